From an optimization exercise on the open Yosys and OpenROAD flow, aimed at small area; shortcuts taken in it are not production practice.
Function was checked by simulation only, so behaviour that the tests miss may differ from the original.
The runs stand in the order in which they began. Some may have run side by side, so a run need not build on the results above it, and the first need not be the original design.
Not every run is shown, and edits may drop behaviour that the tests do not exercise.
The flow treats the clock pin as an ideal source, which a real chip does not have.
Power is estimated from default activity; no workload was simulated.

==> design.v <==
`timescale 1ns / 1ps
module Top(
    input CLK,RST,BTNC,BTNU,BTNL,BTNR,BTND,
    input [15:0] SW,
    output [15:0] LED,
    output [7:0] SSEG_CA,
    output [7:0] SSEG_AN
    );
    localparam [4:0] S_IDLE = 5'd0,  S_SHOW = 5'd9,  S_GUESS = 5'd10,
                     S_WRONG = 5'd11, S_RIGHT = 5'd12, S_SLA = 5'd13,
                     S_SLB = 5'd14, S_NEXT = 5'd20, S_WINL = 5'd21,
                     S_WIND = 5'd22, S_LOSEL = 5'd23, S_LOSED = 5'd24,
                     S_DEAD = 5'd31;
    localparam [1:0] CL_FLASH = 2'd0, CL_GUESS = 2'd1, CL_WIN = 2'd2,
                     CL_LOSE = 2'd3;
    reg [20:0] C;
    wire tick = C[1] & C[0];
    wire fl   = C[4];
    wire sl   = C[6];
    wire slow = C[7];
    wire [2:0] pt = C[4:2];
    always @(posedge CLK)
        if (RST) C <= 21'd1;
        else     C <= C + 21'd1;
    reg [4:0] st;
    reg [1:0] ig, id;           
    reg [2:0] sp;               
    reg       ans, act;         
    reg [1:0] cl;               
    reg [3:0] sh;               
    reg [3:0] val;
    reg [3:0] u7, u6, u5;       
    reg [2:0] r0;               
    reg [2:0] r1;
    reg [3:0] r2, r3;
    reg l15, l0, lmid, lodd, leven;
    reg [2:0] pp;               
    reg       dir;
    wire [3:0] rd0 = {r0[2], r0[1], 1'b1, r0[0]};
    wire [3:0] rd1 = {r1, 1'b1};
    reg [3:0] nv;
    integer j;
    always @(*) begin
        nv = val;
        for (j = 0; j < 16; j = j + 1)
            if (SW[j]) nv = j[3:0];
    end
    reg [3:0] rsel;
    always @(*)
        case (id)
            2'd0: rsel = rd0;
            2'd1: rsel = rd1;
            2'd2: rsel = r2;
            default: rsel = r3;
        endcase
    wire [2:0] sp_next = sp - 3'd1;
    always @(posedge CLK) begin
        if (RST) begin
            st <= S_IDLE;
            cl <= CL_FLASH;
            sh <= 4'd8;
            ig <= 2'd0;
            id <= 2'd0;
            act <= 1'b0;
            val <= 4'd0;
            {l15, l0, lmid, lodd, leven} <= 5'b00000;
        end
        else if (tick) begin
            case (st)
            S_IDLE: begin
                cl <= CL_FLASH;
                sh <= 4'd8;
                ig <= 2'd0;
                id <= 2'd0;
                if (BTNC) begin
                    st <= 5'd1;
                    r0 <= {C[2], C[4], C[3]};
                    r1 <= {C[6], C[7], C[19]};
                    r2 <= {C[5], C[9], C[13], C[20]};
                    r3 <= {C[8], C[11], C[16], C[12]};
                end
            end
            5'd1, 5'd2, 5'd3, 5'd4, 5'd5, 5'd6, 5'd7, 5'd8: begin
                cl <= CL_FLASH;
                sh <= {1'b0, st[2:0] - 3'd1};
                if (fl != st[0]) st <= st + 5'd1;
            end
            S_SHOW: begin
                if (fl) begin
                    cl <= CL_FLASH;
                    sh <= BTNR ? 4'd4 : 4'd8;
                end
                else begin
                    cl <= CL_GUESS;
                    ans <= BTNR;
                    ig <= 2'd0;
                    id <= 2'd3;
                    act <= 1'b0;
                    st <= S_GUESS;
                end
            end
            S_GUESS: begin
                if (BTND && slow) begin
                    val <= nv;
                    case (ig)
                        2'd0: u7 <= nv;
                        2'd1: u6 <= nv;
                        2'd2: u5 <= nv;
                        default: ;
                    endcase
                    sp <= {1'b1, ~ig};
                    act <= 1'b1;
                    if (nv > rsel) begin
                        {l15, l0, lmid, lodd, leven} <= 5'b10000;
                        st <= S_WRONG;
                    end
                    else if (nv < rsel) begin
                        {l15, l0, lmid, lodd, leven} <= 5'b01000;
                        st <= S_WRONG;
                    end
                    else begin
                        {l15, l0, lmid, lodd, leven} <= 5'b11111;
                        st <= S_RIGHT;
                    end
                end
            end
            S_WRONG: begin
                if (!slow && !BTND) begin
                    if (ig == 2'd3) st <= S_LOSEL;
                    else begin
                        ig <= ig + 2'd1;
                        act <= 1'b0;
                        st <= S_GUESS;
                    end
                end
            end
            S_RIGHT: begin
                if (!sl) st <= S_SLA;
            end
            S_SLA, S_SLB: begin
                if (sl == (st == S_SLA)) begin
                    {l15, l0, lmid, lodd, leven} <= 5'b00000;
                    sp <= sp_next;
                    if (sp_next == {1'b0, id}) st <= S_NEXT;
                    else st <= (st == S_SLA) ? S_SLB : S_SLA;
                end
            end
            S_NEXT: begin
                if (!sl) begin
                    act <= 1'b0;
                    ig <= 2'd0;
                    id <= id - 2'd1;
                    if (id == 2'd0) begin
                        ans <= 1'b1;
                        st <= S_WINL;
                    end
                    else st <= S_GUESS;
                end
            end
            S_WINL: begin
                if (slow) begin
                    {l15, l0, lmid, lodd, leven} <= 5'b01011;
                    cl <= CL_FLASH;
                    sh <= 4'd4;
                    st <= BTNC ? 5'd1 : S_WIND;
                end
                else if (BTNC) st <= S_IDLE;
            end
            S_WIND: begin
                if (!slow) begin
                    {l15, l0, lmid, lodd, leven} <= 5'b00000;
                    cl <= CL_WIN;
                    st <= BTNC ? S_DEAD : S_WINL;
                end
                else if (BTNC) st <= S_IDLE;
            end
            S_LOSEL: begin
                if (slow) cl <= CL_LOSE;
                if (BTNC) st <= S_IDLE;
                else if (slow) st <= S_LOSED;
            end
            S_LOSED: begin
                if (!slow) begin
                    cl <= CL_FLASH;
                    sh <= 4'd4;
                end
                if (BTNC) st <= S_IDLE;
                else if (!slow) st <= S_LOSEL;
            end
            default: begin
                {l15, l0, lmid, lodd, leven} <= 5'b00010;
            end
            endcase
        end
    end
    always @(posedge CLK)
        if (RST) begin
            pp  <= 3'd7;
            dir <= 1'b1;
        end
        else if (C[7:0] == 8'h81 && st != S_DEAD) begin
            pp  <= dir ? pp + 3'd1 : pp - 3'd1;
            dir <= (id == 2'd0);
        end
    assign LED = {l15, {7{lmid}}, {4{lodd, leven}}} | {15'd0, l0};
    wire [3:0] t = {1'b0, pt} + sh;
    reg [1:0] ri;
    reg [3:0] rv;
    always @(*) begin
        ri = (cl == CL_FLASH) ? t[1:0] : pt[1:0];
        case (ri)
            2'd0: rv = rd0;
            2'd1: rv = rd1;
            2'd2: rv = r2;
            default: rv = r3;
        endcase
    end
    reg en;
    reg [3:0] dg;
    always @(*) begin
        en = 1'b0;
        dg = 4'h0;
        case (cl)
        CL_FLASH: begin
            if (t[3:2] == 2'b01) begin en = 1'b1; dg = rv; end
        end
        CL_GUESS: begin
            if (act && pt == sp) begin en = 1'b1; dg = val; end
            else if (!pt[2]) begin
                if (ans || pt[1:0] > id) begin en = 1'b1; dg = rv; end
            end
            else if (~pt[1:0] < ig) begin
                en = 1'b1;
                case (pt[1:0])
                    2'd3: dg = u7;
                    2'd2: dg = u6;
                    default: dg = u5;
                endcase
            end
        end
        CL_WIN: begin
            if (pt == 3'd6) begin en = 1'b1; dg = {1'b0, pp}; end
            else if (pt[2:1] == 2'b10) en = 1'b1;
        end
        default: begin
            en = 1'b1;
            if (!pt[2]) dg = rv;
            else if (pt == 3'd7) dg = 4'hF;
        end
        endcase
    end
    reg [6:0] seg;
    always @(*)
        case (dg)
            4'h0: seg = 7'b0111111;
            4'h1: seg = 7'b0000110;
            4'h2: seg = 7'b1011011;
            4'h3: seg = 7'b1001111;
            4'h4: seg = 7'b1100110;
            4'h5: seg = 7'b1101101;
            4'h6: seg = 7'b1111101;
            4'h7: seg = 7'b0000111;
            4'h8: seg = 7'b1111111;
            4'h9: seg = 7'b1100111;
            4'hA: seg = 7'b1110111;
            4'hB: seg = 7'b1111100;
            4'hC: seg = 7'b0111001;
            4'hD: seg = 7'b1011110;
            4'hE: seg = 7'b1111001;
            default: seg = 7'b1110001;
        endcase
    assign SSEG_CA = {1'b1, ~seg};
    assign SSEG_AN = ~({7'd0, en} << pt);
endmodule
==> run.sh <==
#!/bin/bash
# synth_recipe.tcl (not shown) runs the flow's synth.tcl, then flattens the netlist and writes it again
# the make line also repeats each setting of config.mk as NAME=value (left out here)
make -C /OpenROAD-flow-scripts/flow DESIGN_CONFIG=/design/flow/config.mk WORK_HOME=/design/flow/orfs CLKGATE_MAP_FILE= SYNTH_SCRIPT=/design/flow/synth_recipe.tcl finish
==> config.mk <==
export PLATFORM = sky130hd
export DESIGN_NAME = Top
export DESIGN_NICKNAME = Top
export VERILOG_FILES = /design/flow/design.v
export SDC_FILE = /design/flow/constraint.sdc
export NUM_CORES = 4
export LEC_CHECK = 0
export CAP_MARGIN = 20
export CORE_MARGIN = 2
export CORE_UTILIZATION = 40
export SLEW_MARGIN = 20
==> constraint.sdc <==
create_clock -name core_clock -period 8.0 [get_ports {CLK}]
set_input_delay 1.6000 -clock core_clock [delete_from_list [all_inputs] [get_ports {CLK}]]
set_output_delay 1.6000 -clock core_clock [all_outputs]
set_load 0.01 [all_outputs]
==> results.sh, run 1 <==
export IMPL_finalSetupViolCount=0
export IMPL_grt_max_degree=58
export IMPL_routed_via_density=5.87
export IMPL_crit_fanout=21
export IMPL_routedWlPerCell_um=18.0
export IMPL_cap_violations=0
export IMPL_fp_dieH_um=124
export IMPL_worst_slew_pin_transition_ns=0.910
export IMPL_synth_edff_count=30
export IMPL_rsz0062_at_grt="false"
export IMPL_power_frac_comb=0.133
export IMPL_cp_required_ns=6.40
export IMPL_synth_seq_area_share=0.329
export IMPL_grt_pass1_wl_mm=25.9
export IMPL_die_x_um=124
export IMPL_ys_ff_latch=80
export IMPL_root_buffer="clkbuf_16"
export IMPL_power_density_nw_per_um2=157
export IMPL_holdCritPathClass="reg2reg"
export IMPL_p_total_uw=1030
export IMPL_critPathArrivalTime_ns=5.03
export IMPL_grt_pass1_vias=5109
export IMPL_nets=762
export IMPL_hpwlAfterDp_mm=11.6
export IMPL_dieArea_um2=15400
export IMPL_yosys_warnings=1
export IMPL_finalSetupTns_ns=0
export IMPL_dp_slack_ns=1.70
export IMPL_yosysMostFrequentCell="nor2_1"
export IMPL_antenna_found_initial=0
export IMPL_synth_commonest_cells="nor2_1, nand2_1, dfxtp_1"
export IMPL_routabilityCongestion=0.892
export IMPL_switching_share=0.272
export IMPL_slew_headroom=0.389
export IMPL_drt_first_pass_iters=5
export IMPL_overflow=0
export IMPL_place_inst=874
export IMPL_synth_area_leaders="dfxtp_1, edfxtp_1, ha_1"
export IMPL_yosys_area_top_type_share=0.173
export IMPL_clock_path_buffers=2
export IMPL_fp_coreArea_um2=14000
export IMPL_n_antenna_cell=0
export IMPL_max_freq_mhz=151
export IMPL_critPathLaunchType="flop"
export IMPL_cp_end_kind="output pin"
export IMPL_drtIter0Drc=335
export IMPL_drc=0
export IMPL_fin_cells=890
export IMPL_status="no timing/DRC/antenna violations"
export IMPL_path_clk_slew_ns=0.07
export IMPL_fin_worst_skew_ns=0.00990
export IMPL_cts_buffers=9
export IMPL_slowest_delay_ns=0.87
export IMPL_cp_cell_sequence="inv_1 > fa_1 > or3_1 > a211o_1 > nand3_1 > a221oi_1 > nor3b_1 > inv_1 > ha_1 > mux2_2 > o21ai_0 > clkdlybuf4s50_1"
export IMPL_fin_ws_ns=1.37
export IMPL_synthFlopType="dfxtp_1"
export IMPL_cts_setup_buffers=0
export IMPL_placement_io_buffers=51
export IMPL_start_util=0.413
export IMPL_cts_resized_gates=0
export IMPL_worstSkewPairLatency_ns=0.36
export IMPL_finalHoldViolations=0
export IMPL_finalWirelength_mm=16.0
export IMPL_cts_tree="yes"
export IMPL_num_vias=5226
export IMPL_hold_buffers=0
export IMPL_report_final_slew_viol_count=0
export IMPL_power_frac_clock=0.446
export IMPL_intPower_uw=750
export IMPL_pwr_share_seq=0.421
export IMPL_cpMaxStageDelayCell="dfxtp_1"
export IMPL_worstSetupPathType="reg2out"
export IMPL_ys_types=79
export IMPL_ir_drop_v=0.0000865
export IMPL_power_switching_uw=280
export IMPL_grt_use_total=0.218
export IMPL_syn_inst=695
export IMPL_rows=43
export IMPL_p_leak_uw=0.00232
export IMPL_crit_top_cell="inv_1"
export IMPL_syn_cell_area_um2=5780
export IMPL_drive_above_1_share=0.0521
export IMPL_fin_crit_ns=6.63
export IMPL_synthesis_nets=752
export IMPL_n_fill_cell=1374
export IMPL_num_io_pins=55
export IMPL_avgSynthCellArea_um2=8.31
export IMPL_htree_levels=3
export IMPL_syn_to_final_growth_pct=13.9
export IMPL_async_flop_share=0
export IMPL_fin_crit_sh=0.829
export IMPL_yosys_area_top_type="dfxtp_1"
export IMPL_clock_sinks=80
export IMPL_ant_nets=0
[flip-flops by register name, indices dropped and copies added, names as in the netlist, 4 cells and up]
| register | count |
|---|---|
| val | 4 |
| u6 | 4 |
| r3 | 4 |
| u7 | 4 |
| C | 21 |
| u5 | 4 |
| st | 5 |
| r2 | 4 |
| sh | 4 |
[power groups by stage]
stage | logic, µW | registers (µW) | clock network (µW)
floorplan | 91.8 | 438 | 0
global placement | 131 | 442 | 0
detailed placement | 134 | 442 | 0
CTS | 135 | 433 | 465
global route | 151 | 434 | 479
finish | 137 | 433 | 460
[metrics by stage]
stage | instance area [µm²] | hold slack [ns] | util
global placement | 6240 | 0.409 | 0.446
finish | 6580 | 0.424 | 0.470
global route | 6580 | 0.446 | 0.470
CTS | 6560 | 0.431 | 0.469
floorplan | 5780 | 0.400 | -
detailed placement | 6240 | 0.417 | 0.446
[metal layers]
layer / GRT usage / share of wire / vias to the layer above / wire length [µm]
met4: 0.0976 / 0.031 / 0 / 490
met2: 0.356 / 0.45 / 205 / 7260
met3: 0.0375 / 0.063 / 33 / 1010
li1: - / - / 2531 / -
met1: 0.282 / 0.45 / 2457 / 7250
met5: 0 / 0 / - / 0
[final cells by class]
class,instances,area (µm²),share of cell area
Clock inverter,6,76.3,0.0116
Clock buffer,10,250,0.0381
Tap cell,180,225,0.0342
Sequential cell,80,1900,0.289
Inverter,32,120,0.0183
Timing Repair Buffer,54,531,0.0807
Multi-Input combinational cell,528,3470,0.528
[kinds of logic (layout without fill, tap and decap cells)]
family,count (synthesis),count (layout),share of synthesized area
adder cells (fa/ha/maj),34,34,0.0763
multiplexers,13,13,0.0227
AND/OR/NAND/NOR,268,268,0.238
AO/OA/AOI/OAI,180,180,0.212
flip-flops,80,80,0.329
XOR/XNOR,32,32,0.0485
buffers and inverters,87,102,0.0724
other,1,1,0.000649
[critical path, delay by kind of cell (launching register included)]
kind / cells / cell delay [ns]
buffers and inverters: 3 / 1.01
adder cells (fa/ha/maj): 2 / 0.86
AO/OA/AOI/OAI: 3 / 0.60
multiplexers: 1 / 0.27
flip-flops: 1 / 0.87
AND/OR/NAND/NOR: 3 / 1.05
[path summary, 6_finish.rpt]
path	slack, ns	end	startpoint	cells after the start
setup / recovery	1.37	SSEG_CA[1]	C[3]	12
hold / removal	0.42	C[0]	C[0]	1
setup reg to reg	4.84	lmid	id[0]	12
hold reg to reg	0.42	C[0]	C[0]	1
[layout by cell type (no fill, tap or decap), types with 5 or more instances in the layout]
| cell type | instances |
|---|---|
| xor2_1 | 17 |
| and2_1 | 6 |
| dfxtp_1 | 50 |
| and3_1 | 5 |
| or2_2 | 7 |
| o21ai_0 | 38 |
| mux2i_1 | 12 |
| a21oi_1 | 45 |
| clkbuf_16 | 10 |
| xnor2_1 | 15 |
| o211ai_1 | 7 |
| or3_1 | 10 |
| nand2_1 | 62 |
| edfxtp_1 | 30 |
| nand4_1 | 12 |
| and3b_1 | 6 |
| a211o_1 | 5 |
| a31oi_1 | 7 |
| nand3_1 | 26 |
| a22oi_1 | 5 |
| nor3_1 | 17 |
| a21o_1 | 7 |
| nor2_1 | 65 |
| inv_1 | 32 |
| nor4_1 | 5 |
| a211oi_1 | 5 |
| nor2b_1 | 13 |
| nand2b_1 | 9 |
| ha_1 | 32 |
| o31ai_1 | 5 |
| nor3b_1 | 7 |
| clkdlybuf4s50_1 | 50 |
==> run 2, diff against run 1 <==
==> design.v (replaced) <==
`timescale 1ns / 1ps
module Top(
    input CLK,RST,BTNC,BTNU,BTNL,BTNR,BTND,
    input [15:0] SW,
    output [15:0] LED,
    output [7:0] SSEG_CA,
    output [7:0] SSEG_AN
    );
    localparam [4:0] S_IDLE = 5'd0,  S_F1 = 5'd8, S_SHOW = 5'd16,
                     S_GUESS = 5'd1, S_WRONG = 5'd2, S_RIGHT = 5'd3,
                     S_SLA = 5'd4, S_SLB = 5'd5, S_NEXT = 5'd6,
                     S_WINL = 5'd17, S_WIND = 5'd18, S_LOSEL = 5'd19,
                     S_LOSED = 5'd20, S_DEAD = 5'd21;
    localparam [1:0] CL_FLASH = 2'd0, CL_GUESS = 2'd1, CL_WIN = 2'd2,
                     CL_LOSE = 2'd3;
    reg [20:0] C;
    wire [21:0] cy;
    assign cy[0] = 1'b1;
    genvar k;
    generate for (k = 0; k < 21; k = k + 1) begin : g_cy
        assign cy[k+1] = cy[k] & C[k];
    end endgenerate
    always @(posedge CLK)
        if (RST) C <= 21'd1;
        else     C <= C ^ cy[20:0];
    wire tick = cy[2];
    wire fl   = C[4];
    wire sl   = C[6];
    wire slow = C[7];
    wire [2:0] pt = C[4:2];
    reg [4:0] st;
    reg [1:0] ig, id;           
    reg [2:0] sp;               
    reg       ans, act;         
    reg [1:0] cl;               
    reg [3:0] sh;               
    reg [3:0] val;
    reg [3:0] u7, u6, u5;       
    reg [2:0] r0, r1;           
    reg [3:0] r2, r3;
    reg lo, lh, ll;             
    reg [2:0] pp;               
    reg       dir;
    wire [3:0] rd0 = {r0[2], r0[1], 1'b1, r0[0]};
    wire [3:0] rd1 = {r1, 1'b1};
    reg [3:0] nv;
    integer j;
    always @(*) begin
        nv = val;
        for (j = 0; j < 16; j = j + 1)
            if (SW[j]) nv = j[3:0];
    end
    reg [3:0] rsel;
    always @(*)
        case (id)
            2'd0: rsel = rd0;
            2'd1: rsel = rd1;
            2'd2: rsel = r2;
            default: rsel = r3;
        endcase
    wire [2:0] sp_next = sp - 3'd1;
    wire eq = (nv == rsel);
    wire gt = (nv[3] & ~rsel[3]) |
              (~(nv[3] ^ rsel[3]) & nv[2] & ~rsel[2]) |
              (~(nv[3] ^ rsel[3]) & ~(nv[2] ^ rsel[2]) & nv[1] & ~rsel[1]) |
              (~(nv[3] ^ rsel[3]) & ~(nv[2] ^ rsel[2]) & ~(nv[1] ^ rsel[1]) & nv[0] & ~rsel[0]);
    always @(posedge CLK) begin
        if (RST) begin
            st <= S_IDLE;
            cl <= CL_FLASH;
            sh[3] <= 1'b1;
            val <= 4'd0;
            {lo, lh, ll} <= 3'b000;
        end
        else if (tick) begin
            case (st)
            S_IDLE: begin
                cl <= CL_FLASH;
                sh <= 4'd8;
                ig <= 2'd0;
                id <= 2'd0;
                if (BTNC) begin
                    st <= S_F1;
                    r0 <= {C[2], C[4], C[3]};
                    r1 <= {C[6], C[7], C[19]};
                    r2 <= {C[5], C[9], C[13], C[20]};
                    r3 <= {C[8], C[11], C[16], C[12]};
                end
            end
            5'd8, 5'd9, 5'd10, 5'd11, 5'd12, 5'd13, 5'd14, 5'd15: begin
                cl <= CL_FLASH;
                sh <= {1'b0, st[2:0]};
                if (fl == st[0]) st <= st + 5'd1;
            end
            S_SHOW: begin
                if (fl) begin
                    cl <= CL_FLASH;
                    sh <= {~BTNR, BTNR, 2'b00};
                end
                else begin
                    cl <= CL_GUESS;
                    ans <= BTNR;
                    ig <= 2'd0;
                    id <= 2'd3;
                    act <= 1'b0;
                    st <= S_GUESS;
                end
            end
            S_GUESS: begin
                if (BTND && slow) begin
                    val <= nv;
                    case (ig)
                        2'd0: u7 <= nv;
                        2'd1: u6 <= nv;
                        2'd2: u5 <= nv;
                        default: ;
                    endcase
                    sp <= {1'b1, ~ig};
                    act <= 1'b1;
                    if (gt) begin
                        {lo, lh, ll} <= 3'b010;
                        st <= S_WRONG;
                    end
                    else if (!eq) begin
                        {lo, lh, ll} <= 3'b001;
                        st <= S_WRONG;
                    end
                    else begin
                        {lo, lh, ll} <= 3'b111;
                        st <= S_RIGHT;
                    end
                end
            end
            S_WRONG: begin
                if (!slow && !BTND) begin
                    if (ig == 2'd3) st <= S_LOSEL;
                    else begin
                        ig <= ig + 2'd1;
                        act <= 1'b0;
                        st <= S_GUESS;
                    end
                end
            end
            S_RIGHT: begin
                if (!sl) st <= S_SLA;
            end
            S_SLA, S_SLB: begin
                if (sl == (st == S_SLA)) begin
                    {lo, lh, ll} <= 3'b000;
                    sp <= sp_next;
                    if (sp_next == {1'b0, id}) st <= S_NEXT;
                    else st <= (st == S_SLA) ? S_SLB : S_SLA;
                end
            end
            S_NEXT: begin
                if (!sl) begin
                    act <= 1'b0;
                    ig <= 2'd0;
                    id <= id - 2'd1;
                    if (id == 2'd0) begin
                        ans <= 1'b1;
                        st <= S_WINL;
                    end
                    else st <= S_GUESS;
                end
            end
            S_WINL: begin
                if (slow) begin
                    {lo, lh, ll} <= 3'b101;
                    cl <= CL_FLASH;
                    sh <= 4'd4;
                    st <= BTNC ? S_F1 : S_WIND;
                end
                else if (BTNC) st <= S_IDLE;
            end
            S_WIND: begin
                if (!slow) begin
                    {lo, lh, ll} <= 3'b000;
                    cl <= CL_WIN;
                    st <= BTNC ? S_DEAD : S_WINL;
                end
                else if (BTNC) st <= S_IDLE;
            end
            S_LOSEL: begin
                if (slow) cl <= CL_LOSE;
                if (BTNC) st <= S_IDLE;
                else if (slow) st <= S_LOSED;
            end
            S_LOSED: begin
                if (!slow) begin
                    cl <= CL_FLASH;
                    sh <= 4'd4;
                end
                if (BTNC) st <= S_IDLE;
                else if (!slow) st <= S_LOSEL;
            end
            default: begin    
                {lo, lh, ll} <= 3'b100;
            end
            endcase
        end
    end
    always @(posedge CLK)
        if (RST) begin
            pp  <= 3'd7;
            dir <= 1'b1;
        end
        else if (C[7:0] == 8'h81 && st != S_DEAD) begin
            pp  <= dir ? pp + 3'd1 : pp - 3'd1;
            dir <= (id == 2'd0);
        end
    assign LED = {lh, {7{lo & lh}}, {4{lo, lo & ll}}} | {15'd0, ll};
    wire fcl = (cl == 2'd0), gcl = (cl == 2'd1), wcl = (cl == 2'd2), lcl = (cl == 2'd3);
    wire c0 = pt[0] & sh[0];
    wire t0 = pt[0] ^ sh[0];
    wire t1 = pt[1] ^ sh[1] ^ c0;
    wire c1 = (pt[1] & sh[1]) | (c0 & (pt[1] ^ sh[1]));
    wire fen = ~sh[3] & (pt[2] ^ sh[2] ^ c1) & ~(pt[2] & sh[2] & c1);
    wire [1:0] ri = fcl ? {t1, t0} : pt[1:0];
    reg [3:0] rv;
    always @(*)
        case (ri)
            2'd0: rv = rd0;
            2'd1: rv = rd1;
            2'd2: rv = r2;
            default: rv = r3;
        endcase
    wire mv = gcl & act & ~|(pt ^ sp);
    wire gt_id = (pt[1] & ~id[1]) | (~(pt[1] ^ id[1]) & pt[0] & ~id[0]);
    wire lt_ig = (ig[1] & pt[1]) | (~(ig[1] ^ ~pt[1]) & ig[0] & pt[0]);
    wire s_r  = (fcl & fen) | (~mv & ~pt[2] & ((gcl & (ans | gt_id)) | lcl));
    wire s_v  = mv;
    wire s_u  = ~mv & gcl & pt[2] & lt_ig;
    wire s_p  = wcl & pt[2] & pt[1] & ~pt[0];
    wire s_f  = lcl & pt[2] & pt[1] & pt[0];
    wire en = s_r | s_v | s_u | (wcl & pt[2] & ~(pt[1] & pt[0])) | (lcl);
    reg [3:0] uv;
    always @(*)
        case (pt[1:0])
            2'd3: uv = u7;
            2'd2: uv = u6;
            default: uv = u5;
        endcase
    wire [3:0] dg = ({4{s_r}} & rv) | ({4{s_v}} & val) | ({4{s_u}} & uv) | ({4{s_p}} & {1'b0, pp}) | {4{s_f}};
    reg [6:0] seg;
    always @(*)
        case (dg)
            4'h0: seg = 7'b0111111;
            4'h1: seg = 7'b0000110;
            4'h2: seg = 7'b1011011;
            4'h3: seg = 7'b1001111;
            4'h4: seg = 7'b1100110;
            4'h5: seg = 7'b1101101;
            4'h6: seg = 7'b1111101;
            4'h7: seg = 7'b0000111;
            4'h8: seg = 7'b1111111;
            4'h9: seg = 7'b1100111;
            4'hA: seg = 7'b1110111;
            4'hB: seg = 7'b1111100;
            4'hC: seg = 7'b0111001;
            4'hD: seg = 7'b1011110;
            4'hE: seg = 7'b1111001;
            default: seg = 7'b1110001;
        endcase
    assign SSEG_CA = {1'b1, ~seg};
    wire [7:0] dec = {pt == 7, pt == 6, pt == 5, pt == 4, pt == 3, pt == 2, pt == 1, pt == 0};
    assign SSEG_AN = ~({8{en}} & dec);
endmodule
--- a/config.mk
+++ b/config.mk
@@ -8,4 +8,5 @@
 export CAP_MARGIN = 20
 export CORE_MARGIN = 2
 export CORE_UTILIZATION = 40
+export CTS_BUF_LIST = sky130_fd_sc_hd__clkbuf_8
 export SLEW_MARGIN = 20
==> run 2 against run 1 <==
Net effect: highest routed layer unchanged; critical endpoint is now SSEG_CA[0]; largest cell class unchanged; power is 19% lower; sequential cell count is 2 lower; sequential share of layout area is 3.8 points higher; die area is 8.4% lower; via count is 21% lower.
==> results.sh, run 2 <==
export IMPL_min_delay_start="C[0]"
export IMPL_dieArea_um2=14100
export IMPL_fin_cells=756
export IMPL_nets=648
export IMPL_finalSetupTns_ns=0
export IMPL_antenna_found_initial=0
export IMPL_path_clk_slew_ns=0.08
export IMPL_yosys_area_top_type="edfxtp_1"
export IMPL_cts_setup_buffers=0
export IMPL_root_buffer="clkbuf_8"
export IMPL_overflow=0
export IMPL_use_met2=0.286
export IMPL_placement_io_buffers=51
export IMPL_n_fill_cell=1194
export IMPL_fp_coreArea_um2=12800
export IMPL_p_leak_uw=0.00227
export IMPL_cts_tree="yes"
export IMPL_cp_end_kind="output pin"
export IMPL_finalWirelength_mm=12.7
export IMPL_cap_violations=0
export IMPL_worstSetupPathType="reg2out"
export IMPL_drt_first_pass_iters=5
export IMPL_clock_sinks=78
export IMPL_clock_path_buffers=2
export IMPL_finalSetupViolCount=0
export IMPL_critPathLaunchType="flop"
export IMPL_grt_pass1_wl_mm=20.3
export IMPL_ir_drop_v=0.0000583
export IMPL_routabilityCongestion=0.913
export IMPL_rsz0062_at_grt="false"
export IMPL_final_cell_mix="clkdlybuf4s50_1, ha_1, dfxtp_1, nor2_1, edfxtp_1"
export IMPL_busiest_layer="met2"
export IMPL_worstRegToRegCells=20
export IMPL_async_flop_share=0
export IMPL_yosys_warnings=1
export IMPL_fp_dieH_um=119
export IMPL_fin_ws_ns=1.79
export IMPL_fin_worst_skew_ns=0.0117
export IMPL_synth_commonest_cells="ha_1, dfxtp_1, nor2_1"
export IMPL_worst_r2r_setup_slack_ns=3.69
export IMPL_grt_util_met1=0.248
export IMPL_hold_slack_ns=0.426
export IMPL_routed_via_density=5.43
export IMPL_rows=41
export IMPL_syn_inst=556
export IMPL_synthFlopType="dfxtp_1"
export IMPL_ant_nets=0
export IMPL_r2r_end="C[20]"
export IMPL_htree_levels=3
export IMPL_num_io_pins=55
export IMPL_slew_headroom=0.426
export IMPL_top_register="C"
export IMPL_synth_edff_count=38
export IMPL_yosysMostFrequentCell="ha_1"
export IMPL_die_x_um=119
export IMPL_n_antenna_cell=0
export IMPL_multi_input_area_um2=2940
export IMPL_critPathArrivalTime_ns=4.61
export IMPL_synth_area_leaders="edfxtp_1, dfxtp_1, ha_1"
export IMPL_regArea_um2=1940
export IMPL_yosys_area_top_type_share=0.216
export IMPL_hold_end="C[0]"
export IMPL_status="no timing/DRC/antenna violations"
export IMPL_dp_slack_ns=2.19
export IMPL_final_common_cell="clkdlybuf4s50_1"
export IMPL_hold_buffers=0
export IMPL_drive_above_1_share=0.0719
export IMPL_place_inst=740
export IMPL_avgSynthCellArea_um2=9.49
export IMPL_cp_required_ns=6.40
export IMPL_hpwlAfterDp_mm=9.58
export IMPL_grt_max_degree=48
export IMPL_fin_crit_ns=6.21
export IMPL_syn_cell_area_um2=5280
export IMPL_finalHoldViolations=0
export IMPL_largest_reg_flops=21
export IMPL_top_regs="C x21, st x5"
export IMPL_grtUsageMet3=0.0455
export IMPL_synth_seq_area_share=0.368
export IMPL_power_density_nw_per_um2=141
export IMPL_ys_ff_latch=78
export IMPL_num_vias=4107
export IMPL_grt_use_total=0.182
export IMPL_synthesis_nets=625
export IMPL_grt_pass1_vias=3866
export IMPL_fin_crit_sh=0.776
export IMPL_holdCritPathClass="reg2reg"
export IMPL_final_core_util=0.465
export IMPL_drtIter0Drc=296
export IMPL_report_final_slew_viol_count=0
export IMPL_worstSkewPairLatency_ns=0.37
export IMPL_syn_to_final_growth_pct=12.6
export IMPL_holdPathStages=1
export IMPL_reg2reg_from="C[2]"
export IMPL_cts_buffers=9
export IMPL_crit_fanout=20
export IMPL_drc=0
export IMPL_max_freq_mhz=161
export IMPL_start_util=0.413
export IMPL_ys_types=81
export IMPL_worst_slew_pin_transition_ns=0.860
export IMPL_cts_resized_gates=0
export IMPL_routedWlPerCell_um=16.8
==> run 2: layout make-up <==
class | count | area share
clock inverters | 7 | 0.0110
inverters | 34 | 0.0223
repair buffers | 52 | 0.0872
multi-input cells | 404 | 0.496
flip-flops and latches | 78 | 0.327
well taps | 172 | 0.0362
clock buffers | 9 | 0.0209
==> run 2: worst max-delay path: stages (launching register included) <==
cell             delay [ns]
dfxtp_1                0.84
ha_1                   0.28
fa_1                   0.42
mux2i_2                0.36
mux4_2                 0.60
a221oi_2               0.68
nand2b_2               0.28
o22ai_1                0.08
a31oi_1                0.14
clkdlybuf4s50_1        0.55
==> run 2: layer usage <==
| layer | part of all wire | vias up |
|---|---|---|
| met5 | 0 | - |
| met3 | 0.048 | 11 |
| met4 | 0.013 | 0 |
| li1 | - | 2068 |
| met1 | 0.46 | 1930 |
| met2 | 0.48 | 98 |
==> run 2: how the worst max path moves through the flow <==
stage,from,endpoint,slack (ns),cells after the start
2_1_floorplan,sh[0],SSEG_CA[0],3.64,9
3_3_place_gp,C[2],SSEG_CA[0],2.27,9
3_5_place_dp,C[2],SSEG_CA[0],2.19,9
4_1_cts,C[2],SSEG_CA[0],1.76,9
5_1_grt,C[2],SSEG_CA[0],1.51,9
6_report,C[2],SSEG_CA[0],1.79,9
==> run 2: power breakdown <==
group | total (µW) | leakage, µW | switching (µW) | internal, µW
sequential | 438 | 0.000679 | 14.6 | 424
combinational | 107 | 0.00148 | 58.9 | 48.3
clock | 292 | 0.000102 | 150 | 142
total | 838 | 0.00227 | 223 | 614
==> run 2: cells by family after synthesis <==
logic type,count (synthesis),synth area share
and+or+nand+nor,197,0.210
AOI/OAI and AO/OA,124,0.164
DFF,78,0.368
buffers and inverters,74,0.0740
adders and majority gates,46,0.112
muxes,23,0.0498
xor gates and xnor gates,13,0.0216
other,1,0.000711
==> run 2: metrics by stage <==
step                      total power, µW  area, µm²
after detailed placement              554       5750
final                                 838       5940
after floorplan                       518       5280
after CTS                             848       5940
after global routing                  877       5940
after global placement                552       5750
==> run 3, diff against run 2 <==
==> flow/run.sh (new file) <==
#!/bin/bash
# Own layout flow: the standard ORFS layout (standard.sh) with
#  - synthesis: the standard script, but abc runs an area-oriented script
#    (flow/area.abc) and Yosys does not extract half/full adder cells;
#  - port buffers: sky130_fd_sc_hd__buf_1 on every input and output;
set -euo pipefail
HERE=$(pwd)

# synthesis script: synth_recipe.tcl with the abc command given our script
{
  head -n 1 synth_recipe.tcl
  echo "proc abc {args} {"
  echo "  set i [lsearch \$args -script]"
  echo "  set args [lreplace \$args [expr {\$i + 1}] [expr {\$i + 1}] $HERE/flow/area.abc]"
  echo "  yosys abc {*}\$args"
  echo "}"
  tail -n +2 synth_recipe.tcl
} > own_synth.tcl
sed -e "s#SYNTH_SCRIPT=[^ ]*#SYNTH_SCRIPT=$HERE/own_synth.tcl#" standard.sh > own_standard.sh

export ADDER_MAP_FILE=
export BUFFER_PORTS_ARGS="-buffer_cell sky130_fd_sc_hd__buf_1"
export CTS_ARGS="-sink_clustering_enable -repair_clock_nets -dont_use_dummy_load -buf_list sky130_fd_sc_hd__clkbuf_8"

bash own_standard.sh 2>&1 | tee flow_make.log | tail -n 40
==> flow/area.abc (new file) <==
strash
&get -n
&deepsyn -T 30
&put
dch -f
amap
mfs2
strash
dch -f
amap
topo
dnsize
==> standard.sh (new file) <==
#!/bin/bash
# synth_recipe.tcl (not shown) runs the flow's synth.tcl, then flattens the netlist and writes it again
# the make line also repeats each setting of config.mk as NAME=value (left out here)
make -C /OpenROAD-flow-scripts/flow DESIGN_CONFIG=/design/flow/config.mk WORK_HOME=/design/flow/orfs CLKGATE_MAP_FILE= SYNTH_SCRIPT=/design/flow/synth_recipe.tcl "${@:-finish}"
--- a/config.mk
+++ b/config.mk
@@ -5,6 +5,7 @@
 export SDC_FILE = /design/flow/constraint.sdc
 export NUM_CORES = 4
 export LEC_CHECK = 0
+export ABC_AREA = 1
 export CAP_MARGIN = 20
 export CORE_MARGIN = 2
 export CORE_UTILIZATION = 40
removed: run.sh
==> run 3 against run 2 <==
Net effect: global-route usage is 1.1 points higher; power shrank 6.4%; routed wire length decreased by 16%; critical endpoint is now SSEG_CA[6]; highest routed layer unchanged.
==> results.sh, run 3 <==
export IMPL_yosys_area_top_type="edfxtp_1"
export IMPL_critPathLaunchType="flop"
export IMPL_nets=586
export IMPL_finalSetupViolCount=0
export IMPL_cap_violations=0
export IMPL_grt_max_degree=31
export IMPL_synth_commonest_cells="nor2_1, clkinv_1, dfxtp_1"
export IMPL_grt_use_total=0.193
export IMPL_hold_slack_ns=0.438
export IMPL_power_density_nw_per_um2=171
export IMPL_grt_pass1_vias=3525
export IMPL_worstSetupPathType="reg2out"
export IMPL_fp_coreArea_um2=10200
export IMPL_final_cell_mix="nor2_1, clkinv_1, buf_1"
export IMPL_cts_tree="yes"
export IMPL_largest_reg_flops=21
export IMPL_async_flop_share=0
export IMPL_syn_inst=514
export IMPL_drc=0
export IMPL_dieArea_um2=11300
export IMPL_slew_headroom=0.336
export IMPL_synthFlopType="dfxtp_1"
export IMPL_ir_drop_v=0.0000828
export IMPL_htree_levels=3
export IMPL_n_antenna_cell=0
export IMPL_syn_to_final_growth_pct=9.52
export IMPL_drtIter0Drc=322
export IMPL_overflow=0
export IMPL_cts_buffers=9
export IMPL_intPower_uw=565
export IMPL_path_clk_slew_ns=0.07
export IMPL_top_register="C"
export IMPL_cp_end_kind="output pin"
export IMPL_synth_xor_area_share=0
export IMPL_synthAdderAreaFrac=0
export IMPL_synth_seq_area_share=0.465
export IMPL_fin_area_um2=4580
export IMPL_switching_share=0.279
export IMPL_fin_crit_sh=0.857
export IMPL_report_final_slew_viol_count=0
export IMPL_crit_fanout=15
export IMPL_power_frac_clock=0.284
export IMPL_synth_edff_count=38
export IMPL_holdCritPathClass="reg2reg"
export IMPL_drive_above_1_share=0.0214
export IMPL_final_common_cell="nor2_1"
export IMPL_die_x_um=106
export IMPL_hpwlAfterDp_mm=8.31
export IMPL_routabilityCongestion=0.973
export IMPL_status="no timing/DRC/antenna violations"
export IMPL_grt_pass1_wl_mm=17.0
export IMPL_use_met2=0.300
export IMPL_synth_simple_gate_area_frac=0.229
export IMPL_place_inst=688
export IMPL_routed_via_density=5.60
export IMPL_finalSetupTns_ns=0
export IMPL_p_leak_uw=0.00146
export IMPL_drt_first_pass_iters=5
export IMPL_ant_nets=0
export IMPL_cts_resized_gates=0
export IMPL_finalHoldViolations=0
export IMPL_fin_crit_ns=6.86
export IMPL_power_frac_comb=0.154
export IMPL_clock_path_buffers=2
export IMPL_final_core_util=0.447
export IMPL_busiest_layer="met2"
export IMPL_top_regs="C x21, st x5"
export IMPL_root_buffer="clkbuf_8"
export IMPL_ys_types=43
export IMPL_pwr_share_seq=0.562
export IMPL_rsz0062_at_grt="false"
export IMPL_clock_sinks=78
export IMPL_yosysMostFrequentCell="nor2_1"
export IMPL_dpl_cell_area_um2=4450
export IMPL_routedWlPerCell_um=15.3
export IMPL_fin_cells=697
export IMPL_placement_io_buffers=51
export IMPL_synth_area_leaders="edfxtp_1, dfxtp_1, nor2_1"
export IMPL_avgSynthCellArea_um2=8.13
export IMPL_worst_slew_pin_transition_ns=0.983
export IMPL_max_freq_mhz=146
export IMPL_yosys_warnings=1
export IMPL_synth_top_family_by_area="simple AND/OR/NAND/NOR gates"
export IMPL_ys_ff_latch=78
export IMPL_worstSkewPairLatency_ns=0.35
export IMPL_cp_required_ns=6.40
export IMPL_grt_util_met1=0.264
export IMPL_hold_buffers=0
export IMPL_finalWirelength_mm=10.7
export IMPL_fp_dieH_um=106
export IMPL_fin_worst_skew_ns=0.0257
export IMPL_start_util=0.408
export IMPL_critPathArrivalTime_ns=5.26
export IMPL_synthesis_nets=537
export IMPL_yosys_area_top_type_share=0.273
export IMPL_power_switching_uw=219
export IMPL_syn_cell_area_um2=4180
export IMPL_synth_compound_area_frac=0.216
export IMPL_antenna_found_initial=0
export IMPL_synthMuxAreaShare=0
export IMPL_grtUsageMet3=0.0331
export IMPL_cts_setup_buffers=0
export IMPL_rows=37
export IMPL_num_vias=3900
export IMPL_num_io_pins=55
-- run 3: cell types whose count changed in the layout (fill, tap and decap cells not counted), moves of 23 or more --
cell / previous run / this run
buf_1: 0 / 51
clkdlybuf4s50_1: 51 / 0
clkinv_1: 1 / 70
ha_1: 44 / 0
inv_1: 32 / 0
nor2_1: 40 / 102
nor2b_1: 26 / 3
nor3_1: 8 / 34
-- run 3: routing by layer --
metal,share of wire,routed length (µm)
met1,0.48,5110
met2,0.45,4770
met3,0.059,632
met4,0.015,159
met5,0,0
-- run 3: path summary, 6_finish.rpt --
kind	startpoint	to	slack [ns]	cells past startpoint
worst max-delay path	C[3]	SSEG_CA[6]	1.14	19
worst min-delay path	C[0]	C[0]	0.44	1
worst max register to register	C[2]	C[20]	4.28	15
worst min register to register	C[0]	C[0]	0.44	1
-- run 3: power by group through the flow --
stage / combinational, µW / sequential, µW / clock, µW
global placement: 117 / 449 / 0
detailed placement: 118 / 449 / 0
CTS: 118 / 440 / 231
global route: 134 / 442 / 244
floorplan: 83.6 / 444 / 0
finish: 121 / 441 / 223
-- run 3: cell families after synthesis --
kind of cell,count (synthesis)
DFF,78
buffers and inverters,85
AOI/OAI and AO/OA,136
and+or+nand+nor,214
other,1
-- run 3: cell type report --
type	count	area [µm²]
sequential	78	1940
timing repair buffer	53	206
fill	1017	5650
tap	136	170
clock buffer	9	124
multi-input combinational	351	1870
inverter	70	263
-- run 3: metrics by stage --
step	total power [µW]	setup WS, ns
global route	820	0.666
global placement	565	1.75
finish	784	1.14
CTS	789	1.18
detailed placement	566	1.59
floorplan	528	2.54
-- run 3: worst max-delay path, cell delays in order (launching register included) --
cell,delay (ns)
dfxtp_1,0.65
clkinv_1,0.42
o22ai_1,0.22
a2111oi_0,0.11
nand3_1,0.25
clkinv_1,0.14
or4_1,0.47
o21ai_0,0.25
clkinv_1,0.18
o311ai_0,0.64
clkinv_1,0.23
nor2_1,0.20
o22ai_1,0.13
clkinv_1,0.12
a21oi_1,0.07
o22a_1,0.18
nor2_1,0.15
clkinv_1,0.11
a32o_1,0.27
buf_1,0.12
==> run 4, diff against run 3 <==
--- a/flow/run.sh
+++ b/flow/run.sh
@@ -3,6 +3,11 @@
 #  - synthesis: the standard script, but abc runs an area-oriented script
 #    (flow/area.abc) and Yosys does not extract half/full adder cells;
 #  - port buffers: sky130_fd_sc_hd__buf_1 on every input and output;
+#  - CTS: clkbuf_8 buffers and no dummy loads, then each clock buffer
+#    shrunk to the smallest size that keeps the flip-flop clock-pin slew
+#    under 105 ps (flow/downsize_clk.tcl, run after CTS).
+# Every tool's output goes to the ORFS logs under orfs/logs; make's own
+# output goes to flow_make.log here.
 set -euo pipefail
 HERE=$(pwd)
 
@@ -20,6 +25,7 @@
 
 export ADDER_MAP_FILE=
 export BUFFER_PORTS_ARGS="-buffer_cell sky130_fd_sc_hd__buf_1"
+export POST_CTS_TCL=$HERE/flow/downsize_clk.tcl
 export CTS_ARGS="-sink_clustering_enable -repair_clock_nets -dont_use_dummy_load -buf_list sky130_fd_sc_hd__clkbuf_8"
 
 bash own_standard.sh 2>&1 | tee flow_make.log | tail -n 40
==> flow/downsize_clk.tcl (new file) <==
# POST_CTS hook: downsize each clock-tree buffer (clkbuf_8 from CTS) to the
# smallest of clkbuf_2 / clkbuf_4 that keeps every flip-flop clock pin's
# slew under the target; cells only shrink, so placement stays legal.
proc worst_clk_slew {} {
  set worst 0
  foreach pin [get_pins -hierarchical */CLK] {
    set s [get_property $pin slew_max]
    if {$s > $worst} { set worst $s }
  }
  return $worst
}
set target 0.105
estimate_parasitics -placement
puts "clock slew before downsizing: [worst_clk_slew]"
foreach inst [get_cells *] {
  if {[get_property $inst ref_name] != "sky130_fd_sc_hd__clkbuf_8"} { continue }
  foreach size {2 4} {
    replace_cell $inst sky130_fd_sc_hd__clkbuf_$size
    estimate_parasitics -placement
    if {[worst_clk_slew] <= $target} {
      puts "downsized [get_full_name $inst] to clkbuf_$size"
      break
    }
    replace_cell $inst sky130_fd_sc_hd__clkbuf_8
    estimate_parasitics -placement
  }
}
puts "clock slew after downsizing: [worst_clk_slew]"
==> run 4 against run 3 <==
Net effect: clock power decreased by 15%; sequential cell count unchanged; setup slack got worse by 0.18 ns; maximum frequency shrank 2.6%; still clean; register-to-register slack worse by 0.05 ns; first-iteration DRC count increased by 2.5%.
==> results.sh, run 4 <==
export IMPL_status="no timing/DRC/antenna violations"
export IMPL_slowest_delay_ns=0.66
export IMPL_syn_to_final_growth_pct=8.77
export IMPL_fin_crit_ns=7.04
export IMPL_drtIter0Drc=330
export IMPL_busiest_layer="met2"
export IMPL_die_x_um=106
export IMPL_cp_cell_sequence="clkinv_1 > o22ai_1 > a2111oi_0 > nand3_1 > clkinv_1 > or4_1 > o21ai_0 > clkinv_1 > o311ai_0 > clkinv_1 > nor2_1 > o22ai_1 > clkinv_1 > a21oi_1 > o22a_1 > nor2_1 > clkinv_1 > a32o_1 > buf_1"
export IMPL_hold_slack_ns=0.438
export IMPL_cap_violations=0
export IMPL_grt_max_degree=31
export IMPL_antenna_found_initial=1
export IMPL_rsz0062_at_grt="false"
export IMPL_ir_drop_v=0.0000742
export IMPL_dp_slack_ns=1.59
export IMPL_holdCritPathClass="reg2reg"
export IMPL_critPathArrivalTime_ns=5.44
export IMPL_dieArea_um2=11300
export IMPL_placement_io_buffers=51
export IMPL_yosys_area_top_type="edfxtp_1"
export IMPL_drt_first_pass_iters=7
export IMPL_synth_edff_count=38
export IMPL_grt_pass1_wl_mm=17.0
export IMPL_routed_via_density=5.57
export IMPL_final_cell_mix="nor2_1, clkinv_1, buf_1"
export IMPL_grt_util_met1=0.265
export IMPL_worst_slew_pin_transition_ns=0.990
export IMPL_worstSetupPathType="reg2out"
export IMPL_use_met2=0.300
export IMPL_holdPathStages=1
export IMPL_fin_worst_skew_ns=0.0303
export IMPL_cts_tree="yes"
export IMPL_power_switching_uw=217
export IMPL_avgSynthCellArea_um2=8.13
export IMPL_fp_coreArea_um2=10200
export IMPL_overflow=0
export IMPL_dpl_cell_area_um2=4450
export IMPL_routabilityCongestion=0.973
export IMPL_fin_area_um2=4550
export IMPL_num_io_pins=55
export IMPL_max_freq_mhz=142
export IMPL_rows=37
export IMPL_top_regs="C x21, st x5"
export IMPL_fin_ws_ns=0.963
export IMPL_hpwlAfterDp_mm=8.31
export IMPL_num_vias=3890
export IMPL_drc=0
export IMPL_worstRegToRegCells=15
export IMPL_cp_end_kind="output pin"
export IMPL_clock_sinks=78
export IMPL_largest_reg_flops=21
export IMPL_slew_headroom=0.332
export IMPL_synth_area_leaders="edfxtp_1, dfxtp_1, nor2_1"
export IMPL_syn_cell_area_um2=4180
export IMPL_intPower_uw=534
export IMPL_report_final_slew_viol_count=0
export IMPL_cpMaxStageDelayCell="dfxtp_1"
export IMPL_cp_required_ns=6.40
export IMPL_ys_types=43
export IMPL_yosysMostFrequentCell="nor2_1"
export IMPL_critPathLaunchType="flop"
export IMPL_top_register="C"
export IMPL_n_fill_cell=1025
export IMPL_yosys_area_top_type_share=0.273
export IMPL_reg2reg_from="C[2]"
export IMPL_crit_top_cell="clkinv_1"
export IMPL_power_frac_clock=0.253
export IMPL_power_frac_comb=0.161
export IMPL_crit_fanout=15
export IMPL_grtUsageMet3=0.0331
export IMPL_hold_end="C[0]"
export IMPL_path_clk_slew_ns=0.10
export IMPL_finalHoldViolations=0
export IMPL_ant_nets=0
export IMPL_synth_commonest_cells="nor2_1, clkinv_1, dfxtp_1"
export IMPL_finalWirelength_mm=10.7
export IMPL_start_util=0.408
export IMPL_fin_crit_sh=0.880
export IMPL_finalSetupViolCount=0
export IMPL_syn_inst=514
export IMPL_finalSetupTns_ns=0
export IMPL_worst_r2r_setup_slack_ns=4.23
export IMPL_min_delay_start="C[0]"
export IMPL_p_leak_uw=0.00145
export IMPL_async_flop_share=0
export IMPL_routedWlPerCell_um=15.3
export IMPL_pwr_share_seq=0.586
export IMPL_drive_above_1_share=0.0214
export IMPL_nets=586
export IMPL_synthesis_nets=537
export IMPL_worstSkewPairLatency_ns=0.50
export IMPL_switching_share=0.289
export IMPL_ys_ff_latch=78
export IMPL_r2r_end="C[20]"
export IMPL_grt_use_total=0.193
export IMPL_fp_dieH_um=106
export IMPL_grt_pass1_vias=3525
export IMPL_final_common_cell="nor2_1"
export IMPL_power_density_nw_per_um2=165
export IMPL_synth_seq_area_share=0.465
export IMPL_yosys_warnings=1
export IMPL_synthFlopType="dfxtp_1"
[run 4: cell counts after synthesis]
Identical to the previous run, type by type.
[run 4: area by class of cell]
| cell class | instances | area [µm²] | share of cell area |
|---|---|---|---|
| inverter | 70 | 263 | 0.0578 |
| sequential | 78 | 1940 | 0.427 |
| clock buffer | 9 | 90.1 | 0.0198 |
| antenna | 1 | 2.50 | 0.000551 |
| timing repair buffer | 53 | 206 | 0.0454 |
| multi-input combinational | 351 | 1870 | 0.412 |
| tap | 136 | 170 | 0.0374 |
[run 4: worst max-delay path by stage]
stage / cells past startpoint / slack [ns] / from / end
after floorplan: 18 / 2.54 / C[3] / SSEG_CA[6]
after global placement: 19 / 1.75 / C[3] / SSEG_CA[6]
after detailed placement: 19 / 1.59 / C[3] / SSEG_CA[6]
after global routing: 20 / 0.46 / C[3] / SSEG_CA[6]
final: 19 / 0.96 / C[3] / SSEG_CA[6]
[run 4: power groups by stage]
stage / logic, µW / clock network (µW) / registers (µW)
2_1_floorplan: 83.6 / 0 / 444
3_3_place_gp: 117 / 0 / 449
3_5_place_dp: 118 / 0 / 449
5_1_grt: 134 / 211 / 442
6_report: 121 / 190 / 440
[run 4: cells by family (layout without fill, tap and decap cells)]
kind of cell	count (synthesis)	in the layout	synth area share
AOI/OAI and AO/OA	136	136	0.216
buffers and inverters	85	132	0.0889
DFF	78	78	0.465
other	1	2	0.000897
and+or+nand+nor	214	214	0.229
[run 4: metal layers]
layer | wire [µm] | vias up
li1 | - | 1956
met3 | 620 | 16
met2 | 4780 | 133
met4 | 178 | 0
met5 | 0 | -
met1 | 5130 | 1785
[run 4: worst max-delay path: cells and delay by family, from the launching register on]
kind                   cells  cell delay [ns]
flip-flops                 1             0.66
AO/OA/AOI/OAI              8             1.88
buffers and inverters      7             1.33
AND/OR/NAND/NOR            4             1.05
[run 4: through the flow]
stage                util  cells  power [µW]
global route        0.444    698         786
floorplan               -    514         528
detailed placement  0.435    688         566
finish              0.444    698         751
global placement    0.435    688         565
==> run 5, diff against run 4 <==
--- a/design.v
+++ b/design.v
@@ -33,7 +33,7 @@
     reg [2:0] sp;               
     reg       ans, act;         
     reg [1:0] cl;               
-    reg [3:0] sh;               
+    reg [1:0] fm;               
     reg [3:0] val;
     reg [3:0] u7, u6, u5;       
     reg [2:0] r0, r1;           
@@ -68,7 +68,7 @@
         if (RST) begin
             st <= S_IDLE;
             cl <= CL_FLASH;
-            sh[3] <= 1'b1;
+            fm <= 2'b10;
             val <= 4'd0;
             {lo, lh, ll} <= 3'b000;
         end
@@ -76,7 +76,7 @@
             case (st)
             S_IDLE: begin
                 cl <= CL_FLASH;
-                sh <= 4'd8;
+                fm <= 2'b10;
                 ig <= 2'd0;
                 id <= 2'd0;
                 if (BTNC) begin
@@ -89,13 +89,13 @@
             end
             5'd8, 5'd9, 5'd10, 5'd11, 5'd12, 5'd13, 5'd14, 5'd15: begin
                 cl <= CL_FLASH;
-                sh <= {1'b0, st[2:0]};
+                fm <= {1'b0, fl == st[0]};
                 if (fl == st[0]) st <= st + 5'd1;
             end
             S_SHOW: begin
                 if (fl) begin
                     cl <= CL_FLASH;
-                    sh <= {~BTNR, BTNR, 2'b00};
+                    fm <= {1'b1, BTNR};
                 end
                 else begin
                     cl <= CL_GUESS;
@@ -168,7 +168,7 @@
                 if (slow) begin
                     {lo, lh, ll} <= 3'b101;
                     cl <= CL_FLASH;
-                    sh <= 4'd4;
+                    fm <= 2'b11;
                     st <= BTNC ? S_F1 : S_WIND;
                 end
                 else if (BTNC) st <= S_IDLE;
@@ -189,7 +189,7 @@
             S_LOSED: begin
                 if (!slow) begin
                     cl <= CL_FLASH;
-                    sh <= 4'd4;
+                    fm <= 2'b11;
                 end
                 if (BTNC) st <= S_IDLE;
                 else if (!slow) st <= S_LOSEL;
@@ -211,11 +211,12 @@
         end
     assign LED = {lh, {7{lo & lh}}, {4{lo, lo & ll}}} | {15'd0, ll};
     wire fcl = (cl == 2'd0), gcl = (cl == 2'd1), wcl = (cl == 2'd2), lcl = (cl == 2'd3);
+    wire [2:0] sh = fm[1] ? 3'd4 : st[2:0] - {2'b00, fm[0]};
     wire c0 = pt[0] & sh[0];
     wire t0 = pt[0] ^ sh[0];
     wire t1 = pt[1] ^ sh[1] ^ c0;
     wire c1 = (pt[1] & sh[1]) | (c0 & (pt[1] ^ sh[1]));
-    wire fen = ~sh[3] & (pt[2] ^ sh[2] ^ c1) & ~(pt[2] & sh[2] & c1);
+    wire fen = ~(fm[1] & ~fm[0]) & (pt[2] ^ sh[2] ^ c1) & ~(pt[2] & sh[2] & c1);
     wire [1:0] ri = fcl ? {t1, t0} : pt[1:0];
     reg [3:0] rv;
     always @(*)
==> run 5 against run 4 <==
Net effect: power increased by 1.1%; non-clock buffer count increased by 1; critical endpoint is now SSEG_CA[0]; combinational power increased by about 20%; highest routed layer unchanged; final cell count increased by 1.0%; routed wire length increased by 7.3%.
==> results.sh, run 5 <==
export IMPL_cp_end_kind="output pin"
export IMPL_ant_nets=0
export IMPL_switching_share=0.302
export IMPL_synth_commonest_cells="nor2_1, clkinv_1, dfxtp_1"
export IMPL_syn_to_final_growth_pct=9.16
export IMPL_syn_cell_area_um2=4140
export IMPL_syn_inst=521
export IMPL_finalSetupViolCount=0
export IMPL_drt_first_pass_iters=5
export IMPL_yosys_warnings=1
export IMPL_fin_worst_skew_ns=0.0275
export IMPL_crit_fanout=11
export IMPL_rsz0062_at_grt="false"
export IMPL_drtIter0Drc=278
export IMPL_reg2reg_from="st[0]"
export IMPL_routedWlPerCell_um=16.3
export IMPL_report_final_slew_viol_count=0
export IMPL_power_density_nw_per_um2=168
export IMPL_holdCritPathClass="reg2reg"
export IMPL_nets=594
export IMPL_path_clk_slew_ns=0.09
export IMPL_rows=37
export IMPL_num_vias=3992
export IMPL_async_flop_share=0
export IMPL_antenna_found_initial=0
export IMPL_worstSetupPathType="reg2out"
export IMPL_yosys_area_top_type="edfxtp_1"
export IMPL_pwr_share_seq=0.562
export IMPL_ys_ff_latch=76
export IMPL_cp_startpoint="st[0]"
export IMPL_ir_drop_v=0.0000689
export IMPL_worst_slew_pin_transition_ns=0.860
export IMPL_overflow=0
export IMPL_dieArea_um2=11200
export IMPL_fp_dieH_um=106
export IMPL_synth_edff_count=35
export IMPL_grt_max_degree=32
export IMPL_slew_headroom=0.420
export IMPL_cts_tree="yes"
export IMPL_avgSynthCellArea_um2=7.95
export IMPL_grt_use_total=0.210
export IMPL_critPathArrivalTime_ns=5.68
export IMPL_die_x_um=106
export IMPL_top_regs="C x21, st x5"
export IMPL_fp_coreArea_um2=10200
export IMPL_worstSkewPairLatency_ns=0.51
export IMPL_grt_pass1_vias=3699
export IMPL_hold_slack_ns=0.423
export IMPL_synth_seq_area_share=0.452
export IMPL_max_freq_mhz=137
export IMPL_grt_pass1_wl_mm=18.5
export IMPL_routed_via_density=5.66
export IMPL_finalWirelength_mm=11.5
export IMPL_yosysMostFrequentCell="nor2_1"
export IMPL_drive_above_1_share=0.0246
export IMPL_drc=0
export IMPL_status="no timing/DRC/antenna violations"
export IMPL_routabilityCongestion=0.904
export IMPL_synthesis_nets=544
export IMPL_fin_crit_sh=0.910
export IMPL_min_delay_start="C[0]"
export IMPL_n_antenna_cell=0
export IMPL_power_switching_uw=229
export IMPL_num_io_pins=55
export IMPL_hpwlAfterDp_mm=8.89
export IMPL_synthFlopType="dfxtp_1"
export IMPL_power_frac_comb=0.191
export IMPL_finalHoldViolations=0
export IMPL_cap_violations=0
export IMPL_intPower_uw=530
export IMPL_fin_crit_ns=7.28
export IMPL_final_cell_mix="nor2_1, clkinv_1, buf_1"
export IMPL_finalSetupTns_ns=0
export IMPL_p_leak_uw=0.00145
export IMPL_top_register="C"
export IMPL_placement_io_buffers=51
export IMPL_critPathLaunchType="flop"
export IMPL_clock_sinks=76
export IMPL_power_frac_clock=0.247
export IMPL_ys_types=43
export IMPL_synth_area_leaders="edfxtp_1, dfxtp_1, nor2_1"
export IMPL_start_util=0.407
export IMPL_cp_required_ns=6.40
export IMPL_yosys_area_top_type_share=0.254
export IMPL_final_common_cell="nor2_1"
export IMPL_largest_reg_flops=21
-- run 5: worst max-delay path: stages, from the launching register on --
cell	delay, ns
dfxtp_1	0.42
clkinv_1	0.34
nand2_1	0.19
clkinv_1	0.09
nor2_1	0.16
nor2_1	0.09
and2_0	0.17
o22ai_1	0.18
clkinv_1	0.12
a221oi_1	0.36
a21oi_1	0.13
or2_0	0.22
a31oi_2	0.35
a31oi_1	0.11
a21o_1	0.18
a2111oi_1	0.54
clkinv_1	0.22
nor2_1	0.33
nor2_1	0.11
nor2_1	0.17
xor2_1	0.23
clkinv_1	0.11
a21oi_1	0.16
a21oi_1	0.06
buf_1	0.13
-- run 5: logic make-up after synthesis --
family	Yosys count	share of synthesized area
and+or+nand+nor	226	0.244
AOI/OAI and AO/OA	138	0.217
buffers and inverters	79	0.0843
DFF	76	0.452
xor gates and xnor gates	1	0.00212
other	1	0.000906
-- run 5: final timing paths --
check,endpoint,slack (ns),cells after the start
max,SSEG_CA[0],0.72,24
min,C[0],0.42,1
max reg2reg,st[2],4.23,16
min reg2reg,C[0],0.42,1
-- run 5: stage by stage --
step	std cells	setup slack (ns)	power, µW	util	area (µm²)
after global placement	696	1.41	575	0.434	4420
after detailed placement	696	1.21	577	0.434	4420
final	705	0.716	759	0.444	4520
after global routing	705	0.111	801	0.444	4520
after floorplan	521	2.22	530	-	4140
-- run 5: per-layer routing --
| metal | global-route usage | wire (µm) |
|---|---|---|
| met2 | 0.342 | 5250 |
| met3 | 0.0353 | 780 |
| met4 | 0.0752 | 225 |
| met5 | 0 | 0 |
| met1 | 0.283 | 5230 |
-- run 5: power by group through the flow --
stage | sequential, µW | combinational (µW) | clock [µW]
finish | 427 | 145 | 188
floorplan | 431 | 99.0 | 0
global route | 428 | 162 | 211
detailed placement | 435 | 142 | 0
global placement | 435 | 140 | 0
-- run 5: cell type report --
| cell class | instances | area, µm² |
|---|---|---|
| clock buffers | 9 | 90.1 |
| fillers | 1072 | 5670 |
| inverters | 64 | 240 |
| multi-input cells | 366 | 1930 |
| flip-flops and latches | 76 | 1870 |
| well taps | 136 | 170 |
| repair buffers | 54 | 214 |
==> run 6, diff against run 5 <==
==> flow/run.sh (replaced) <==
#!/bin/bash
# Own layout flow: the standard ORFS layout (standard.sh) with
#  - synthesis: the standard script, but Yosys does not extract half/full
#    adder cells, and abc runs each area-oriented script flow/area*.abc
#    (the same script with different &deepsyn seeds) and keeps the mapping
#    with the smallest cell area;
#  - port buffers: sky130_fd_sc_hd__buf_1 on every input and output;
#  - CTS: clkbuf_8 buffers and no dummy loads, then each clock buffer
#    shrunk to the smallest size that keeps the flip-flop clock-pin slew
#    under 105 ps (flow/downsize_clk.tcl, run after CTS).
# Every tool's output goes to the ORFS logs under orfs/logs; make's own
# output goes to flow_make.log here.
set -euo pipefail
HERE=$(pwd)

# synthesis script: synth_recipe.tcl with abc replaced by the multi-script try
{
  head -n 1 synth_recipe.tcl
  echo "set ::own_abc_scripts [list $(ls $HERE/flow/area*.abc | tr '\n' ' ')]"
  cat flow/multi_abc.tcl
  tail -n +2 synth_recipe.tcl
} > own_synth.tcl
sed -e "s#SYNTH_SCRIPT=[^ ]*#SYNTH_SCRIPT=$HERE/own_synth.tcl#" standard.sh > own_standard.sh

export ADDER_MAP_FILE=
export BUFFER_PORTS_ARGS="-buffer_cell sky130_fd_sc_hd__buf_1"
export POST_CTS_TCL=$HERE/flow/downsize_clk.tcl
export CTS_ARGS="-sink_clustering_enable -repair_clock_nets -dont_use_dummy_load -buf_list sky130_fd_sc_hd__clkbuf_8"

bash own_standard.sh 2>&1 | tee flow_make.log | tail -n 40
==> flow/area0.abc (new file) <==
strash
&get -n
&deepsyn -T 30
&put
dch -f
amap
mfs2
strash
dch -f
amap
topo
dnsize
==> flow/area11.abc (new file) <==
strash
&get -n
&deepsyn -T 30 -S 11
&put
dch -f
amap
mfs2
strash
dch -f
amap
topo
dnsize
==> flow/area2.abc (new file) <==
strash
&get -n
&deepsyn -T 30 -S 2
&put
dch -f
amap
mfs2
strash
dch -f
amap
topo
dnsize
==> flow/area5.abc (new file) <==
strash
&get -n
&deepsyn -T 30 -S 5
&put
dch -f
amap
mfs2
strash
dch -f
amap
topo
dnsize
==> flow/area7.abc (new file) <==
strash
&get -n
&deepsyn -T 30 -S 7
&put
dch -f
amap
mfs2
strash
dch -f
amap
topo
dnsize
==> flow/multi_abc.tcl (new file) <==
# abc replacement: map with each of ::own_abc_scripts, keep the smallest result
proc abc {args} {
  set i [lsearch $args -script]
  set li [lsearch $args -liberty]
  set lib [lindex $args [expr {$li + 1}]]
  yosys design -save own_pre_abc
  set best 1e30
  foreach s $::own_abc_scripts {
    yosys design -load own_pre_abc
    yosys abc {*}[lreplace $args [expr {$i + 1}] [expr {$i + 1}] $s]
    set st [tee -q -s result.string stat -liberty $lib]
    regexp {Chip area for module [^:]*: *([0-9.]+)} $st -> area
    puts "OWN_ABC $s area $area"
    if {$area < $best} { set best $area; yosys design -save own_best_abc }
  }
  yosys design -load own_best_abc
}
removed: flow/area.abc
==> run 6 against run 5 <==
Net effect: clock skew fell by 0.0041 ns; via count rose by 0.98%; setup slack improved by 0.50 ns; sequential power barely moved; clock-buffer cell count did not move; combinational power fell by 6%; global-route usage fell by 0.41 points; maximum frequency rose by 7.3%; clock power rose by 9%; sequential cell count did not move; critical path type unchanged; critical endpoint unchanged; largest power group unchanged.
==> results.sh, run 6 <==
export IMPL_num_vias=4031
export IMPL_ant_nets=0
export IMPL_holdCritPathClass="reg2reg"
export IMPL_cts_tree="yes"
export IMPL_antenna_found_initial=0
export IMPL_overflow=0
export IMPL_routabilityCongestion=0.904
export IMPL_ys_types=42
export IMPL_grt_max_degree=30
export IMPL_placement_io_buffers=51
export IMPL_place_inst=687
export IMPL_drive_above_1_share=0.0214
export IMPL_critPathLaunchType="flop"
export IMPL_finalSetupViolCount=0
export IMPL_slew_headroom=0.391
export IMPL_power_density_nw_per_um2=171
export IMPL_drtIter0Drc=382
export IMPL_max_freq_mhz=147
export IMPL_final_core_util=0.444
export IMPL_hpwlAfterDp_mm=8.59
export IMPL_path_clk_slew_ns=0.08
export IMPL_status="no timing/DRC/antenna violations"
export IMPL_fin_cells=696
export IMPL_crit_fanout=14
export IMPL_yosysMostFrequentCell="nor2_1"
export IMPL_report_final_slew_viol_count=0
export IMPL_cpMaxStageDelayCell="dfxtp_1"
export IMPL_synthesis_nets=536
export IMPL_cp_end_kind="output pin"
export IMPL_grt_pass1_wl_mm=18.2
export IMPL_yosys_area_top_type="edfxtp_1"
export IMPL_drc=0
export IMPL_fin_ws_ns=1.21
export IMPL_fp_dieH_um=105
export IMPL_async_flop_share=0
export IMPL_syn_inst=513
export IMPL_die_x_um=105
export IMPL_routed_via_density=5.79
export IMPL_avgSynthCellArea_um2=8.02
export IMPL_rsz0062_at_grt="false"
export IMPL_cp_required_ns=6.40
export IMPL_grt_use_total=0.206
export IMPL_fin_crit_sh=0.849
export IMPL_drt_first_pass_iters=5
export IMPL_crit_buf_inv=2
export IMPL_routedWlPerCell_um=16.2
export IMPL_path_delay_family="compound AO/OA/AOI/OAI gates"
export IMPL_synth_commonest_cells="nor2_1, clkinv_1, dfxtp_1"
export IMPL_fin_worst_skew_ns=0.0234
export IMPL_ir_drop_v=0.0000866
export IMPL_critPathArrivalTime_ns=5.19
export IMPL_n_antenna_cell=0
export IMPL_worstSetupPathType="reg2out"
export IMPL_synth_edff_count=35
export IMPL_grt_pass1_vias=3774
export IMPL_final_common_cell="nor2_1"
export IMPL_synthFlopType="dfxtp_1"
export IMPL_dp_slack_ns=1.78
export IMPL_largest_reg_flops=21
export IMPL_start_util=0.406
export IMPL_clock_sinks=76
export IMPL_syn_cell_area_um2=4120
export IMPL_nets=585
export IMPL_num_io_pins=55
export IMPL_top_register="C"
export IMPL_yosys_area_top_type_share=0.255
export IMPL_cap_violations=0
export IMPL_rows=37
export IMPL_finalSetupTns_ns=0
export IMPL_p_leak_uw=0.00144
export IMPL_cp_cell_sequence="clkinv_1 > a222oi_1 > o2111ai_1 > or2_0 > a31oi_1 > nor3_1 > a21oi_1 > o2111ai_1 > a21oi_1 > nor2_1 > o31ai_1 > nor2_1 > nor3_1 > a21oi_1 > nor2_1 > nor2_1 > a21oi_1 > buf_1"
export IMPL_slowest_delay_ns=0.61
export IMPL_top_regs="C x21, st x5"
export IMPL_dieArea_um2=11100
export IMPL_syn_to_final_growth_pct=9.27
export IMPL_ys_ff_latch=76
export IMPL_yosys_warnings=1
export IMPL_worst_slew_pin_transition_ns=0.891
export IMPL_synth_seq_area_share=0.455
export IMPL_finalWirelength_mm=11.3
export IMPL_fin_crit_ns=6.79
export IMPL_finalHoldViolations=0
export IMPL_worstSkewPairLatency_ns=0.51
export IMPL_final_cell_mix="nor2_1, clkinv_1, buf_1"
export IMPL_synth_area_leaders="edfxtp_1, dfxtp_1, nor2_1"
export IMPL_fp_coreArea_um2=10100
## run 6: cell count changes after synthesis, sizes merged, moves of 4 or more
cell and change:
clkinv -7, o22ai -9, nor2 -9, nand2 +9, nor3 +4
## run 6: routing by layer
layer  GRT usage  wire length, µm
met3      0.0371              715
met4      0.0657              198
met1       0.281             5160
met5           0                0
met2       0.332             5200
## run 6: worst reg2reg max path: cells and delay by family (launching register included)
family	cells	cell delay, ns
and+or+nand+nor	5	1.28
buffers and inverters	4	0.98
AOI/OAI and AO/OA	7	1.01
DFF	1	0.58
## run 6: stage by stage
step                      instance area [µm²]  hold slack [ns]  total power [µW]
after detailed placement                 4390            0.406               567
final                                    4500            0.421               767
after global placement                   4390            0.397               566
after global routing                     4500            0.453               805
after floorplan                          4120            0.385               521
## run 6: area by class of cell
| cell class | count | area (µm²) |
|---|---|---|
| clock buffer | 9 | 103 |
| fill | 1006 | 5640 |
| inverter | 57 | 214 |
| multi-input combinational | 365 | 1930 |
| sequential | 76 | 1870 |
| tap | 136 | 170 |
| timing repair buffer | 53 | 206 |
## run 6: power by group
| part | leakage [µW] | switching (µW) | internal (µW) |
|---|---|---|---|
| Sequential | 0.000653 | 12.2 | 413 |
| Combinational | 0.000730 | 94.1 | 42.5 |
| Clock | 0.0000565 | 125 | 80.3 |
| Total | 0.00144 | 231 | 536 |
## run 6: final timing paths
check | from | endpoint | slack [ns] | depth (start not counted)
hold reg to reg | C[0] | C[0] | 0.42 | 1
setup reg to reg | st[0] | st[4] | 4.07 | 16
setup / recovery | C[3] | SSEG_CA[0] | 1.21 | 18
hold / removal | C[0] | C[0] | 0.42 | 1
## run 6: logic make-up (layout without fill, tap and decap cells)
logic type	count (synthesis)	after routing	share of synthesized area
and+or+nand+nor	234	234	0.257
DFF	76	76	0.455
other	1	1	0.000911
buffers and inverters	72	119	0.0784
AOI/OAI and AO/OA	130	130	0.209
==> run 7, diff against run 6 <==
--- a/config.mk
+++ b/config.mk
@@ -6,8 +6,8 @@
 export NUM_CORES = 4
 export LEC_CHECK = 0
 export ABC_AREA = 1
-export CAP_MARGIN = 20
+export CAP_MARGIN = 0
 export CORE_MARGIN = 2
 export CORE_UTILIZATION = 40
 export CTS_BUF_LIST = sky130_fd_sc_hd__clkbuf_8
-export SLEW_MARGIN = 20
+export SLEW_MARGIN = 0
==> run 7 against run 6 <==
Net effect: sequential power hardly changed; final area is 0.14% lower; die area stayed put; highest routed layer unchanged.
==> results.sh, run 7 <==
export IMPL_status="no timing/DRC/antenna violations"
export IMPL_fin_ws_ns=1.21
export IMPL_fin_crit_sh=0.849
export IMPL_cts_tree="yes"
export IMPL_syn_to_final_growth_pct=9.12
export IMPL_fin_crit_ns=6.79
export IMPL_top_register="C"
export IMPL_critPathLaunchType="flop"
export IMPL_finalWirelength_mm=11.2
export IMPL_regArea_um2=1870
export IMPL_final_common_cell="nor2_1"
export IMPL_overflow=0
export IMPL_drc=0
export IMPL_die_x_um=105
export IMPL_ys_ff_latch=76
export IMPL_ant_nets=0
export IMPL_antenna_found_initial=0
export IMPL_synth_edff_count=35
export IMPL_ys_types=42
export IMPL_nets=585
export IMPL_synth_commonest_cells="nor2_1, clkinv_1, dfxtp_1"
export IMPL_largest_reg_flops=21
export IMPL_fp_dieH_um=105
export IMPL_report_final_slew_viol_count=0
export IMPL_finalSetupTns_ns=0
export IMPL_r2r_end="st[4]"
export IMPL_power_density_nw_per_um2=171
export IMPL_n_fill_cell=1005
export IMPL_fp_coreArea_um2=10100
export IMPL_n_antenna_cell=0
export IMPL_synth_seq_area_share=0.455
export IMPL_slew_headroom=0.258
export IMPL_async_flop_share=0
export IMPL_drive_above_1_share=0.0214
export IMPL_synthFlopType="dfxtp_1"
export IMPL_finalHoldViolations=0
export IMPL_yosys_area_top_type_share=0.255
export IMPL_cp_endpoint="SSEG_CA[0]"
export IMPL_worstSkewPairLatency_ns=0.50
export IMPL_grt_pass1_wl_mm=18.2
export IMPL_ir_drop_v=0.0000861
export IMPL_routedWlPerCell_um=16.0
export IMPL_placement_io_buffers=51
export IMPL_num_io_pins=55
export IMPL_grt_max_degree=30
export IMPL_routed_via_density=5.68
export IMPL_holdCritPathClass="reg2reg"
export IMPL_synth_area_leaders="edfxtp_1, dfxtp_1, nor2_1"
export IMPL_cp_end_kind="output pin"
export IMPL_yosys_warnings=1
export IMPL_path_clk_slew_ns=0.08
export IMPL_holdPathStages=1
export IMPL_drtIter0Drc=418
export IMPL_finalSetupViolCount=0
export IMPL_clock_sinks=76
export IMPL_syn_cell_area_um2=4120
export IMPL_reg2reg_from="st[0]"
export IMPL_final_cell_mix="nor2_1, clkinv_1, buf_1"
export IMPL_max_freq_mhz=147
export IMPL_crit_fanout=14
export IMPL_drt_first_pass_iters=5
export IMPL_worst_r2r_setup_slack_ns=4.08
export IMPL_cpMaxStageDelayCell="dfxtp_1"
export IMPL_dp_slack_ns=1.78
export IMPL_avgSynthCellArea_um2=8.02
export IMPL_yosys_area_top_type="edfxtp_1"
export IMPL_multi_input_area_um2=1930
export IMPL_cp_required_ns=6.40
export IMPL_cp_cell_sequence="clkinv_1 > a222oi_1 > o2111ai_1 > or2_0 > a31oi_1 > nor3_1 > a21oi_1 > o2111ai_1 > a21oi_1 > nor2_1 > o31ai_1 > nor2_1 > nor3_1 > a21oi_1 > nor2_1 > nor2_1 > a21oi_1 > buf_1"
export IMPL_rsz0062_at_grt="false"
export IMPL_cp_startpoint="C[3]"
export IMPL_syn_inst=513
export IMPL_top_regs="C x21, st x5"
export IMPL_p_leak_uw=0.00144
export IMPL_yosysMostFrequentCell="nor2_1"
export IMPL_start_util=0.406
export IMPL_worstRegToRegCells=16
export IMPL_grt_pass1_vias=3774
export IMPL_synthesis_nets=536
export IMPL_routabilityCongestion=0.904
export IMPL_worst_slew_pin_transition_ns=1.11
export IMPL_final_core_util=0.443
export IMPL_rows=37
export IMPL_num_vias=3953
export IMPL_hpwlAfterDp_mm=8.59
export IMPL_slowest_delay_ns=0.62
export IMPL_cap_violations=0
export IMPL_grt_use_total=0.206
export IMPL_fin_worst_skew_ns=0.0217
export IMPL_critPathArrivalTime_ns=5.19
export IMPL_dieArea_um2=11100
export IMPL_worstSetupPathType="reg2out"
[run 7: cell counts after synthesis]
No cell type changed its count.
[run 7: layout make-up]
cell class | instances | share of cell area
Multi-Input combinational cell | 365 | 0.429
Sequential cell | 76 | 0.417
Inverter | 57 | 0.0476
Timing Repair Buffer | 53 | 0.0460
Tap cell | 136 | 0.0379
Clock buffer | 9 | 0.0228
[run 7: through the flow]
step                      hold slack, ns  std cells  power, µW  cell area (µm²)
after floorplan                    0.385        513        521             4120
after global placement             0.397        687        566             4390
after detailed placement           0.406        687        567             4390
after global routing               0.453        696        805             4490
final                              0.420        696        766             4490
[run 7: power breakdown]
group	leakage, µW	switching, µW	internal [µW]
Sequential	0.000653	12.3	413
Clock	0.0000565	124	80.3
Combinational	0.000727	93.3	42.4
[run 7: critical path: cells and delay by family, from the launching register on]
family                 cells  cell delay (ns)
buffers and inverters      2             0.61
AOI/OAI and AO/OA          9             2.20
and+or+nand+nor            7             1.26
DFF                        1             0.62
[run 7: worst min path at each step]
stage | from | to | slack [ns]
after global placement | C[0] | C[0] | 0.40
final | C[0] | C[0] | 0.42
after detailed placement | C[0] | C[0] | 0.41
after global routing | C[0] | C[0] | 0.45
after floorplan | C[0] | C[0] | 0.38
[run 7: kinds of logic (layout without fill, tap and decap cells)]
family          after synthesis  in the layout  synth area share
compound gates              130            130             0.209
buf+inv                      72            119            0.0784
flops                        76             76             0.455
simple gates                234            234             0.257
other cells                   1              1          0.000911
[run 7: per-layer routing]
layer	global-route usage	share of wire	vias to the layer above	routed length, µm
met5	0	0	-	0
met4	0.0657	0.014	0	160
met3	0.0371	0.060	15	672
met1	0.281	0.47	1863	5200
li1	-	-	1938	-
met2	0.332	0.46	137	5130
==> run 8, diff against run 7 <==
--- a/flow/run.sh
+++ b/flow/run.sh
@@ -7,7 +7,7 @@
 #  - port buffers: sky130_fd_sc_hd__buf_1 on every input and output;
 #  - CTS: clkbuf_8 buffers and no dummy loads, then each clock buffer
 #    shrunk to the smallest size that keeps the flip-flop clock-pin slew
-#    under 105 ps (flow/downsize_clk.tcl, run after CTS).
+#    under 115 ps (flow/downsize_clk.tcl, run after CTS).
 # Every tool's output goes to the ORFS logs under orfs/logs; make's own
 # output goes to flow_make.log here.
 set -euo pipefail
--- a/flow/downsize_clk.tcl
+++ b/flow/downsize_clk.tcl
@@ -9,7 +9,7 @@
   }
   return $worst
 }
-set target 0.105
+set target 0.115
 estimate_parasitics -placement
 puts "clock slew before downsizing: [worst_clk_slew]"
 foreach inst [get_cells *] {
--- a/config.mk
+++ b/config.mk
@@ -6,8 +6,8 @@
 export NUM_CORES = 4
 export LEC_CHECK = 0
 export ABC_AREA = 1
-export CAP_MARGIN = 0
+export CAP_MARGIN = 20
 export CORE_MARGIN = 2
 export CORE_UTILIZATION = 40
 export CTS_BUF_LIST = sky130_fd_sc_hd__clkbuf_8
-export SLEW_MARGIN = 0
+export SLEW_MARGIN = 20
==> run 8 against run 7 <==
Net effect: still clean; final cell count did not move; via count is 2.3% higher; power shrank 0.65%; final area is the same; die area is the same; non-clock buffer count is the same; clock skew is 0.011 ns higher; sequential share of layout area stayed put; critical path depth did not move; maximum frequency is 0.19% higher; critical path type unchanged; largest power group unchanged; highest routed layer unchanged.
==> results.sh, run 8 <==
export IMPL_fin_ws_ns=1.22
export IMPL_dp_slack_ns=1.78
export IMPL_drtIter0Drc=385
export IMPL_finalWirelength_mm=11.3
export IMPL_path_clk_slew_ns=0.07
export IMPL_routedWlPerCell_um=16.2
export IMPL_yosys_area_top_type_share=0.255
export IMPL_fin_crit_sh=0.847
export IMPL_worst_r2r_setup_slack_ns=4.09
export IMPL_cp_end_kind="output pin"
export IMPL_rows=37
export IMPL_ys_ff_latch=76
export IMPL_avgSynthCellArea_um2=8.02
export IMPL_switching_share=0.302
export IMPL_n_antenna_cell=0
export IMPL_synthFlopType="dfxtp_1"
export IMPL_dpl_cell_area_um2=4390
export IMPL_ant_nets=0
export IMPL_final_cell_mix="nor2_1, clkinv_1, buf_1"
export IMPL_antenna_found_initial=0
export IMPL_intPower_uw=531
export IMPL_grt_pass1_wl_mm=18.2
export IMPL_yosys_area_top_type="edfxtp_1"
export IMPL_holdCritPathClass="reg2reg"
export IMPL_report_final_slew_viol_count=0
export IMPL_yosysMostFrequentCell="nor2_1"
export IMPL_cp_required_ns=6.40
export IMPL_overflow=0
export IMPL_fin_worst_skew_ns=0.0322
export IMPL_place_inst=687
export IMPL_cap_violations=0
export IMPL_drive_above_1_share=0.0214
export IMPL_synth_commonest_cells="nor2_1, clkinv_1, dfxtp_1"
export IMPL_routed_via_density=5.81
export IMPL_routabilityCongestion=0.904
export IMPL_fp_coreArea_um2=10100
export IMPL_finalHoldViolations=0
export IMPL_num_vias=4042
export IMPL_syn_to_final_growth_pct=9.12
export IMPL_synth_edff_count=35
export IMPL_top_register="C"
export IMPL_p_leak_uw=0.00144
export IMPL_final_common_cell="nor2_1"
export IMPL_syn_cell_area_um2=4120
export IMPL_grt_pass1_vias=3774
export IMPL_finalSetupViolCount=0
export IMPL_grt_max_degree=30
export IMPL_critPathLaunchType="flop"
export IMPL_dieArea_um2=11100
export IMPL_max_freq_mhz=148
export IMPL_async_flop_share=0
export IMPL_yosys_warnings=1
export IMPL_worst_slew_pin_transition_ns=0.900
export IMPL_top_regs="C x21, st x5"
export IMPL_drc=0
export IMPL_finalSetupTns_ns=0
export IMPL_worstSkewPairLatency_ns=0.51
export IMPL_nets=585
export IMPL_slew_headroom=0.384
export IMPL_rsz0062_at_grt="false"
export IMPL_fin_area_um2=4490
export IMPL_final_core_util=0.443
export IMPL_fp_dieH_um=105
export IMPL_num_io_pins=55
export IMPL_hpwlAfterDp_mm=8.59
export IMPL_clock_sinks=76
export IMPL_cts_tree="yes"
export IMPL_die_x_um=105
export IMPL_status="no timing/DRC/antenna violations"
export IMPL_largest_reg_flops=21
export IMPL_crit_fanout=14
export IMPL_pwr_share_seq=0.559
export IMPL_power_switching_uw=230
export IMPL_worstSetupPathType="reg2out"
export IMPL_fin_cells=696
export IMPL_power_density_nw_per_um2=169
export IMPL_critPathArrivalTime_ns=5.18
export IMPL_synth_area_leaders="edfxtp_1, dfxtp_1, nor2_1"
export IMPL_fin_crit_ns=6.78
export IMPL_drt_first_pass_iters=5
export IMPL_power_frac_clock=0.261
export IMPL_synthesis_nets=536
export IMPL_grt_use_total=0.206
export IMPL_start_util=0.406
export IMPL_placement_io_buffers=51
export IMPL_ys_types=42
export IMPL_synth_seq_area_share=0.455
export IMPL_syn_inst=513
export IMPL_ir_drop_v=0.0000867
export IMPL_power_frac_comb=0.179
==> run 8: changes by cell type in the layout (fill, tap and decap cells not counted) <==
cell and change:
nor3_4 +1, clkbuf_8 -1, nor3_2 -1, clkbuf_4 +1
==> run 8: final cells by class <==
class / count / area, µm²
fillers: 1005 / 5650
inverters: 57 / 214
clock buffers: 9 / 96.3
repair buffers: 53 / 206
multi-input cells: 365 / 1930
well taps: 136 / 170
flip-flops and latches: 76 / 1870
==> run 8: worst paths after layout <==
check | cells past startpoint | endpoint | from
hold / removal | 1 | C[0] | C[0]
hold reg to reg | 1 | C[0] | C[0]
setup / recovery | 18 | SSEG_CA[0] | C[3]
setup reg to reg | 14 | C[20] | C[2]
==> run 8: power by group through the flow <==
stage	registers, µW	logic (µW)	clock network [µW]
floorplan	430	91.3	0
global placement	434	132	0
detailed placement	434	133	0
global route	427	153	220
finish	426	137	199
==> run 8: stage by stage <==
step           hold slack [ns]  power (µW)
5_1_grt                  0.453         799
3_5_place_dp             0.406         567
3_3_place_gp             0.397         566
6_report                 0.420         761
2_1_floorplan            0.385         521
==> run 8: cell families after synthesis <==
family          count (synthesis)  share of synthesized area
simple gates                  234                      0.257
flops                          76                      0.455
compound gates                130                      0.209
buf+inv                        72                     0.0784
other cells                     1                   0.000911
==> run 8: worst max-delay path: stages (launching register included) <==
cell       delay, ns
dfxtp_1         0.62
clkinv_1        0.45
a222oi_1        0.44
o2111ai_1       0.20
or2_0           0.35
a31oi_1         0.48
nor3_1          0.15
a21oi_1         0.15
o2111ai_1       0.12
a21oi_1         0.31
nor2_1          0.15
o31ai_1         0.25
nor2_1          0.10
nor3_1          0.25
a21oi_1         0.10
nor2_1          0.19
nor2_1          0.06
a21oi_1         0.13
buf_1           0.17
==> run 8: per-layer routing <==
| metal | GRT usage | wire (µm) | up-vias | share of wire |
|---|---|---|---|---|
| met5 | 0 | 0 | - | 0 |
| met4 | 0.0657 | 204 | 0 | 0.018 |
| met3 | 0.0371 | 656 | 19 | 0.058 |
| met2 | 0.332 | 5150 | 165 | 0.46 |
| met1 | 0.281 | 5250 | 1919 | 0.47 |
| li1 | - | - | 1939 | - |
==> run 9, diff against run 8 <==
--- a/config.mk
+++ b/config.mk
@@ -6,8 +6,8 @@
 export NUM_CORES = 4
 export LEC_CHECK = 0
 export ABC_AREA = 1
-export CAP_MARGIN = 20
+export CAP_MARGIN = 0
 export CORE_MARGIN = 2
-export CORE_UTILIZATION = 40
+export CORE_UTILIZATION = 65
 export CTS_BUF_LIST = sky130_fd_sc_hd__clkbuf_8
-export SLEW_MARGIN = 20
+export SLEW_MARGIN = 0
==> run 9 against run 8 <==
Net effect: still clean on timing, DRC and antenna; sequential cell count did not move; maximum frequency fell by 2.2%; global-route usage rose by 10 points; final cell count fell by 8.8%; synthesized cell count did not move; core utilization rose by 29 points; area after synthesis did not move; clock-buffer cell count did not move; worst hold slack improved by 0.0048 ns; largest cell class unchanged; largest power group unchanged.
==> results.sh, run 9 <==
export IMPL_final_core_util=0.728
export IMPL_synth_seq_area_share=0.455
export IMPL_slew_headroom=0.320
export IMPL_ant_nets=0
export IMPL_async_flop_share=0
export IMPL_routedWlPerCell_um=17.2
export IMPL_n_antenna_cell=0
export IMPL_die_x_um=83.6
export IMPL_worstRegToRegCells=16
export IMPL_status="no timing/DRC/antenna violations"
export IMPL_regArea_um2=1870
export IMPL_routed_via_density=6.53
export IMPL_yosys_area_top_type="edfxtp_1"
export IMPL_placement_io_buffers=51
export IMPL_dieArea_um2=6980
export IMPL_worstSkewPairLatency_ns=0.50
export IMPL_ys_types=42
export IMPL_path_clk_slew_ns=0.09
export IMPL_synthesis_nets=536
export IMPL_r2r_end="st[4]"
export IMPL_cts_tree="yes"
export IMPL_grt_pass1_vias=3748
export IMPL_fin_cells=635
export IMPL_cap_violations=0
export IMPL_worst_slew_pin_transition_ns=1.01
export IMPL_clock_sinks=76
export IMPL_fp_dieH_um=83.6
export IMPL_synth_edff_count=35
export IMPL_antenna_found_initial=0
export IMPL_finalWirelength_mm=10.9
export IMPL_min_delay_start="C[0]"
export IMPL_cp_endpoint="SSEG_CA[0]"
export IMPL_reg2reg_from="st[0]"
export IMPL_critPathLaunchType="flop"
export IMPL_top_register="C"
export IMPL_hpwlAfterDp_mm=8.23
export IMPL_n_fill_cell=503
export IMPL_multi_input_area_um2=1930
export IMPL_fin_crit_ns=6.93
export IMPL_cp_startpoint="C[3]"
export IMPL_overflow=0
export IMPL_worstSetupPathType="reg2out"
export IMPL_drive_above_1_share=0.0214
export IMPL_yosysMostFrequentCell="nor2_1"
export IMPL_critPathArrivalTime_ns=5.33
export IMPL_drtIter0Drc=473
export IMPL_power_density_nw_per_um2=167
export IMPL_num_vias=4145
export IMPL_rows=28
export IMPL_grt_pass1_wl_mm=17.6
export IMPL_report_final_slew_viol_count=0
export IMPL_start_util=0.683
export IMPL_yosys_area_top_type_share=0.255
export IMPL_finalSetupViolCount=0
export IMPL_syn_inst=513
export IMPL_fp_coreArea_um2=6030
export IMPL_top_regs="C x21, st x5"
export IMPL_finalSetupTns_ns=0
export IMPL_crit_fanout=14
export IMPL_cp_required_ns=6.40
export IMPL_finalHoldViolations=0
export IMPL_fin_worst_skew_ns=0.0424
export IMPL_grt_use_total=0.311
export IMPL_synth_area_leaders="edfxtp_1, dfxtp_1, nor2_1"
export IMPL_final_cell_mix="nor2_1, clkinv_1, buf_1"
export IMPL_syn_cell_area_um2=4120
export IMPL_synth_commonest_cells="nor2_1, clkinv_1, dfxtp_1"
export IMPL_syn_to_final_growth_pct=6.60
export IMPL_ir_drop_v=0.000138
export IMPL_largest_reg_flops=21
export IMPL_rsz0062_at_grt="false"
export IMPL_drt_first_pass_iters=5
export IMPL_p_total_uw=734
export IMPL_routabilityCongestion=1.04
export IMPL_grt_max_degree=30
export IMPL_nets=585
export IMPL_synthFlopType="dfxtp_1"
export IMPL_drc=0
export IMPL_final_common_cell="nor2_1"
export IMPL_ys_ff_latch=76
export IMPL_holdCritPathClass="reg2reg"
export IMPL_num_io_pins=55
export IMPL_cp_end_kind="output pin"
export IMPL_max_freq_mhz=144
export IMPL_fin_crit_sh=0.866
export IMPL_p_leak_uw=0.00143
export IMPL_avgSynthCellArea_um2=8.02
export IMPL_yosys_warnings=1
export IMPL_worst_r2r_setup_slack_ns=4.01
export IMPL_place_inst=626
## run 9: cell count changes in the layout (fill, tap and decap cells not counted)
| cell | change |
|---|---|
| nor3_4 | -1 |
| clkbuf_2 | +1 |
| clkbuf_8 | -3 |
| clkbuf_4 | +2 |
| nor3_2 | +1 |
## run 9: report_power, final
part | switching [µW] | internal [µW]
sequential | 12.4 | 413
combinational | 92.8 | 42.4
clock | 116 | 57.1
## run 9: worst min-delay path by stage
stage / end / slack [ns] / cells after the start
floorplan: C[0] / 0.38 / 1
global placement: C[0] / 0.40 / 1
detailed placement: C[0] / 0.40 / 1
global route: C[0] / 0.47 / 1
finish: C[0] / 0.42 / 1
## run 9: layout make-up
type / count / share of cell area
Inverter: 57 / 0.0488
Clock buffer: 9 / 0.0171
Sequential cell: 76 / 0.427
Timing Repair Buffer: 53 / 0.0471
Tap cell: 75 / 0.0214
Multi-Input combinational cell: 365 / 0.439
## run 9: kinds of logic (layout without fill, tap and decap cells)
logic type             count (synthesis)  after routing  synth area share
other                                  1              1          0.000911
AND/OR/NAND/NOR                      234            234             0.257
buffers and inverters                 72            119            0.0784
AO/OA/AOI/OAI                        130            130             0.209
flip-flops                            76             76             0.455
## run 9: routing by layer
metal | track usage | wire length, µm | vias to the layer above
li1 | - | - | 1951
met1 | 0.437 | 4660 | 1928
met2 | 0.484 | 4950 | 239
met3 | 0.0702 | 1090 | 27
met4 | 0.0880 | 206 | 0
met5 | 0 | 0 | -
## run 9: worst max-delay path, stage by stage (launching register included)
cell       delay (ns)
dfxtp_1          0.62
clkinv_1         0.45
a222oi_1         0.56
o2111ai_1        0.21
or2_0            0.34
a31oi_1          0.48
o41ai_1          0.18
a221oi_1         0.51
nor2_1           0.15
o31ai_1          0.31
nor2_1           0.11
nor3_1           0.27
a21oi_1          0.10
nor2_1           0.19
nor2_1           0.06
a21oi_1          0.11
buf_1            0.16
## run 9: per-stage QoR
stage	setup slack [ns]	area, µm²	hold slack (ns)
floorplan	2.40	4120	0.385
global placement	2.07	4310	0.397
detailed placement	1.74	4310	0.400
global route	0.597	4390	0.468
finish	1.07	4390	0.425
==> run 10, diff against run 9 <==
--- a/config.mk
+++ b/config.mk
@@ -8,6 +8,6 @@
 export ABC_AREA = 1
 export CAP_MARGIN = 0
 export CORE_MARGIN = 2
-export CORE_UTILIZATION = 65
+export CORE_UTILIZATION = 40
 export CTS_BUF_LIST = sky130_fd_sc_hd__clkbuf_8
 export SLEW_MARGIN = 0
==> run 10 against run 9 <==
Net effect: global-route usage shrank 10 points; maximum frequency increased by 2.1%; final cell count is 9.6% higher; critical path depth rose by 2; synthesized cell count did not move; power increased by 3.4%; largest power group unchanged; final area up 2.2%; via count shrank 3.6%; non-clock buffer count is the same.
==> results.sh, run 10 <==
export IMPL_grt_pass1_wl_mm=18.2
export IMPL_worstSetupPathType="reg2out"
export IMPL_worst_slew_pin_transition_ns=1.11
export IMPL_critPathArrivalTime_ns=5.19
export IMPL_ys_types=42
export IMPL_routabilityCongestion=0.904
export IMPL_cp_end_kind="output pin"
export IMPL_yosys_area_top_type_share=0.255
export IMPL_yosys_warnings=1
export IMPL_status="no timing/DRC/antenna violations"
export IMPL_worstSkewPairLatency_ns=0.50
export IMPL_p_leak_uw=0.00143
export IMPL_dp_slack_ns=1.78
export IMPL_intPower_uw=531
export IMPL_switching_share=0.301
export IMPL_final_common_cell="nor2_1"
export IMPL_synth_seq_area_share=0.455
export IMPL_worst_r2r_setup_slack_ns=4.09
export IMPL_power_frac_comb=0.179
export IMPL_yosys_area_top_type="edfxtp_1"
export IMPL_hold_slack_ns=0.420
export IMPL_grt_pass1_vias=3774
export IMPL_yosysMostFrequentCell="nor2_1"
export IMPL_cp_required_ns=6.40
export IMPL_path_clk_slew_ns=0.08
export IMPL_power_density_nw_per_um2=169
export IMPL_place_inst=687
export IMPL_fp_dieH_um=105
export IMPL_finalWirelength_mm=11.2
export IMPL_power_frac_clock=0.261
export IMPL_clock_sinks=76
export IMPL_synthFlopType="dfxtp_1"
export IMPL_ys_ff_latch=76
export IMPL_nets=585
export IMPL_async_flop_share=0
export IMPL_rows=37
export IMPL_top_register="C"
export IMPL_dieArea_um2=11100
export IMPL_max_freq_mhz=147
export IMPL_synth_commonest_cells="nor2_1, clkinv_1, dfxtp_1"
export IMPL_overflow=0
export IMPL_power_switching_uw=229
export IMPL_pwr_share_seq=0.560
export IMPL_drt_first_pass_iters=6
export IMPL_slew_headroom=0.257
export IMPL_ant_nets=0
export IMPL_final_cell_mix="nor2_1, clkinv_1, buf_1"
export IMPL_fin_worst_skew_ns=0.0314
export IMPL_drive_above_1_share=0.0214
export IMPL_holdCritPathClass="reg2reg"
export IMPL_finalHoldViolations=0
export IMPL_n_antenna_cell=0
export IMPL_fin_crit_sh=0.848
export IMPL_top_regs="C x21, st x5"
export IMPL_fin_ws_ns=1.21
export IMPL_cap_violations=0
export IMPL_syn_cell_area_um2=4120
export IMPL_num_io_pins=55
export IMPL_ir_drop_v=0.0000861
export IMPL_drtIter0Drc=418
export IMPL_syn_to_final_growth_pct=8.97
export IMPL_grt_max_degree=30
export IMPL_die_x_um=105
export IMPL_routed_via_density=5.74
export IMPL_drc=0
export IMPL_placement_io_buffers=51
export IMPL_synthesis_nets=536
export IMPL_avgSynthCellArea_um2=8.02
export IMPL_rsz0062_at_grt="false"
export IMPL_largest_reg_flops=21
export IMPL_grt_use_total=0.206
export IMPL_syn_inst=513
export IMPL_crit_fanout=14
export IMPL_num_vias=3997
export IMPL_critPathLaunchType="flop"
export IMPL_report_final_slew_viol_count=0
export IMPL_start_util=0.406
export IMPL_fin_cells=696
export IMPL_hpwlAfterDp_mm=8.59
export IMPL_final_core_util=0.442
export IMPL_routedWlPerCell_um=16.1
export IMPL_synth_area_leaders="edfxtp_1, dfxtp_1, nor2_1"
export IMPL_fp_coreArea_um2=10100
export IMPL_finalSetupTns_ns=0
export IMPL_n_fill_cell=1004
export IMPL_fin_crit_ns=6.79
export IMPL_synth_edff_count=35
export IMPL_finalSetupViolCount=0
export IMPL_antenna_found_initial=0
export IMPL_cts_tree="yes"
-- run 10: through the flow --
stage,total power [µW],area (µm²)
detailed placement,567,4390
global route,798,4480
floorplan,521,4120
global placement,566,4390
finish,760,4480
-- run 10: metal layers --
layer / vias up / routed length (µm) / GRT usage
li1: 1941 / - / -
met1: 1876 / 5170 / 0.281
met2: 162 / 5130 / 0.332
met3: 18 / 684 / 0.0371
met4: 0 / 201 / 0.0657
met5: - / 0 / 0
-- run 10: final timing paths --
path,end,depth (start not counted),from
min,C[0],1,C[0]
max reg2reg,C[20],14,C[2]
max,SSEG_CA[0],18,C[3]
min reg2reg,C[0],1,C[0]
-- run 10: cells by family after synthesis --
kind of cell / Yosys count / share of synthesized area
other cells: 1 / 0.000911
simple gates: 234 / 0.257
flops: 76 / 0.455
buf+inv: 72 / 0.0784
compound gates: 130 / 0.209
-- run 10: area by class of cell --
type / count / area (µm²) / share of cell area
multi-input cells: 365 / 1930 / 0.429
flip-flops and latches: 76 / 1870 / 0.417
inverters: 57 / 214 / 0.0477
repair buffers: 53 / 206 / 0.0460
well taps: 136 / 170 / 0.0379
clock buffers: 9 / 96.3 / 0.0215
-- run 10: power groups by stage --
| stage | registers, µW | clock network, µW | logic, µW |
|---|---|---|---|
| 3_3_place_gp | 434 | 0 | 132 |
| 6_report | 426 | 198 | 136 |
| 2_1_floorplan | 430 | 0 | 91.3 |
| 3_5_place_dp | 434 | 0 | 133 |
| 5_1_grt | 427 | 220 | 152 |
-- run 10: critical path, stage by stage (launching register included) --
cell and delay [ns]:
dfxtp_1 0.61, clkinv_1 0.44, a222oi_1 0.44, o2111ai_1 0.20
or2_0 0.35, a31oi_1 0.49, nor3_1 0.16, a21oi_1 0.16
o2111ai_1 0.12, a21oi_1 0.31, nor2_1 0.15, o31ai_1 0.26
nor2_1 0.10, nor3_1 0.25, a21oi_1 0.10, nor2_1 0.20
nor2_1 0.06, a21oi_1 0.13, buf_1 0.17
==> run 11, diff against run 10 <==
--- a/flow/run.sh
+++ b/flow/run.sh
@@ -7,7 +7,7 @@
 #  - port buffers: sky130_fd_sc_hd__buf_1 on every input and output;
 #  - CTS: clkbuf_8 buffers and no dummy loads, then each clock buffer
 #    shrunk to the smallest size that keeps the flip-flop clock-pin slew
-#    under 115 ps (flow/downsize_clk.tcl, run after CTS).
+#    under 110 ps (flow/downsize_clk.tcl, run after CTS).
 # Every tool's output goes to the ORFS logs under orfs/logs; make's own
 # output goes to flow_make.log here.
 set -euo pipefail
--- a/flow/downsize_clk.tcl
+++ b/flow/downsize_clk.tcl
@@ -9,7 +9,7 @@
   }
   return $worst
 }
-set target 0.115
+set target 0.110
 estimate_parasitics -placement
 puts "clock slew before downsizing: [worst_clk_slew]"
 foreach inst [get_cells *] {
--- a/config.mk
+++ b/config.mk
@@ -8,6 +8,6 @@
 export ABC_AREA = 1
 export CAP_MARGIN = 0
 export CORE_MARGIN = 2
-export CORE_UTILIZATION = 40
+export CORE_UTILIZATION = 50
 export CTS_BUF_LIST = sky130_fd_sc_hd__clkbuf_8
 export SLEW_MARGIN = 0
==> run 11 against run 10 <==
Net effect: largest power group unchanged; non-clock buffer count unchanged; global-route usage increased by 4.8 points; maximum frequency decreased by 0.68%; power decreased by 2.6%; sequential cell count unchanged; final area decreased by 1.1%; sequential power about the same; core utilization increased by 11 points; still clean; clock skew decreased by 0.0018 ns; setup slack got worse by 0.046 ns; critical path depth decreased by 1; highest routed layer unchanged; register-to-register slack got worse by 0.07 ns.
==> results.sh, run 11 <==
export IMPL_finalWirelength_mm=10.9
export IMPL_ir_drop_v=0.0000714
export IMPL_final_cell_mix="nor2_1, clkinv_1, buf_1"
export IMPL_critPathArrivalTime_ns=5.23
export IMPL_synthFlopType="dfxtp_1"
export IMPL_synth_xor_area_share=0
export IMPL_synth_edff_count=35
export IMPL_max_freq_mhz=146
export IMPL_fp_dieH_um=94.7
export IMPL_slowest_delay_ns=0.62
export IMPL_n_antenna_cell=0
export IMPL_grt_pass1_wl_mm=17.6
export IMPL_top_register="C"
export IMPL_cts_tree="yes"
export IMPL_fin_crit_sh=0.854
export IMPL_synth_area_leaders="edfxtp_1, dfxtp_1, nor2_1"
export IMPL_worstSetupPathType="reg2out"
export IMPL_start_util=0.509
export IMPL_routed_via_density=5.91
export IMPL_avgSynthCellArea_um2=8.02
export IMPL_finalSetupTns_ns=0
export IMPL_final_common_cell="nor2_1"
export IMPL_cp_required_ns=6.40
export IMPL_min_delay_start="C[0]"
export IMPL_fin_ws_ns=1.17
export IMPL_yosys_warnings=1
export IMPL_worstSkewPairLatency_ns=0.50
export IMPL_placement_io_buffers=51
export IMPL_synth_compound_area_frac=0.209
export IMPL_clock_sinks=76
export IMPL_fp_coreArea_um2=8090
export IMPL_synthAdderAreaFrac=0
export IMPL_num_vias=3927
export IMPL_die_x_um=94.7
export IMPL_power_density_nw_per_um2=167
export IMPL_synth_commonest_cells="nor2_1, clkinv_1, dfxtp_1"
export IMPL_yosysMostFrequentCell="nor2_1"
export IMPL_worst_slew_pin_transition_ns=1.11
export IMPL_fin_crit_ns=6.83
export IMPL_overflow=0
export IMPL_yosys_area_top_type="edfxtp_1"
export IMPL_drive_above_1_share=0.0214
export IMPL_synthesis_nets=536
export IMPL_largest_reg_flops=21
export IMPL_cp_cell_sequence="clkinv_1 > a222oi_1 > o2111ai_1 > or2_0 > a31oi_1 > nor4_1 > a2111oi_0 > buf_4 > nor2_1 > o31ai_1 > nor2_1 > nor3_1 > a21oi_1 > nor2_1 > nor2_1 > a21oi_1 > buf_1"
export IMPL_path_clk_slew_ns=0.10
export IMPL_drc=0
export IMPL_synth_simple_gate_area_frac=0.257
export IMPL_ys_ff_latch=76
export IMPL_slew_headroom=0.259
export IMPL_cp_startpoint="C[3]"
export IMPL_fin_worst_skew_ns=0.0296
export IMPL_drt_first_pass_iters=5
export IMPL_status="no timing/DRC/antenna violations"
export IMPL_dieArea_um2=8970
export IMPL_critPathLaunchType="flop"
export IMPL_rsz0062_at_grt="false"
export IMPL_nets=585
export IMPL_finalSetupViolCount=0
export IMPL_ys_types=42
export IMPL_syn_cell_area_um2=4120
export IMPL_routabilityCongestion=0.946
export IMPL_syn_inst=513
export IMPL_top_regs="C x21, st x5"
export IMPL_grt_pass1_vias=3561
export IMPL_reg2reg_from="st[0]"
export IMPL_crit_fanout=14
export IMPL_cp_end_kind="output pin"
export IMPL_grt_max_degree=30
export IMPL_hpwlAfterDp_mm=8.34
export IMPL_rows=33
export IMPL_syn_to_final_growth_pct=7.72
export IMPL_drtIter0Drc=367
export IMPL_antenna_found_initial=0
export IMPL_synth_seq_area_share=0.455
export IMPL_cap_violations=0
export IMPL_dp_slack_ns=1.68
export IMPL_p_leak_uw=0.00143
export IMPL_async_flop_share=0
export IMPL_cpMaxStageDelayCell="dfxtp_1"
export IMPL_grt_use_total=0.255
export IMPL_ant_nets=0
export IMPL_routedWlPerCell_um=16.3
export IMPL_synth_top_family_by_area="simple AND/OR/NAND/NOR gates"
export IMPL_holdCritPathClass="reg2reg"
export IMPL_crit_top_cell="nor2_1"
export IMPL_synthMuxAreaShare=0
export IMPL_p_total_uw=740
export IMPL_num_io_pins=55
export IMPL_report_final_slew_viol_count=0
export IMPL_finalHoldViolations=0
export IMPL_yosys_area_top_type_share=0.255
-- run 11: changes by cell type in the layout (fill, tap and decap cells not counted) --
cell	delta
clkbuf_4	+2
clkbuf_8	-2
-- run 11: logic make-up after synthesis --
logic type | Yosys count
AO/OA/AOI/OAI | 130
other | 1
AND/OR/NAND/NOR | 234
flip-flops | 76
buffers and inverters | 72
-- run 11: path summary, 6_finish.rpt --
kind                            depth (start not counted)  slack, ns    endpoint
worst max-delay path                                   17       1.17  SSEG_CA[0]
worst min-delay path                                    1       0.43        C[0]
worst min register to register                          1       0.43        C[0]
worst max register to register                         16       4.02       st[4]
-- run 11: final cells by class --
class | count | area, µm²
multi-input cells | 365 | 1930
flip-flops and latches | 76 | 1870
fillers | 793 | 3660
inverters | 57 | 214
well taps | 105 | 131
clock buffers | 9 | 83.8
repair buffers | 53 | 206
-- run 11: worst max-delay path: cells and delay by family, from the launching register on --
family | cells | cell delay (ns)
DFF | 1 | 0.62
and+or+nand+nor | 7 | 1.15
buffers and inverters | 3 | 0.83
AOI/OAI and AO/OA | 7 | 2.12
-- run 11: where the power goes --
part           internal, µW  leakage [µW]  switching (µW)  total [µW]
Clock                  64.7     0.0000487             116         181
Combinational          42.4      0.000727            91.3         134
Sequential              413      0.000653            12.3         426
Total                   520       0.00143             220         740
-- run 11: per-layer routing --
layer	GRT usage	share of wire	up-vias
li1	-	-	1947
met1	0.375	0.47	1817
met3	0.0351	0.072	12
met4	0.0785	0.012	0
met5	0	0	-
met2	0.389	0.44	151
-- run 11: through the flow --
step | hold WS [ns] | util | std cells | cell area [µm²]
global placement | 0.397 | 0.537 | 656 | 4350
global route | 0.462 | 0.548 | 665 | 4430
finish | 0.426 | 0.548 | 665 | 4430
floorplan | 0.385 | - | 513 | 4120
detailed placement | 0.404 | 0.537 | 656 | 4350

-- port drivers added, routing unchanged --
No port has a modelled driver above. Below, the same layouts with a new extraction and two added sets of constraints. Step 1 (the two cells are an assumption about what drives the block):
set clk [get_ports {CLK}]
set_driving_cell -lib_cell sky130_fd_sc_hd__clkbuf_16 $clk
set_driving_cell -lib_cell sky130_fd_sc_hd__buf_2 [delete_from_list [all_inputs] $clk]
Step 2, shift: input delay + t, output delay - t, t = (earliest + latest rising clock arrival at the registers) / 2. This alone moves slack from input paths to output paths. Three values: ideal, step 1, step 2; two values: the first two.
run | shift t [ns] | setup slack, ns | worst slew at a driven data input, ns | cell pins on the clock port's net
run 1 | 0.391 | 1.371 / 1.330 / 1.721 | 0.04 | 1
run 2 | 0.401 | 1.791 / 1.758 / 2.159 | 0.04 | 1
run 3 | 0.368 | 1.142 / 1.110 / 1.478 | 0.03 | 1
run 4 | 0.522 | 0.963 / 0.930 / 1.452 | 0.03 | 1
run 5 | 0.529 | 0.716 / 0.685 / 1.214 | 0.03 | 1
run 6 | 0.530 | 1.211 / 1.180 / 1.710 | 0.04 | 1
run 7 | 0.520 | 1.211 / 1.180 / 1.699 | 0.04 | 1
run 8 | 0.524 | 1.224 / 1.194 / 1.719 | 0.04 | 1
run 9 | 0.504 | 1.069 / 1.045 / 1.549 | 0.04 | 1
run 10 | 0.516 | 1.215 / 1.184 / 1.700 | 0.04 | 1
run 11 | 0.514 | 1.168 / 1.139 / 1.653 | 0.03 | 1
After both steps every run listed still meets setup and hold.
